Context: an optimization exercise on an open-source flow, tuned for small area. The choices shown serve that exercise and are no tape-out recipe. Function was checked by simulation only, so behaviour that the tests miss may differ from the original. Runs are listed by start time; runs that overlapped did not see each other's results, and the first one shown may already differ from the original design. Some runs may be left out. An edit can pass the tests and still lose a function that they never use. No activity file was given, so power comes from the tool's default toggle rates.

[constraint.sdc]
create_clock -name core_clock -period 14.0 [get_ports {clk}]
set_input_delay 2.8000 -clock core_clock [delete_from_list [all_inputs] [get_ports {clk}]]
set_output_delay 2.8000 -clock core_clock [all_outputs]
set_load 0.01 [all_outputs]
[run.sh]
#!/bin/bash
# synth_recipe.tcl (not shown) runs the flow's synth.tcl, then flattens the netlist and writes it again
# the make line also repeats each setting of config.mk as NAME=value (left out here)
make -C /OpenROAD-flow-scripts/flow DESIGN_CONFIG=/design/flow/config.mk WORK_HOME=/design/flow/orfs CLKGATE_MAP_FILE= SYNTH_SCRIPT=/design/flow/synth_recipe.tcl finish
[design.v]
package rv32i_pkg;
    typedef enum logic [6:0] {
        LUI     = 7'b0110111,
        AUIPC   = 7'b0010111,
        JAL     = 7'b1101111,
        B       = 7'b1100011,
        LW      = 7'b0000011,
        JALR    = 7'b1100111,
        I       = 7'b0010011,
        SW      = 7'b0100011,
        R       = 7'b0110011,
        SYSTEM  = 7'b1110011
    } rv32i_opcode;
    typedef enum logic [5:0] {
        ADD,
        SUB,
        SLL,
        SLT,
        SLTU,
        XOR,
        SRL,
        SRA,
        OR,
        AND,
        ADDI,
        SLTI,
        SLTIU,
        XORI,
        ORI,
        ANDI,
        BYPASS,
        ALU_JALR,
        NOP,
        INVALID
    } alu_ops;
endpackage
module morv_top (
    input logic clk,
    input logic rst_n,
    output logic [31:0] address,
    output logic [31:0] wdata,
    output logic write,
    output logic [3:0] wstrb,
    input logic [31:0] rdata,
    input logic ready,
    output logic exception
);
    parameter [31:0] RESET_VECTOR = 32'b0;
    logic [31:0] pc;
    logic [31:0] ir;
    logic mem_access_en;
    logic [31:0] alu_result;
    assign address = mem_access_en ? alu_result : pc;
    logic [31:0] next_pc;
    always_ff @(posedge clk) begin
        if (!rst_n)
            pc <= RESET_VECTOR;
        else
            pc <= next_pc;
    end
    always_ff @(posedge clk) begin
        ir <= ready ? rdata : ir;
    end
    wire [6:0] opcode = ir[6:0];
    wire [4:0] rd = ir[11:7];
    wire [2:0] funct3 = ir[14:12];
    wire [4:0] rs1 = ir[19:15];
    wire [4:0] rs2 = ir[24:20];
    wire [6:0] funct7 = ir[31:25];
    logic [31:0] imm;
    always_comb begin
        imm = 0;
        case (opcode)
            rv32i_pkg::LUI,
            rv32i_pkg::AUIPC:
                imm = {ir[31:12], 12'b0};
            rv32i_pkg::JAL: begin
                imm[31:21] = {11{ir[31]}};
                imm[20] = ir[31];
                imm[19:12] = ir[19:12];
                imm[11] = ir[20];
                imm[10:1] = ir[30:21];
                imm[0] = 1'b0;
            end
            rv32i_pkg::JALR,
            rv32i_pkg::LW,
            rv32i_pkg::I:
                imm = {{20{ir[31]}}, ir[31:20]};
            rv32i_pkg::B: begin
                imm[31:13] = {20{ir[31]}};
                imm[12] = ir[31];
                imm[11] = ir[7];
                imm[10:5] = ir[30:25];
                imm[4:1] = ir[11:8];
                imm[0] = 1'b0;
            end
            rv32i_pkg::SW: begin
                imm[31:12] = {20{ir[31]}};
                imm[11:5] = ir[31:25];
                imm[4:0] = ir[11:7];
            end
            default: imm = 0;
        endcase
    end
    logic [31:0] xreg [0:31];
    wire [31:0] rs1_data;
    assign rs1_data = rs1 == 5'b0 ? 32'b0 : xreg[rs1];
    wire [31:0] rs2_data;
    assign rs2_data = rs2 == 5'b0 ? 32'b0 : xreg[rs2];
    logic [31:0] xreg_wdata;
    logic [4:0] xreg_rd;
    logic xreg_wren;
    always_ff @(posedge clk) begin
        if (!rst_n)
            for (int i = 0; i < 32; i++) begin
                xreg[i] <= 32'b0;
            end
        else if (rst_n && xreg_wren && (xreg_rd != 5'b0))
            xreg[xreg_rd] <= xreg_wdata;
    end
    wire [31:0] alu_a;
    logic alu_a_sel;
    assign alu_a = alu_a_sel ? rs1_data : pc;
    wire [31:0] alu_b;
    logic alu_b_sel;
    assign alu_b = alu_b_sel ? rs2_data : imm;
    rv32i_pkg::alu_ops alu_op;
    always_comb begin
        alu_a_sel = 0;
        alu_b_sel = 0;
        alu_op = rv32i_pkg::INVALID;
        case (opcode)
            rv32i_pkg::R: begin
                alu_a_sel = 1;
                alu_b_sel = 1;
                case (funct3)
                    3'b000: begin
                        case (funct7)
                            7'b0: alu_op = rv32i_pkg::ADD;
                            7'b0100000: alu_op = rv32i_pkg::SUB;
                            default: alu_op = rv32i_pkg::INVALID;
                        endcase
                    end
                    3'b001: alu_op = rv32i_pkg::SLL;
                    3'b010: alu_op = rv32i_pkg::SLT;
                    3'b011: alu_op = rv32i_pkg::SLTU;
                    3'b100: alu_op = rv32i_pkg::XOR;
                    3'b101: begin
                        case (funct7)
                            7'b0: alu_op = rv32i_pkg::SRL;
                            7'b0100000: alu_op = rv32i_pkg::SRA;
                            default: alu_op = rv32i_pkg::INVALID;
                        endcase
                    end
                    3'b110: alu_op = rv32i_pkg::OR;
                    3'b111: alu_op = rv32i_pkg::AND;
                    default: alu_op = rv32i_pkg::INVALID;
                endcase
            end
            rv32i_pkg::I: begin
                alu_a_sel = 1;
                alu_b_sel = 0;
                case (funct3)
                    3'b000: alu_op = rv32i_pkg::ADDI;
                    3'b001: alu_op = rv32i_pkg::SLL;
                    3'b010: alu_op = rv32i_pkg::SLTI;
                    3'b011: alu_op = rv32i_pkg::SLTIU;
                    3'b100: alu_op = rv32i_pkg::XORI;
                    3'b101: begin
                        case (funct7)
                            7'b0: alu_op = rv32i_pkg::SRL;
                            7'b0100000: alu_op = rv32i_pkg::SRA;
                            default: alu_op = rv32i_pkg::INVALID;
                        endcase
                    end
                    3'b110: alu_op = rv32i_pkg::ORI;
                    3'b111: alu_op = rv32i_pkg::ANDI;
                    default: alu_op = rv32i_pkg::INVALID;
                endcase
            end
            rv32i_pkg::LW, rv32i_pkg::SW: begin
                alu_a_sel = 1;
                alu_b_sel = 0;
                alu_op = rv32i_pkg::ADD;
            end
            rv32i_pkg::AUIPC: begin
                alu_a_sel = 0;
                alu_b_sel = 0;
                alu_op = rv32i_pkg::ADD;
            end
            rv32i_pkg::JAL, rv32i_pkg::B: begin
                alu_a_sel = 0;
                alu_b_sel = 0;
                alu_op = rv32i_pkg::ADD;
            end
            rv32i_pkg::JALR: begin
                alu_a_sel = 1;
                alu_b_sel = 0;
                alu_op = rv32i_pkg::ALU_JALR;
            end
            rv32i_pkg::LUI: begin
                alu_a_sel = 0;
                alu_b_sel = 0;
                alu_op = rv32i_pkg::BYPASS;
            end
            rv32i_pkg::SYSTEM: begin
                alu_a_sel = 0;
                alu_b_sel = 0;
                case (funct3)
                    3'b000:  
                        case (imm[11:0])
                            12'h000: alu_op = rv32i_pkg::INVALID;  
                            12'h001: alu_op = rv32i_pkg::INVALID;  
                            default: alu_op = rv32i_pkg::INVALID;
                        endcase
                    3'b001: alu_op = rv32i_pkg::NOP;  
                    default: alu_op = rv32i_pkg::INVALID;
                endcase
            end
            default: begin
                alu_a_sel = 0;
                alu_b_sel = 0;
                alu_op = rv32i_pkg::INVALID;
            end
        endcase
    end
    always_comb begin
        alu_result = 0;
        case (alu_op)
            rv32i_pkg::ADD, rv32i_pkg::ADDI: alu_result = alu_a + alu_b;
            rv32i_pkg::SUB: alu_result = alu_a - alu_b;
            rv32i_pkg::SLL: alu_result = alu_a << alu_b;
            rv32i_pkg::SLT, rv32i_pkg::SLTI: alu_result = $signed(alu_a) < $signed(alu_b);
            rv32i_pkg::SLTU, rv32i_pkg::SLTIU: alu_result = alu_a < alu_b;
            rv32i_pkg::XOR, rv32i_pkg::XORI: alu_result = alu_a ^ alu_b;
            rv32i_pkg::SRL: alu_result = alu_a >> alu_b;
            rv32i_pkg::SRA: alu_result = alu_a >>> alu_b;
            rv32i_pkg::OR, rv32i_pkg::ORI: alu_result = alu_a | alu_b;
            rv32i_pkg::AND, rv32i_pkg::ANDI: alu_result = alu_a & alu_b;
            rv32i_pkg::ALU_JALR: alu_result = (alu_a + alu_b) & ~(32'b1);
            rv32i_pkg::BYPASS: alu_result = alu_b;
            rv32i_pkg::NOP: alu_result = 0;
            default: alu_result = 0;  
        endcase
    end
    assign exception = alu_op == rv32i_pkg::INVALID;
    always_comb begin
        xreg_wren = 0;
        xreg_rd = rd;
        xreg_wdata = 0;
        case (opcode)
            rv32i_pkg::R, rv32i_pkg::I: begin
                xreg_wren = 1;
                xreg_wdata = alu_result;
            end
            rv32i_pkg::LW: begin
                xreg_wren = 1;
                case (funct3)
                    3'b000: begin  
                        case (alu_result[1:0])
                            2'b00: xreg_wdata = {{24{rdata[7]}}, rdata[7:0]};
                            2'b01: xreg_wdata = {{24{rdata[15]}}, rdata[15:8]};
                            2'b10: xreg_wdata = {{24{rdata[23]}}, rdata[23:16]};
                            2'b11: xreg_wdata = {{24{rdata[31]}}, rdata[31:24]};
                        endcase
                    end
                    3'b001: begin  
                        case (alu_result[1:0])
                            2'b00: xreg_wdata = {{16{rdata[15]}}, rdata[15:0]};
                            2'b10: xreg_wdata = {{16{rdata[31]}}, rdata[31:16]};
                            default: xreg_wdata = 0;  
                        endcase
                    end
                    3'b010: xreg_wdata = rdata;  
                    3'b100: begin  
                        case (alu_result[1:0])
                            2'b00: xreg_wdata = {24'b0, rdata[7:0]};
                            2'b01: xreg_wdata = {24'b0, rdata[15:8]};
                            2'b10: xreg_wdata = {24'b0, rdata[23:16]};
                            2'b11: xreg_wdata = {24'b0, rdata[31:24]};
                        endcase
                    end
                    3'b101: begin  
                        case (alu_result[1:0])
                            2'b00: xreg_wdata = {16'b0, rdata[15:0]};
                            2'b10: xreg_wdata = {16'b0, rdata[31:16]};
                            default: xreg_wdata = 0;  
                        endcase
                    end
                    default: xreg_wdata = 0;
                endcase
            end
            rv32i_pkg::LUI: begin
                xreg_wren = 1;
                xreg_wdata = alu_result;
            end
            rv32i_pkg::AUIPC: begin
                xreg_wren = 1;
                xreg_wdata = alu_result;
            end
            rv32i_pkg::JAL, rv32i_pkg::JALR: begin
                xreg_wren = 1;
                xreg_wdata = pc + 4;
            end
            rv32i_pkg::B, rv32i_pkg::SW, rv32i_pkg::SYSTEM: xreg_wren = 0;
            default: xreg_wren = 0;
        endcase
    end
    always_comb begin
        mem_access_en = 0;
        write = 0;
        wdata = 0;
        wstrb = 0;
        case (opcode)
            rv32i_pkg::LW: begin
                mem_access_en = 1;
                write = 0;
                wdata = 0;  
                wstrb = 0;  
            end
            rv32i_pkg::SW: begin
                mem_access_en = 1;
                write = 1;
                wdata = rs2_data;
                case (funct3)
                    3'b000: wstrb = 4'b0001 << alu_result[1:0];  
                    3'b001: wstrb = 4'b0011 << alu_result[1:0];  
                    3'b010: wstrb = 4'b1111 << alu_result[1:0];  
                    default: wstrb = 4'b0000;
                endcase
            end
            default: begin
                mem_access_en = 0;
                write = 0;
                wdata = 0;  
                wstrb = 0;  
            end
        endcase
    end
    always_comb begin
        next_pc = pc + 4;
        case (opcode)
            rv32i_pkg::JAL, rv32i_pkg::JALR: next_pc = alu_result;
            rv32i_pkg::B: begin
                case (funct3)
                    3'b000: begin  
                        if (rs1_data == rs2_data)
                            next_pc = alu_result;
                        else
                            next_pc = pc + 4;
                    end
                    3'b001: begin  
                        if (rs1_data != rs2_data)
                            next_pc = alu_result;
                        else
                            next_pc = pc + 4;
                    end
                    3'b100: begin  
                        if ($signed(rs1_data) < $signed(rs2_data))
                            next_pc = alu_result;
                        else
                            next_pc = pc + 4;
                    end
                    3'b101: begin  
                        if ($signed(rs1_data) >= $signed(rs2_data))
                            next_pc = alu_result;
                        else
                            next_pc = pc + 4;
                    end
                    3'b110: begin  
                        if (rs1_data < rs2_data)
                            next_pc = alu_result;
                        else
                            next_pc = pc + 4;
                    end
                    3'b111: begin  
                        if (rs1_data >= rs2_data)
                            next_pc = alu_result;
                        else
                            next_pc = pc + 4;
                    end
                endcase
            end
            default: next_pc = pc + 4;
        endcase
    end
endmodule
[config.mk]
export PLATFORM = sky130hd
export DESIGN_NAME = morv_top
export DESIGN_NICKNAME = morv_top
export VERILOG_FILES = /design/flow/design.v
export SDC_FILE = /design/flow/constraint.sdc
export NUM_CORES = 4
export LEC_CHECK = 0
export CAP_MARGIN = 20
export CORE_MARGIN = 2
export CORE_UTILIZATION = 40
export SLEW_MARGIN = 20
==> flow_summary.ini, run 1 <==
[floorplan]
core_um2 = 174000
num_io_pins = 105
die-area_um2 = 178000
die-width_um = 422
die_y_um = 422
initial_core_util_pct = 40.2
rows = 153

[job]
cap_violations = 0

[pwr]
p_leak_nw = 27.3
power_frac_seq_pct = 42.9
combPwrFrac_pct = 20.9
p_per_area_nw_per_um2 = 116
vdd_drop_max_uv = 118
switching_share_pct = 31.3
p_int_mw = 6.15
switching_power_mw = 2.81
power.share.clock_pct = 36.2

[synthesis]
synthSimpleGateAreaFrac_pct = 10.6
synthArstFlopShare_pct = 0
syn_inst = 6450
synth_area_um2 = 70000
synth_fa_ha_area_share_pct = 2.36
synth_edf_count = 1056
synth_top_cell_area_share_pct = 45.3
ys_types = 104
synth.avg_cell_area_um2 = 10.9
synth_xor_area_share_pct = 0.475
ys_seq_area_share_pct = 46.5
synth_largest_area_cell = edfxtp_1
synth_top_family_by_area = multiplexers
synth_compound_area_share_pct = 15.9
ys_warn_count = 1
synth.area.top_cells = edfxtp_1, mux2i_1, mux4_2
ys_ff_latch = 1098
synthMuxAreaShare_pct = 19.4
ys.flop_type = edfxtp_1

[final_layout]
final_common_cell = edfxtp_1
layout_common_cells = edfxtp_1, mux2i_1, nor2_1
fin_cells = 8739
final_nets = 6472
nFillCells = 16235
drive_gt1_share_pct = 14.4
areaGrowthSynthToFinish_pct = 10.5
fin_area_um2 = 77400

[clocking]
clock-sinks = 1098
insertion_delay_ns = 0.80
cts_hold_buf = 0
clock_tree.buffer_depth = 3
cts_made_buffers = 119
post_cts_buffers = 0
cts_resized = 0
cts_max_level = 3
clock-root-buffer = clkbuf_16
cts_tree = done
cts.clk_slew.worst_paths_ns = 0.06

[worst_setup_path]
worstSetupPathType = register to output port
cpPeakStageDelay_ns = 0.98
path_cells = buf_4 -> mux4_2 -> mux2_2 -> a221o_1 -> nand3_1 -> o21ai_4 -> ha_1 -> nor2b_1 -> o21ai_0 -> a21boi_0 -> o221ai_1 -> a21oi_1 -> o211ai_1 -> a21oi_1 -> o41ai_2 -> a221oi_1 -> and3_1 -> o21ai_0 -> clkdlybuf4s50_1
worstPathRequired_ns = 11.20
worstPathArrival_ns = 9.29
cp-end-kind = output port
start_kind = register
crit_slowest_cell = dfxtp_4
critPathMaxFanout = 47

[drt]
avgViaCountPerCell = 6.95
drt_iter0_drc = 9584
wire_per_inst_um = 38.4
routed_wirelength_um = 336000
dr.pass1.iters = 6
ant_nets = 0
drc_errors = 0
vias = 60772

[global_route]
antenna_found_initial = 20
grt_pass1_vias = 57803
grt_max_degree = 126
grt.total_usage_pct = 36.3
grt_pass1_wl_um = 459000
grt_overflow_total = 0

[timing]
hold_viol_final = 0
setup_viol = 0
slew_viol_final = 0
final.period_utilization_pct = 86.4
worst_pin_slew_ns = 1.35
finalSetupTns_ns = 0
postLayoutSetupSlackWorst_ns = 1.91
finClkSkew_ns = 0.0614
fin_crit_ns = 12.09
hold_ws_ns = 0.569
max_freq_mhz = 82.7
relSlewSlack_pct = 9.78
rsz0062_at_grt = false

[run_status]
status = finished clean

[placed_design]
place_hpwl_um = 215000
placed_area_um2 = 73400
portBuffers = 104
pre_cts_ws_ns = 2.95
dp_cells = 8509
place.gp.congestion = 1.02

[min_path]
min_path_type = register to register
critical path: cells and delay by family (launching register included):
| family | cells | cell delay [ns] |
|---|---|---|
| simple gates | 3 | 1.09 |
| fa+ha+maj | 1 | 0.50 |
| compound gates | 11 | 3.84 |
| mux | 2 | 0.87 |
| buf+inv | 2 | 1.17 |
| flops | 1 | 0.98 |
flip-flops by register name, indices dropped and copies added (netlist names), named ones only:
| signal | count |
|---|---|
| xreg | 1024 |
| ir | 32 |
| pc | 32 |
metrics by stage:
step / utilization, % / total power, mW
3_5_place_dp: 42.2 / 5.69
3_3_place_gp: 42.2 / 5.68
4_1_cts: 44.4 / 8.86
5_1_grt: 44.5 / 9.12
2_1_floorplan: - / 4.94
6_report: 44.5 / 8.96
cell type report:
type / instances / area (um^2) / share of cell area, %
Inverter: 116 / 438 / 0.566
Timing Repair Buffer: 315 / 2710 / 3.50
Clock inverter: 81 / 806 / 1.04
Clock buffer: 140 / 3080 / 3.98
Tap cell: 2325 / 2910 / 3.76
Antenna cell: 8 / 20.0 / 0.0259
Multi-Input combinational cell: 4656 / 34900 / 45.0
Sequential cell: 1098 / 32600 / 42.1
power groups by stage:
stage / Combinational, mW / Sequential (mW) / Clock [mW]
2_1_floorplan: 1.11 / 3.83 / 0
3_3_place_gp: 1.78 / 3.90 / 0
3_5_place_dp: 1.78 / 3.90 / 0
4_1_cts: 1.79 / 3.84 / 3.24
5_1_grt: 1.91 / 3.85 / 3.35
6_report: 1.87 / 3.84 / 3.24
cell families after synthesis:
group	after synthesis
XOR/XNOR	38
other	1
multiplexers	1127
AO/OA/AOI/OAI	1686
adder cells (fa/ha/maj)	131
flip-flops	1098
AND/OR/NAND/NOR	1642
buffers and inverters	727
cells in the mapped netlist (all sizes together) (51+ instances only):
library cell and n:
nand2 367, buf 296, o21ai 150, mux4 178
nand3 94, inv 116, o22ai 51, ha 129
mux2 63, nor2 825, nor2b 62, a21oi 672
clkbuf 315, mux2i 886, nor3 53, a211oi 72
a22oi 318, edfxtp 1056
layer usage:
layer / part of all wire (%) / wire length, um / track usage (%) / vias to the layer above
met4: 8.5 / 28400 / 25.8 / 12
met2: 43 / 145000 / 54.6 / 4999
met1: 35 / 119000 / 45.2 / 30270
li1: - / - / - / 24255
met3: 13 / 43200 / 9.78 / 1236
met5: 0.024 / 79 / 0.108 / -
path summary, 6_finish.rpt:
check	startpoint	end	slack, ns	depth (start not counted)
hold reg to reg	pc[0]	pc[0]	0.57	2
setup reg to reg	register	xreg[7][13]	3.96	21
setup / recovery	register	address[0]	1.91	19
hold / removal	pc[0]	pc[0]	0.57	2
==> inputs of run 2 (changes only) <==
==> design.v (replaced) <==
package rv32i_pkg;
    typedef enum logic [6:0] {
        LUI     = 7'b0110111,
        AUIPC   = 7'b0010111,
        JAL     = 7'b1101111,
        B       = 7'b1100011,
        LW      = 7'b0000011,
        JALR    = 7'b1100111,
        I       = 7'b0010011,
        SW      = 7'b0100011,
        R       = 7'b0110011,
        SYSTEM  = 7'b1110011
    } rv32i_opcode;
    typedef enum logic [5:0] {
        ADD,
        SUB,
        SLL,
        SLT,
        SLTU,
        XOR,
        SRL,
        SRA,
        OR,
        AND,
        ADDI,
        SLTI,
        SLTIU,
        XORI,
        ORI,
        ANDI,
        BYPASS,
        ALU_JALR,
        NOP,
        INVALID
    } alu_ops;
endpackage
module morv_aoi222 (
    input  logic a1, a2, b1, b2, c1, c2,
    output logic y
);
    assign y = ~((a1 & a2) | (b1 & b2) | (c1 & c2));
endmodule
module morv_mux2i (
    input  logic a, b, s,
    output logic y
);
    assign y = ~(s ? b : a);
endmodule
module morv_rdbit (
    input  logic [31:1] s,
    input  logic [31:1] d,
    output logic        y
);
    logic [10:0] t;
    genvar k;
    generate
        for (k = 0; k < 10; k++) begin : g_aoi
            morv_aoi222 u_aoi (
                .a1(s[3*k+1]), .a2(d[3*k+1]),
                .b1(s[3*k+2]), .b2(d[3*k+2]),
                .c1(s[3*k+3]), .c2(d[3*k+3]),
                .y(t[k])
            );
        end
    endgenerate
    assign t[10] = ~(s[31] & d[31]);
    assign y = ~&t;
endmodule
module morv_add #(parameter int N = 32) (
    input  logic [N-1:0] a,
    input  logic [N-1:0] b,
    input  logic         ci,
    output logic [N-1:0] s,
    output logic         co,
    output logic [N-1:0] p,
    output logic [N-1:0] g
);
    localparam int L0 = (N > 16) ? 16 : (N > 8) ? 8 : (N > 4) ? 4 : (N > 2) ? 2 : 1;
    logic [N-1:0] pp, gg;
    always_comb begin
        p = a ^ b;
        g = a & b;
        gg = g;
        pp = p;
        gg[0] = g[0] | (p[0] & ci);
        for (int l = 1; l < N; l = l * 2)
            for (int i = 0; i < N; i++)
                if (((i + 1) % (2 * l)) == 0) begin
                    gg[i] = gg[i] | (pp[i] & gg[i - l]);
                    pp[i] = pp[i] & pp[i - l];
                end
        for (int l = L0; l >= 1; l = l / 2)
            for (int i = 0; i < N; i++)
                if ((((i + 1) % (2 * l)) == l) && (i >= 2 * l)) begin
                    gg[i] = gg[i] | (pp[i] & gg[i - l]);
                    pp[i] = pp[i] & pp[i - l];
                end
        s[0] = p[0] ^ ci;
        for (int i = 1; i < N; i++) s[i] = p[i] ^ gg[i - 1];
        co = gg[N - 1];
    end
endmodule
module morv_rca #(parameter int N = 31, parameter int H = 8) (
    input  logic [N-1:0] a,
    input  logic [N-1:0] b,
    output logic [N-1:0] s
);
    logic [H-1:0] s0;
    logic         cl;
    always_comb begin
        logic c;
        c = 1'b0;
        for (int i = 0; i < N - H; i++) begin
            s[i] = a[i] ^ b[i] ^ c;
            c = (a[i] & b[i]) | (a[i] & c) | (b[i] & c);
        end
        cl = c;
        c = 1'b0;
        for (int i = 0; i < H; i++) begin
            s0[i] = a[N-H+i] ^ b[N-H+i] ^ c;
            c = (a[N-H+i] & b[N-H+i]) | (a[N-H+i] & c) | (b[N-H+i] & c);
        end
        s[N-1:N-H] = cl ? s0 + 1'b1 : s0;
    end
endmodule
module morv_shr (
    input  logic [31:0] a,
    input  logic        rev,
    input  logic [4:0]  n,
    output logic [31:0] y
);
    logic [31:0] x [0:5];
    genvar i, k;
    generate
        for (i = 0; i < 32; i++) begin : g_rev
            morv_mux2i u_m (.a(a[i]), .b(a[31-i]), .s(rev), .y(x[0][i]));
        end
        for (k = 0; k < 5; k++) begin : g_st
            for (i = 0; i < 32; i++) begin : g_b
                if (i + (1 << k) < 32) begin : g_m
                    morv_mux2i u_m (.a(x[k][i]), .b(x[k][i + (1 << k)]), .s(n[k]), .y(x[k+1][i]));
                end else if (k % 2 == 0) begin : g_z0
                    assign x[k+1][i] = ~(n[k] | x[k][i]);
                end else begin : g_z1
                    assign x[k+1][i] = ~(~n[k] & x[k][i]);
                end
            end
        end
    endgenerate
    assign y = x[5];
endmodule
module morv_top (
    input logic clk,
    input logic rst_n,
    output logic [31:0] address,
    output logic [31:0] wdata,
    output logic write,
    output logic [3:0] wstrb,
    input logic [31:0] rdata,
    input logic ready,
    output logic exception
);
    logic [31:1] pc_q;
    logic [31:0] ir;
    wire  [31:0] pc = {pc_q, 1'b0};
    always_ff @(posedge clk)
        if (ready) ir <= rdata;
    wire [6:0] opcode = ir[6:0];
    wire [4:0] rd     = ir[11:7];
    wire [2:0] funct3 = ir[14:12];
    wire [4:0] rs1    = ir[19:15];
    wire [4:0] rs2    = ir[24:20];
    wire [6:0] funct7 = ir[31:25];
    wire op_lui    = opcode == rv32i_pkg::LUI;
    wire op_auipc  = opcode == rv32i_pkg::AUIPC;
    wire op_jal    = opcode == rv32i_pkg::JAL;
    wire op_jalr   = opcode == rv32i_pkg::JALR;
    wire op_branch = opcode == rv32i_pkg::B;
    wire op_load   = opcode == rv32i_pkg::LW;
    wire op_store  = opcode == rv32i_pkg::SW;
    wire op_imm    = opcode == rv32i_pkg::I;
    wire op_reg    = opcode == rv32i_pkg::R;
    wire op_system = opcode == rv32i_pkg::SYSTEM;
    wire op_alu    = op_reg | op_imm;
    wire f7_zero = funct7 == 7'b0000000;
    wire f7_alt  = funct7 == 7'b0100000;
    wire f7_ok   = f7_zero | f7_alt;
    wire r_bad = op_reg & (funct3 == 3'b000 || funct3 == 3'b101) & ~f7_ok;
    wire i_bad = op_imm & (funct3 == 3'b101) & ~f7_ok;
    wire known = op_lui | op_auipc | op_jal | op_jalr | op_branch | op_load |
                 op_store | op_imm | op_reg | op_system;
    assign exception = ~known | r_bad | i_bad | (op_system & (funct3 != 3'b001));
    logic [31:0] xreg [1:31];
    logic [31:0] rf_wdata;
    wire rf_wen = op_alu | op_load | op_lui | op_auipc | op_jal | op_jalr;
    genvar g, b;
    generate
        for (g = 1; g < 32; g++) begin : g_rf
            wire en = ~rst_n | (rf_wen & (rd == g));
            always_ff @(posedge clk)
                if (en) xreg[g] <= rf_wdata;
        end
    endgenerate
    logic [31:1] sel1, sel2;
    always_comb
        for (int i = 1; i < 32; i++) begin
            sel1[i] = (rs1 == i) & ~op_lui;
            sel2[i] = (rs2 == i);
        end
    logic [31:0] rs1_data, rs2_data;
    generate
        for (b = 0; b < 32; b++) begin : g_rd
            logic [31:1] col;
            for (g = 1; g < 32; g++) begin : g_col
                assign col[g] = xreg[g][b];
            end
            morv_rdbit u_rd1 (.s(sel1), .d(col), .y(rs1_data[b]));
            morv_rdbit u_rd2 (.s(sel2), .d(col), .y(rs2_data[b]));
        end
    endgenerate
    wire [31:0] imm_i = {{20{ir[31]}}, ir[31:20]};
    wire [31:0] imm_s = {{20{ir[31]}}, ir[31:25], ir[11:7]};
    wire [31:0] imm_u = {ir[31:12], 12'b0};
    logic [31:0] op_b;
    always_comb begin
        if (op_reg | op_branch) op_b = rs2_data;
        else if (op_store)      op_b = imm_s;
        else if (op_lui)        op_b = imm_u;
        else                    op_b = imm_i;
    end
    wire f3_slt = funct3 == 3'b010 || funct3 == 3'b011;
    wire is_sub = (op_reg & (funct3 == 3'b000) & f7_alt) | (op_alu & f3_slt) | op_branch;
    wire [31:0] add_r, add_p, add_g;
    wire        add_co;
    morv_add #(.N(32)) u_add (
        .a(rs1_data), .b(op_b ^ {32{is_sub}}), .ci(is_sub), .s(add_r), .co(add_co),
        .p(add_p), .g(add_g)
    );
    wire ltu = ~add_co;
    wire lt  = (rs1_data[31] ^ op_b[31]) ? rs1_data[31] : ltu;
    wire eq  = ~|add_r;
    logic [31:1] imm_pc;
    always_comb begin
        if (op_auipc)     imm_pc = {ir[31:12], 11'b0};
        else if (op_jal)  imm_pc = {{12{ir[31]}}, ir[19:12], ir[20], ir[30:21]};
        else              imm_pc = {{20{ir[31]}}, ir[7], ir[30:25], ir[11:8]};
    end
    wire [31:1] pc_t;
    morv_rca #(.N(31)) u_pcadd (.a(pc_q), .b(imm_pc), .s(pc_t));
    wire [31:1] pc4 = {pc_q[31:2] + 30'd1, pc_q[1]};
    wire shl = funct3 == 3'b001;
    wire [31:0] sh_out;
    morv_shr u_shr (.a(rs1_data), .rev(shl), .n(op_b[4:0]), .y(sh_out));
    wire sh_ok = ~|op_b[31:5];
    wire [1:0] la = add_r[1:0];
    logic [31:0] ld_r;
    always_comb begin
        logic [7:0]  lb;
        logic [15:0] lh;
        case (la)
            2'b00: lb = rdata[7:0];
            2'b01: lb = rdata[15:8];
            2'b10: lb = rdata[23:16];
            default: lb = rdata[31:24];
        endcase
        lh = la[1] ? rdata[31:16] : rdata[15:0];
        case (funct3)
            3'b000: ld_r = {{24{lb[7]}}, lb};
            3'b100: ld_r = {24'b0, lb};
            3'b001: ld_r = la[0] ? 32'b0 : {{16{lh[15]}}, lh};
            3'b101: ld_r = la[0] ? 32'b0 : {16'b0, lh};
            3'b010: ld_r = rdata;
            default: ld_r = 32'b0;
        endcase
    end
    wire alu_ok = op_alu & ~r_bad & ~i_bad & rst_n;
    wire w_add  = (alu_ok & (funct3 == 3'b000)) | (op_lui & rst_n);
    wire w_sh   = alu_ok & (funct3 == 3'b001 || funct3 == 3'b101) & sh_ok;
    wire w_srl  = w_sh & ~shl;
    wire w_sll  = w_sh & shl;
    wire w_slt  = alu_ok & (funct3 == 3'b010);
    wire w_sltu = alu_ok & (funct3 == 3'b011);
    wire w_p    = alu_ok & (funct3 == 3'b100 || funct3 == 3'b110);
    wire w_g    = alu_ok & (funct3 == 3'b110 || funct3 == 3'b111);
    wire w_ld   = op_load & rst_n;
    wire w_pct  = op_auipc & rst_n;
    wire w_pc4  = (op_jal | op_jalr) & rst_n;
    always_comb
        for (int i = 0; i < 32; i++)
            rf_wdata[i] = (w_add & add_r[i]) | (w_srl & sh_out[i]) | (w_sll & sh_out[31 - i]) |
                          (w_p & add_p[i]) | (w_g & add_g[i]) | (w_ld & ld_r[i]) |
                          (w_pct & ((i == 0) ? 1'b0 : pc_t[i])) |
                          (w_pc4 & ((i == 0) ? 1'b0 : pc4[i])) |
                          ((i == 0) & ((w_slt & lt) | (w_sltu & ltu)));
    wire mem = op_load | op_store;
    assign address = mem ? add_r : pc;
    assign write   = op_store;
    assign wdata   = op_store ? rs2_data : 32'b0;
    always_comb begin
        wstrb = 4'b0000;
        if (op_store)
            case (funct3)
                3'b000: wstrb = 4'b0001 << add_r[1:0];
                3'b001: wstrb = 4'b0011 << add_r[1:0];
                3'b010: wstrb = 4'b1111 << add_r[1:0];
                default: wstrb = 4'b0000;
            endcase
    end
    logic taken;
    always_comb begin
        case (funct3)
            3'b000: taken = eq;
            3'b001: taken = ~eq;
            3'b100: taken = lt;
            3'b101: taken = ~lt;
            3'b110: taken = ltu;
            3'b111: taken = ~ltu;
            default: taken = 1'b0;
        endcase
    end
    wire n_jalr = op_jalr & rst_n;
    wire n_tgt  = (op_jal | (op_branch & taken)) & rst_n;
    wire n_seq  = ~(op_jalr | op_jal | (op_branch & taken)) & rst_n;
    always_ff @(posedge clk)
        pc_q <= ({31{n_jalr}} & add_r[31:1]) | ({31{n_tgt}} & pc_t) | ({31{n_seq}} & pc4);
endmodule
==> config.mk (replaced) <==
export PLATFORM = sky130hd
export DESIGN_NAME = morv_top
export DESIGN_NICKNAME = morv_top
export VERILOG_FILES = /design/flow/design.v
export SDC_FILE = /design/flow/constraint.sdc
export NUM_CORES = 4
export LEC_CHECK = 0
export CAP_MARGIN = 25
export CORE_MARGIN = 2
export CORE_UTILIZATION = 55
export CTS_BUF_LIST = sky130_fd_sc_hd__clkbuf_16
export CTS_CLUSTER_DIAMETER = 80
export CTS_CLUSTER_SIZE = 25
export SLEW_MARGIN = 25
export SYNTH_HIERARCHICAL = 1
==> run 2 against run 1 <==
Worst setup slack worse by 0.37 ns. Via count decreased by 33%. Clock-buffer cell count fell by 87. Area after synthesis down 29%. Clock skew up 0.033 ns. Flip-flop and latch count shrank 43. Largest power group unchanged. First-iteration DRC count rose by 13%. Largest cell class is now registers. Synthesized cell count fell by 48%. Worst hold slack gained 0.080 ns. Non-clock buffer count shrank 58. Die area fell by 48%.
==> flow_summary.ini, run 2 <==
[worst_setup_path]
r2r-start = ir[6]
crit_slowest_cell = edfxtp_1
reg2reg_slack_ns = 1.54
critPathMaxFanout = 31
worstPathArrival_ns = 12.75
path_common_cell = fa_1
worstPathRequired_ns = 14.29
r2r-end = xreg[31][31]
start_kind = register
r2r_cells = 33
cp-end-kind = register
worstSetupPathType = register to register
cpPeakStageDelay_ns = 0.52

[pwr]
p_per_area_nw_per_um2 = 124
combPwrFrac_pct = 20.8
power.share.clock_pct = 24.9
vdd_drop_max_uv = 116
power_frac_seq_pct = 54.2
p_leak_nw = 19.4
switching_power_mw = 2.12
p_int_mw = 4.74
finalPower_mw = 6.87
switching_share_pct = 31.0

[drt]
wire_per_inst_um = 45.3
vias = 40951
ant_nets = 0
dr.pass1.iters = 13
drt_iter0_drc = 10800
drc_errors = 0
avgViaCountPerCell = 8.61
routed_wirelength_um = 216000

[min_path]
hold_depth = 1
min-delay-start = pc_q[1]
whs_endpoint = pc_q[1]
min_path_type = register to register

[synthesis]
ys_warn_count = 13
ys.flop_type = edfxtp_1
synthTopCellsByCount = edfxtp_1, a222oi_1, mux2i_1
ys_ff_latch = 1055
yosysMostFrequentCell = edfxtp_1
synth_edf_count = 1024
synth_largest_area_cell = edfxtp_1
ys_types = 85
synth_top_cell_area_share_pct = 61.6
syn_inst = 3353
ys_seq_area_share_pct = 62.9
synth_area_um2 = 49900
synth.area.top_cells = edfxtp_1, a222oi_1, mux2i_1
synthArstFlopShare_pct = 0
synth.avg_cell_area_um2 = 14.9

[clocking]
cts_tree = done
clock_tree.buffer_depth = 3
post_cts_buffers = 0
insertion_delay_ns = 0.71
cts_hold_buf = 0
cts.clk_slew.worst_paths_ns = 0.10
cts_max_level = 2
cts_made_buffers = 53
cts_resized = 0
clock-root-buffer = clkbuf_16
clock-sinks = 1055

[final_layout]
layout_common_cells = edfxtp_1, a222oi_1, mux2i_1
drive_gt1_share_pct = 11.3
final_common_cell = edfxtp_1
largest_reg_flops = 992
top_register = xreg
final_util_pct = 61.7
areaGrowthSynthToFinish_pct = 11.4
final_nets = 3677
top_regs = xreg (992), ir (32), pc_q (31)

[timing]
rsz0062_at_grt = false
finClkSkew_ns = 0.0941
slew_viol_final = 0
max_freq_mhz = 80.2
setup_viol = 0
relSlewSlack_pct = 26.9
final.period_utilization_pct = 89.0
worst_pin_slew_ns = 1.09
finalSetupTns_ns = 0
hold_viol_final = 0
fin_crit_ns = 12.46

[placed_design]
place_hpwl_um = 138000
portBuffers = 104
place.gp.congestion = 1.03

[floorplan]
die-width_um = 305
initial_core_util_pct = 55.4
num_io_pins = 105
die_y_um = 305
rows = 110
core_um2 = 90000
die-area_um2 = 93200

[global_route]
grt_overflow_total = 0
antenna_found_initial = 12
grt_max_degree = 69
grt_pass1_vias = 38958
grt.total_usage_pct = 44.9
grt_pass1_wl_um = 295000

[job]
cap_violations = 0

[run_status]
status = finished clean
[run 2: cell count changes after synthesis, moves of 65 or more]
cell,previous run,this run
a211oi_1,67,2
a21oi_1,671,62
a222oi_1,10,668
a22oi_1,318,48
buf_2,171,11
clkbuf_1,315,79
ha_1,129,36
mux2i_1,886,213
mux4_2,178,2
nand2_1,367,185
nand3_1,93,20
nand4_1,28,143
nor2_1,733,117
nor2_2,90,1
[run 2: layout make-up]
type	instances	area, um^2
fillers	6837	34400
diodes	5	12.5
clock buffers	53	1330
repair buffers	257	2190
well taps	1176	1470
inverters	46	173
multi-input cells	2148	18900
clock inverters	17	156
flip-flops and latches	1055	31400
[run 2: how the worst max path moves through the flow]
stage | from | to | depth (start not counted) | slack, ns
after global routing | ir[6] | xreg[31][31] | 33 | 1.20
after CTS | ir[6] | xreg[31][31] | 33 | 1.56
after floorplan | ir[6] | xreg[10][29] | 36 | 1.91
after global placement | ir[6] | xreg[13][31] | 33 | 1.67
after detailed placement | ir[6] | xreg[18][31] | 33 | 1.53
final | ir[6] | xreg[31][31] | 33 | 1.54
[run 2: metal layers]
metal | up-vias | GRT usage, % | share of wire [%]
li1 | 15697 | - | -
met2 | 4301 | 64.5 | 41
met1 | 19963 | 58.1 | 33
met4 | 20 | 23.8 | 7.0
met3 | 970 | 18.8 | 18
met5 | - | 0 | 0.086
[run 2: cell families (layout without fill, tap and decap cells)]
kind of cell | after synthesis | in the layout | share of synthesized area, %
AO/OA/AOI/OAI | 1101 | 1101 | 20.0
XOR/XNOR | 86 | 86 | 1.51
adder cells (fa/ha/maj) | 81 | 81 | 2.71
buffers and inverters | 150 | 373 | 1.20
flip-flops | 1055 | 1055 | 62.9
multiplexers | 245 | 245 | 5.05
other | 0 | 5 | 0
AND/OR/NAND/NOR | 635 | 635 | 6.63
[run 2: critical path: cells and delay by family (launching register included)]
family / cells / cell delay [ns]
and+or+nand+nor: 5 / 0.92
DFF: 1 / 0.52
xor gates and xnor gates: 1 / 0.17
buffers and inverters: 1 / 0.35
AOI/OAI and AO/OA: 3 / 1.00
adders and majority gates: 23 / 9.15
[run 2: metrics by stage]
stage	area, um^2	instances	hold slack (ns)	setup WS, ns
floorplan	49900	3353	0.528	1.91
global placement	54000	4681	0.580	1.67
detailed placement	54000	4681	0.605	1.53
CTS	55500	4751	0.624	1.56
global route	55600	4752	0.668	1.20
finish	55600	4757	0.649	1.54
[run 2: Yosys stat by module (local to each module, per instance), excerpt]
module	cells inside	flops+latches	copies in the design
morv_top	2056	1055	1
morv_shr	33	0	1
morv_rdbit	4	0	64
morv_aoi222	1	0	640
morv_mux2i	1	0	161
[run 2: power groups by stage]
stage	Sequential (mW)	Combinational, mW	Clock, mW
after global routing	3.73	1.45	1.80
after CTS	3.71	1.35	1.70
after detailed placement	3.79	1.35	0
final	3.72	1.43	1.71
after global placement	3.77	1.34	0
after floorplan	3.75	0.770	0
==> inputs of run 3 (changes only) <==
--- a/design.v
+++ b/design.v
@@ -40,6 +40,38 @@
 );
     assign y = ~((a1 & a2) | (b1 & b2) | (c1 & c2));
 endmodule
+module morv_aoi22 (
+    input  logic a1, a2, b1, b2,
+    output logic y
+);
+    assign y = ~((a1 & a2) | (b1 & b2));
+endmodule
+module morv_ao #(parameter int N = 3, parameter bit O = 1'b0) (
+    input  logic [N-1:0] s,
+    input  logic [N-1:0] d,
+    input  logic         o,
+    output logic         y
+);
+    localparam int G = N / 3;
+    localparam int R = N % 3;
+    localparam int T = G + ((R > 0) ? 1 : 0);
+    logic [T-1:0] t;
+    genvar k;
+    generate
+        for (k = 0; k < G; k++) begin : g_aoi
+            morv_aoi222 u_aoi (
+                .a1(s[3*k]), .a2(d[3*k]), .b1(s[3*k+1]), .b2(d[3*k+1]),
+                .c1(s[3*k+2]), .c2(d[3*k+2]), .y(t[k])
+            );
+        end
+        if (R == 2) begin : g_r2
+            morv_aoi22 u_aoi (.a1(s[N-2]), .a2(d[N-2]), .b1(s[N-1]), .b2(d[N-1]), .y(t[G]));
+        end else if (R == 1) begin : g_r1
+            assign t[G] = ~(s[N-1] & d[N-1]);
+        end
+    endgenerate
+    assign y = O ? (o | ~&t) : ~&t;
+endmodule
 module morv_mux2i (
     input  logic a, b, s,
     output logic y
@@ -252,27 +284,6 @@
     wire [31:0] sh_out;
     morv_shr u_shr (.a(rs1_data), .rev(shl), .n(op_b[4:0]), .y(sh_out));
     wire sh_ok = ~|op_b[31:5];
-    wire [1:0] la = add_r[1:0];
-    logic [31:0] ld_r;
-    always_comb begin
-        logic [7:0]  lb;
-        logic [15:0] lh;
-        case (la)
-            2'b00: lb = rdata[7:0];
-            2'b01: lb = rdata[15:8];
-            2'b10: lb = rdata[23:16];
-            default: lb = rdata[31:24];
-        endcase
-        lh = la[1] ? rdata[31:16] : rdata[15:0];
-        case (funct3)
-            3'b000: ld_r = {{24{lb[7]}}, lb};
-            3'b100: ld_r = {24'b0, lb};
-            3'b001: ld_r = la[0] ? 32'b0 : {{16{lh[15]}}, lh};
-            3'b101: ld_r = la[0] ? 32'b0 : {16'b0, lh};
-            3'b010: ld_r = rdata;
-            default: ld_r = 32'b0;
-        endcase
-    end
     wire alu_ok = op_alu & ~r_bad & ~i_bad & rst_n;
     wire w_add  = (alu_ok & (funct3 == 3'b000)) | (op_lui & rst_n);
     wire w_sh   = alu_ok & (funct3 == 3'b001 || funct3 == 3'b101) & sh_ok;
@@ -285,13 +296,58 @@
     wire w_ld   = op_load & rst_n;
     wire w_pct  = op_auipc & rst_n;
     wire w_pc4  = (op_jal | op_jalr) & rst_n;
+    wire [1:0] la = add_r[1:0];
+    wire ld_b = funct3[1:0] == 2'b00;            
+    wire ld_h = funct3[1:0] == 2'b01;            
+    wire ld_w = funct3 == 3'b010;                
+    wire ld_s = ~funct3[2];                      
+    logic bsign;
     always_comb
-        for (int i = 0; i < 32; i++)
-            rf_wdata[i] = (w_add & add_r[i]) | (w_srl & sh_out[i]) | (w_sll & sh_out[31 - i]) |
-                          (w_p & add_p[i]) | (w_g & add_g[i]) | (w_ld & ld_r[i]) |
-                          (w_pct & ((i == 0) ? 1'b0 : pc_t[i])) |
-                          (w_pc4 & ((i == 0) ? 1'b0 : pc4[i])) |
-                          ((i == 0) & ((w_slt & lt) | (w_sltu & ltu)));
+        case (la)
+            2'b00: bsign = rdata[7];
+            2'b01: bsign = rdata[15];
+            2'b10: bsign = rdata[23];
+            default: bsign = rdata[31];
+        endcase
+    wire hsign = la[1] ? rdata[31] : rdata[15];
+    wire l0 = w_ld & (ld_w | ((ld_b | ld_h) & (la == 2'd0)));
+    wire l1 = w_ld & ld_b & (la == 2'd1);
+    wire l2 = w_ld & (ld_b | ld_h) & (la == 2'd2);
+    wire l3 = w_ld & ld_b & (la == 2'd3);
+    wire h0 = w_ld & (ld_w | (ld_h & (la == 2'd0)));
+    wire h1 = w_ld & ld_h & (la == 2'd2);
+    wire u0 = w_ld & ld_w;
+    wire sgn8  = w_ld & ld_s & ld_b & bsign;
+    wire sgn16 = w_ld & ld_s & ((ld_b & bsign) | (ld_h & ~la[0] & hsign));
+    generate
+        for (b = 0; b < 32; b++) begin : g_wb
+            if (b == 0) begin : g_b0
+                morv_ao #(.N(11)) u_ao (
+                    .s({w_add, w_srl, w_sll, w_p, w_g, l0, l1, l2, l3, w_slt, w_sltu}),
+                    .d({add_r[b], sh_out[b], sh_out[31-b], add_p[b], add_g[b],
+                        rdata[b], rdata[b+8], rdata[b+16], rdata[b+24], lt, ltu}),
+                    .o(1'b0), .y(rf_wdata[b]));
+            end else if (b < 8) begin : g_lo
+                morv_ao #(.N(11)) u_ao (
+                    .s({w_add, w_srl, w_sll, w_p, w_g, l0, l1, l2, l3, w_pct, w_pc4}),
+                    .d({add_r[b], sh_out[b], sh_out[31-b], add_p[b], add_g[b],
+                        rdata[b], rdata[b+8], rdata[b+16], rdata[b+24], pc_t[b], pc4[b]}),
+                    .o(1'b0), .y(rf_wdata[b]));
+            end else if (b < 16) begin : g_mid
+                morv_ao #(.N(9), .O(1'b1)) u_ao (
+                    .s({w_add, w_srl, w_sll, w_p, w_g, h0, h1, w_pct, w_pc4}),
+                    .d({add_r[b], sh_out[b], sh_out[31-b], add_p[b], add_g[b],
+                        rdata[b], rdata[b+16], pc_t[b], pc4[b]}),
+                    .o(sgn8), .y(rf_wdata[b]));
+            end else begin : g_hi
+                morv_ao #(.N(8), .O(1'b1)) u_ao (
+                    .s({w_add, w_srl, w_sll, w_p, w_g, u0, w_pct, w_pc4}),
+                    .d({add_r[b], sh_out[b], sh_out[31-b], add_p[b], add_g[b],
+                        rdata[b], pc_t[b], pc4[b]}),
+                    .o(sgn16), .y(rf_wdata[b]));
+            end
+        end
+    endgenerate
     wire mem = op_load | op_store;
     assign address = mem ? add_r : pc;
     assign write   = op_store;
==> flow/run.sh (new file) <==
#!/bin/bash
# The standard layout (standard.sh), with three changes made through ORFS's
# own environment variables:
#  - port buffers use the smallest buffer cell instead of clkdlybuf4s50_1;
#  - clock tree synthesis inserts no dummy loads;
#  - timing repair after global routing recovers power (downsizes cells
#    off the critical paths).
set -euo pipefail
export BUFFER_PORTS_ARGS="-buffer_cell sky130_fd_sc_hd__buf_1"
export CTS_ARGS="-sink_clustering_enable -repair_clock_nets -buf_list sky130_fd_sc_hd__clkbuf_16 -sink_clustering_size 25 -sink_clustering_max_diameter 80 -dont_use_dummy_load"
export RECOVER_POWER=100
bash standard.sh > standard.log 2>&1
==> standard.sh (new file) <==
#!/bin/bash
# synth_recipe.tcl (not shown) runs the flow's synth.tcl, then flattens the netlist and writes it again
# the make line also repeats each setting of config.mk as NAME=value (left out here)
make -C /OpenROAD-flow-scripts/flow DESIGN_CONFIG=/design/flow/config.mk WORK_HOME=/design/flow/orfs CLKGATE_MAP_FILE= SYNTH_SCRIPT=/design/flow/synth_recipe.tcl "${@:-finish}"
removed: run.sh
==> run 3 against run 2 <==
Now fails the layout checks on max-capacitance violations, max-slew violations. Flip-flop and latch count did not move. First-iteration DRC count up 1.7%. Clock power decreased by 4%. Combinational power shrank 7%. Die area fell by 1.1%. Sequential power about the same. Largest power group unchanged.
==> flow_summary.ini, run 3 <==
[worst_setup_path]
r2r_cells = 29
critPathMaxFanout = 35
reg2reg_slack_ns = 0.83
worstPathRequired_ns = 11.20
cp-end-kind = output port
start_kind = register
worstPathArrival_ns = 10.68
r2r-end = pc_q[4]
worstSetupPathType = register to output port
r2r-start = ir[22]

[timing]
relSlewSlack_pct = -136
rsz0062_at_grt = false
final.period_utilization_pct = 96.3
slew_viol_final = 1848
setup_viol = 0
finClkSkew_ns = 0.0991
finalSetupTns_ns = 0
fin_crit_ns = 13.48
worst_pin_slew_ns = 3.54
max_freq_mhz = 74.2
hold_viol_final = 0

[global_route]
grt_max_degree = 42
grt_pass1_wl_um = 297000
grt.total_usage_pct = 46.6
antenna_found_initial = 14
grt_pass1_vias = 37635
grt_overflow_total = 0

[floorplan]
die-area_um2 = 92100
num_io_pins = 105
die_y_um = 304
initial_core_util_pct = 55.7
die-width_um = 304
rows = 109
core_um2 = 88600

[final_layout]
top_register = xreg
largest_reg_flops = 992
final_common_cell = edfxtp_1
drive_gt1_share_pct = 9.22
top_regs = xreg (992), ir (32), pc_q (31)
areaGrowthSynthToFinish_pct = 9.61
final_nets = 3643
layout_common_cells = edfxtp_1, a222oi_1, nand2_1
fin_cells = 4701

[placed_design]
place.gp.congestion = 1.05
portBuffers = 104
place_hpwl_um = 138000
dp_cells = 4633

[drt]
dr.pass1.iters = 13
ant_nets = 0
drc_errors = 0
drt_iter0_drc = 10986
vias = 40458
avgViaCountPerCell = 8.61
wire_per_inst_um = 46.5
routed_wirelength_um = 219000

[clocking]
cts_hold_buf = 0
insertion_delay_ns = 0.69
cts_tree = done
clock_tree.buffer_depth = 3
clock-sinks = 1055
cts_resized = 0
clock-root-buffer = clkbuf_16
cts_max_level = 2
cts_made_buffers = 55
cts.clk_slew.worst_paths_ns = 0.06
post_cts_buffers = 0

[synthesis]
synth.avg_cell_area_um2 = 15.2
synth_area_um2 = 49300
syn_inst = 3255
ys_warn_count = 13

[pwr]
p_leak_nw = 18.6
p_per_area_nw_per_um2 = 124
vdd_drop_max_uv = 124

[min_path]
min_path_type = register to register
min-delay-start = pc_q[1]
whs_endpoint = pc_q[1]
hold_depth = 2

[job]
cap_violations = 57

[run_status]
status = failed layout checks
violatedChecks = max-capacitance violations, max-slew violations
## run 3: cell count changes in the layout (fill, tap and decap cells not counted), sizes merged, moves of 24 or more
cell	change
o21ai	-25
buf	+31
and3	-31
clkbuf	+99
inv	+45
mux2i	-50
a21oi	-31
clkdlybuf4s50	-103
and2	+34
a222oi	+52
o221ai	+24
## run 3: worst max-delay path, cell delays in order (launching register included)
cell       delay, ns
edfxtp_1        0.79
nand2b_1        0.54
nor2_4          0.20
clkbuf_1        1.79
a222oi_1        0.46
nand4_1         0.43
a2111o_1        0.32
nor2_1          0.13
nor2_4          0.12
buf_4           0.48
xnor2_1         0.22
inv_1           0.10
fa_1            0.40
inv_1           0.08
fa_1            0.27
a211oi_1        0.10
o21ai_0         0.46
o2111ai_1       0.32
o41ai_1         0.82
o21ai_0         0.25
o21ai_0         0.31
fa_1            0.25
xor2_1          0.50
nand2_1         0.10
o21ai_0         0.26
buf_1           0.23
## run 3: worst max-delay path by stage
stage / from / end
3_5_place_dp: ir[6] / xreg[4][29]
2_1_floorplan: ir[5] / xreg[10][29]
6_report: ir[22] / address[23]
3_3_place_gp: ir[6] / xreg[7][28]
4_1_cts: ir[6] / xreg[17][29]
5_1_grt: ir[22] / address[23]
## run 3: through the flow
stage | utilization, % | hold slack (ns) | instance area [um^2] | power, mW | worst slack (ns)
global placement | 59.9 | 0.581 | 53100 | 5.02 | 1.75
global route | 61.0 | 0.618 | 54100 | 6.80 | 0.562
CTS | 61.4 | 0.588 | 54500 | 6.62 | 1.54
detailed placement | 59.9 | 0.580 | 53100 | 5.04 | 1.57
finish | 61.0 | 0.589 | 54100 | 6.69 | 0.524
floorplan | - | 0.504 | 49300 | 4.38 | 1.99
## run 3: cell type report
type,instances,area (um^2)
repair buffers,282,1460
multi-input cells,2033,18000
fillers,6865,34600
flip-flops and latches,1055,31400
well taps,1165,1460
inverters,100,375
diodes,11,27.5
clock buffers,55,1380
## run 3: per-layer routing
layer  vias to the layer above  GRT usage, %  wire [um]
met5                         -          1.29        249
met4                         8          32.1      21500
li1                      15457             -          -
met2                      4192          70.8      94500
met1                     19789          56.7      67700
met3                      1012          14.8      34600
## run 3: report_power, final
part | internal, mW | switching [mW]
clock network | 0.696 | 0.956
registers | 3.61 | 0.0976
logic | 0.331 | 1.00
==> inputs of run 4 (changes only) <==
--- a/design.v
+++ b/design.v
@@ -65,13 +65,19 @@
             );
         end
         if (R == 2) begin : g_r2
-            morv_aoi22 u_aoi (.a1(s[N-2]), .a2(d[N-2]), .b1(s[N-1]), .b2(d[N-1]), .y(t[G]));
+            assign t[G] = ~((s[N-2] & d[N-2]) | (s[N-1] & d[N-1]));
         end else if (R == 1) begin : g_r1
             assign t[G] = ~(s[N-1] & d[N-1]);
         end
     endgenerate
     assign y = O ? (o | ~&t) : ~&t;
 endmodule
+module morv_hold (
+    input  logic e, h, d, q,
+    output logic y
+);
+    assign y = (e & d) | (h & q);
+endmodule
 module morv_mux2i (
     input  logic a, b, s,
     output logic y
@@ -195,8 +201,16 @@
     logic [31:1] pc_q;
     logic [31:0] ir;
     wire  [31:0] pc = {pc_q, 1'b0};
+    wire ready_n = ~ready;
+    logic [31:0] ir_d;
+    genvar gi;
+    generate
+        for (gi = 0; gi < 32; gi++) begin : g_ir
+            morv_hold u_h (.e(ready), .h(ready_n), .d(rdata[gi]), .q(ir[gi]), .y(ir_d[gi]));
+        end
+    endgenerate
     always_ff @(posedge clk)
-        if (ready) ir <= rdata;
+        ir <= ir_d;
     wire [6:0] opcode = ir[6:0];
     wire [4:0] rd     = ir[11:7];
     wire [2:0] funct3 = ir[14:12];
@@ -229,8 +243,13 @@
     generate
         for (g = 1; g < 32; g++) begin : g_rf
             wire en = ~rst_n | (rf_wen & (rd == g));
+            wire hold = ~en;
+            logic [31:0] xd;
+            for (b = 0; b < 32; b++) begin : g_b
+                morv_hold u_h (.e(en), .h(hold), .d(rf_wdata[b]), .q(xreg[g][b]), .y(xd[b]));
+            end
             always_ff @(posedge clk)
-                if (en) xreg[g] <= rf_wdata;
+                xreg[g] <= xd;
         end
     endgenerate
     logic [31:1] sel1, sel2;
==> flow/run.sh (replaced) <==
#!/bin/bash
# The standard layout (standard.sh), with three changes made through ORFS's
# own environment variables:
#  - port buffers use the smallest buffer cell instead of clkdlybuf4s50_1;
#  - clock tree synthesis inserts no dummy loads.
set -euo pipefail
export BUFFER_PORTS_ARGS="-buffer_cell sky130_fd_sc_hd__buf_1"
export CTS_ARGS="-sink_clustering_enable -repair_clock_nets -buf_list sky130_fd_sc_hd__clkbuf_16 -sink_clustering_size 25 -sink_clustering_max_diameter 80 -dont_use_dummy_load"
bash standard.sh > standard.log 2>&1
==> run 4 against run 3 <==
The run now finishes clean. Fmax is 3.4% higher. Combinational power is 49% lower. Worst hold slack lost 0.089 ns. Final cell count increased by 22%. Sequential share of layout area fell by 18 points. Utilization grew 0.35 points. Non-clock buffer count decreased by 1. First-iteration DRC count rose by 27%. Clock power hardly changed. Flip-flop and latch count stayed put. Synthesized cell count increased by 33%. Critical endpoint is now xreg[28][27]. Largest cell class is now multi-input gates.
==> flow_summary.ini, run 4 <==
[pwr]
switching_share_pct = 29.2
p_leak_nw = 19.8
vdd_drop_max_uv = 111
p_int_mw = 3.87
combPwrFrac_pct = 12.5
switching_power_mw = 1.60
power.share.clock_pct = 30.6
finalPower_mw = 5.46
p_per_area_nw_per_um2 = 102
power_frac_seq_pct = 56.9

[worst_setup_path]
crit_slowest_cell = nand4b_1
worst_path_dominant_cell_family = adder cells
r2r-end = xreg[28][27]
path_common_cell = fa_1
crit_path_start = ir[4]
r2r-start = ir[4]
cp-end-kind = register
critPathMaxFanout = 33
path_buf_inv = 2
cpPeakStageDelay_ns = 0.84
start_kind = register
worstPathArrival_ns = 13.63
worstSetupPathType = register to register
worstPathRequired_ns = 14.60
r2r_cells = 35
reg2reg_slack_ns = 0.97

[final_layout]
fin_area_um2 = 53300
final_common_cell = dfxtp_1
drive_gt1_share_pct = 9.59
final_nets = 4695
top_regs = xreg (992), ir (32), pc_q (31)
layout_common_cells = dfxtp_1, a22o_1, a222oi_1
largest_reg_flops = 992
fin_cells = 5753
top_register = xreg
areaGrowthSynthToFinish_pct = 10.6

[clocking]
cts_hold_buf = 0
post_cts_buffers = 0
insertion_delay_ns = 0.73
clock-root-buffer = clkbuf_16
clock_tree.buffer_depth = 3
cts_tree = done
clock-sinks = 1055
cts.clk_slew.worst_paths_ns = 0.09
cts_resized = 0
cts_made_buffers = 52
cts_max_level = 2

[floorplan]
die-width_um = 300
core_um2 = 86900
rows = 108
num_io_pins = 105
die_y_um = 300
initial_core_util_pct = 55.5
die-area_um2 = 90100

[drt]
wire_per_inst_um = 43.2
avgViaCountPerCell = 8.73
vias = 50227
ant_nets = 0
drc_errors = 0
routed_wirelength_um = 248000
dr.pass1.iters = 19
drt_iter0_drc = 13910

[global_route]
grt_max_degree = 53
grt.total_usage_pct = 52.8
met2_usage_pct = 70.5
grtUsageMet1_pct = 66.6
grt_pass1_wl_um = 345000
grt_busiest_layer = met2
antenna_found_initial = 40
grtUsageMet3_pct = 26.2
grt_overflow_total = 0
grt_pass1_vias = 45115

[min_path]
hold_depth = 1
min-delay-start = xreg[11][14]
min_path_type = register to register
whs_endpoint = xreg[11][14]

[placed_design]
place.gp.congestion = 1.12
portBuffers = 104
dp_cells = 5678
place_hpwl_um = 150000
placed_area_um2 = 51900

[timing]
rsz0062_at_grt = false
final.period_utilization_pct = 93.1
hold_ws_ns = 0.501
finalSetupTns_ns = 0
max_freq_mhz = 76.8
relSlewSlack_pct = 19.1
setup_viol = 0
slew_viol_final = 0
fin_crit_ns = 13.03
worst_pin_slew_ns = 1.21
hold_viol_final = 0
finClkSkew_ns = 0.0885

[synthesis]
syn_inst = 4315
synth_area_um2 = 48200
synth.avg_cell_area_um2 = 11.2
ys_warn_count = 14

[job]
cap_violations = 0

[run_status]
status = finished clean
==> run 4: worst max path at each step <==
stage | endpoint | slack, ns | cells after the start
floorplan | xreg[10][29] | 1.90 | 35
global placement | xreg[19][27] | 1.41 | 35
detailed placement | xreg[10][27] | 1.16 | 35
CTS | xreg[25][27] | 1.25 | 35
global route | xreg[25][27] | 0.67 | 35
finish | xreg[28][27] | 0.97 | 35
==> run 4: area by class of cell <==
cell class / count / area, um^2
Fill cell: 7250 / 33600
Antenna cell: 21 / 52.6
Tap cell: 1155 / 1450
Clock buffer: 52 / 1300
Inverter: 95 / 357
Timing Repair Buffer: 281 / 1750
Sequential cell: 1055 / 21100
Multi-Input combinational cell: 3094 / 27300
==> run 4: power groups by stage <==
stage          Clock, mW  Sequential, mW  Combinational, mW
2_1_floorplan          0            3.14              0.349
3_3_place_gp           0            3.17              0.626
3_5_place_dp           0            3.17              0.629
4_1_cts             1.66            3.10              0.631
5_1_grt             1.76            3.11              0.676
6_report            1.67            3.11              0.684
==> run 4: per-layer routing <==
| metal | part of all wire, % | wire length (um) | up-vias |
|---|---|---|---|
| met4 | 8.7 | 21500 | 54 |
| met2 | 38 | 94100 | 5161 |
| met3 | 19 | 46900 | 1244 |
| met5 | 0.27 | 677 | - |
| met1 | 34 | 85200 | 24006 |
| li1 | - | - | 19762 |
==> run 4: stage by stage <==
step / utilization [%] / setup slack [ns]
after global routing: 61.3 / 0.668
after global placement: 59.7 / 1.41
after detailed placement: 59.8 / 1.16
after floorplan: - / 1.90
after CTS: 61.3 / 1.25
final: 61.4 / 0.973
==> inputs of run 5 (changes only) <==
==> run.sh (new file) <==
#!/bin/bash
# synth_recipe.tcl (not shown) runs the flow's synth.tcl, then flattens the netlist and writes it again
# the make line also repeats each setting of config.mk as NAME=value (left out here)
make -C /OpenROAD-flow-scripts/flow DESIGN_CONFIG=/design/flow/config.mk WORK_HOME=/design/flow/orfs CLKGATE_MAP_FILE= SYNTH_SCRIPT=/design/flow/synth_recipe.tcl finish
removed: flow/run.sh
removed: standard.sh
==> run 5 against run 4 <==
Critical endpoint is now xreg[15][31]. Die area is the same. Final cell count up 0.50%. Routed wire length up 0.69%. Sequential power is essentially flat. Largest cell class unchanged.
==> flow_summary.ini, run 5 <==
[clocking]
clock-sinks = 1055
clock_tree.buffer_depth = 3
cts_max_level = 2
clock-root-buffer = clkbuf_16
cts_made_buffers = 52
post_cts_buffers = 0
cts_tree = done
cts_resized = 0
insertion_delay_ns = 0.71
cts.clk_slew.worst_paths_ns = 0.10
cts_hold_buf = 0

[pwr]
p_leak_nw = 20.2
p_per_area_nw_per_um2 = 103
vdd_drop_max_uv = 115
finalPower_mw = 5.60

[worst_setup_path]
start_kind = register
cp-end-kind = register
critPathMaxFanout = 33
path_common_cell = fa_1
crit_path_start = ir[4]
worstPathArrival_ns = 13.09
worstSetupPathType = register to register
crit_slowest_cell = dfxtp_1
cpPeakStageDelay_ns = 0.58
worstPathRequired_ns = 14.59
r2r-start = ir[4]

[final_layout]
layout_common_cells = dfxtp_1, a22o_1, a222oi_1
top_regs = xreg (992), ir (32), pc_q (31)
final_common_cell = dfxtp_1
multi_input_area_um2 = 27300
areaGrowthSynthToFinish_pct = 12.5
nFillCells = 7284
largest_reg_flops = 992
top_register = xreg
register_area_um2 = 21100
drive_gt1_share_pct = 9.82
final_nets = 4714

[synthesis]
synth_area_um2 = 48200
synth.avg_cell_area_um2 = 11.2
syn_inst = 4315
ys_warn_count = 14

[floorplan]
num_io_pins = 105
rows = 108
die-width_um = 300
core_um2 = 86900
initial_core_util_pct = 55.5
die_y_um = 300
die-area_um2 = 90100

[drt]
routed_wirelength_um = 250000
vias = 50415
avgViaCountPerCell = 8.72
ant_nets = 0
drc_errors = 0
drt_iter0_drc = 12683
dr.pass1.iters = 15
wire_per_inst_um = 43.2

[min_path]
min_path_type = register to register
min-delay-start = xreg[28][4]

[placed_design]
portBuffers = 104
place.gp.congestion = 1.09
place_hpwl_um = 153000

[timing]
setup_viol = 0
rsz0062_at_grt = false
fin_crit_ns = 12.49
finClkSkew_ns = 0.0375
max_freq_mhz = 80.0
final.period_utilization_pct = 89.2
worst_pin_slew_ns = 1.16
slew_viol_final = 0
hold_viol_final = 0
finalSetupTns_ns = 0
relSlewSlack_pct = 22.8

[global_route]
grt_overflow_total = 0
grt_pass1_wl_um = 350000
grt.total_usage_pct = 53.3
grt_max_degree = 51
antenna_found_initial = 32
grt_pass1_vias = 46535

[run_status]
status = finished clean

[job]
cap_violations = 0
run 5: power by group:
part           switching (mW)  total [mW]  internal [mW]
logic                   0.523       0.702          0.180
registers              0.0686        3.11           3.04
clock network            1.08        1.79          0.715
total                    1.67        5.60           3.94
run 5: path summary, 6_finish.rpt:
check	to	slack, ns	cells past startpoint
setup reg to reg	xreg[15][31]	1.51	35
hold / removal	xreg[28][4]	0.50	1
setup / recovery	xreg[15][31]	1.51	35
hold reg to reg	xreg[28][4]	0.50	1
run 5: critical path, delay by kind of cell (launching register included):
kind                       cells  cell delay (ns)
AOI/OAI and AO/OA              3             0.92
DFF                            1             0.58
and+or+nand+nor                6             1.21
adders and majority gates     23             8.88
buffers and inverters          2             0.62
xor gates and xnor gates       1             0.14
run 5: layer usage:
layer	global-route usage [%]	up-vias	wire [um]
met3	26.6	1282	45700
met5	0.370	-	278
met1	65.9	24286	85800
li1	-	19773	-
met4	36.3	38	22700
met2	72.1	5036	95600
run 5: layout make-up:
type	count	share of cell area, %
clock inverters	13	0.323
multi-input cells	3094	50.2
diodes	16	0.0738
flip-flops and latches	1055	38.9
repair buffers	300	4.66
inverters	95	0.657
clock buffers	54	2.49
well taps	1155	2.66
run 5: stage by stage:
step                      cell area [um^2]  instances  worst slack [ns]  util, %  hold WS [ns]
after floorplan                      48200       4315              1.90        -         0.437
after global placement               52700       5698              1.92     60.6         0.473
after detailed placement             52700       5698              1.75     60.6         0.477
after CTS                            54200       5765              1.75     62.4         0.502
after global routing                 54200       5769              1.16     62.4         0.515
final                                54300       5782              1.51     62.5         0.503
==> inputs of run 6 (changes only) <==
==> flow/run.sh (new file) <==
#!/bin/bash
# The standard layout (standard.sh), with two changes made through ORFS's
# own environment variables:
#  - port buffers use the smallest buffer cell instead of clkdlybuf4s50_1;
#  - clock tree synthesis inserts no dummy loads.
set -euo pipefail
export BUFFER_PORTS_ARGS="-buffer_cell sky130_fd_sc_hd__buf_1"
export CTS_ARGS="-sink_clustering_enable -repair_clock_nets -buf_list sky130_fd_sc_hd__clkbuf_16 -sink_clustering_size 30 -sink_clustering_max_diameter 80 -dont_use_dummy_load"
bash standard.sh > standard.log 2>&1
==> standard.sh (new file) <==
#!/bin/bash
# synth_recipe.tcl (not shown) runs the flow's synth.tcl, then flattens the netlist and writes it again
# the make line also repeats each setting of config.mk as NAME=value (left out here)
make -C /OpenROAD-flow-scripts/flow DESIGN_CONFIG=/design/flow/config.mk WORK_HOME=/design/flow/orfs CLKGATE_MAP_FILE= SYNTH_SCRIPT=/design/flow/synth_recipe.tcl "${@:-finish}"
--- a/config.mk
+++ b/config.mk
@@ -10,6 +10,6 @@
 export CORE_UTILIZATION = 55
 export CTS_BUF_LIST = sky130_fd_sc_hd__clkbuf_16
 export CTS_CLUSTER_DIAMETER = 80
-export CTS_CLUSTER_SIZE = 25
+export CTS_CLUSTER_SIZE = 30
 export SLEW_MARGIN = 25
 export SYNTH_HIERARCHICAL = 1
removed: run.sh
==> run 6 against run 5 <==
Clock skew increased by 0.061 ns. Non-clock buffer count decreased by 20. Final cell count decreased by 0.71%. Largest power group unchanged.
==> flow_summary.ini, run 6 <==
[final_layout]
largest_reg_flops = 992
final_util_pct = 61.2
final_common_cell = dfxtp_1
fin_area_um2 = 53200
top_register = xreg
final_nets = 4689
top_regs = xreg (992), ir (32), pc_q (31)
layout_common_cells = dfxtp_1, a22o_1, a222oi_1
drive_gt1_share_pct = 9.49
nFillCells = 7260
multi_input_area_um2 = 27300
areaGrowthSynthToFinish_pct = 10.3
register_area_um2 = 21100

[worst_setup_path]
critPathMaxFanout = 33
worst_path_dominant_cell_family = adder cells
worstPathRequired_ns = 14.59
cp-end-kind = register
start_kind = register
path_common_cell = fa_1
worstPathArrival_ns = 13.59
worstSetupPathType = register to register
cpPeakStageDelay_ns = 0.82
path_buf_inv = 2
crit_slowest_cell = nand4b_1

[timing]
hold_ws_ns = 0.505
postLayoutSetupSlackWorst_ns = 1.01
finalSetupTns_ns = 0
max_freq_mhz = 77.0
finClkSkew_ns = 0.0984
worst_pin_slew_ns = 1.19
hold_viol_final = 0
final.period_utilization_pct = 92.8
slew_viol_final = 0
fin_crit_ns = 12.99
rsz0062_at_grt = false
setup_viol = 0
relSlewSlack_pct = 20.4

[clocking]
cts_tree = done
post_cts_buffers = 0
clock-root-buffer = clkbuf_16
clock-sinks = 1055
cts.clk_slew.worst_paths_ns = 0.07
cts_max_level = 2
clock_tree.buffer_depth = 3
cts_made_buffers = 47
insertion_delay_ns = 0.74
cts_hold_buf = 0
cts_resized = 0

[floorplan]
initial_core_util_pct = 55.5
rows = 108
die_y_um = 300
core_um2 = 86900
num_io_pins = 105
die-area_um2 = 90100
die-width_um = 300

[pwr]
switching_share_pct = 29.4
p_int_mw = 3.81
p_per_area_nw_per_um2 = 101
power_frac_seq_pct = 57.6
power.share.clock_pct = 29.7
p_leak_nw = 19.7
vdd_drop_max_uv = 124
combPwrFrac_pct = 12.7
switching_power_mw = 1.59

[placed_design]
place.gp.congestion = 1.12
place_hpwl_um = 150000
pre_cts_ws_ns = 1.16
placed_area_um2 = 51900
portBuffers = 104

[drt]
ant_nets = 0
drc_errors = 0
wire_per_inst_um = 43.4
avgViaCountPerCell = 8.68
drt_iter0_drc = 13516
vias = 49831
routed_wirelength_um = 249000
dr.pass1.iters = 14

[synthesis]
synth.avg_cell_area_um2 = 11.2
syn_inst = 4315
synth_area_um2 = 48200
ys_warn_count = 14

[global_route]
grt_overflow_total = 0
grt.total_usage_pct = 52.8
grt_max_degree = 53
grt_pass1_vias = 44937
antenna_found_initial = 32
grt_pass1_wl_um = 346000

[min_path]
min_path_type = register to register

[run_status]
status = finished clean

[job]
cap_violations = 0
-- run 6: worst register-to-register path, delay by kind of cell (launching register included) --
kind | cells | cell delay [ns]
AND/OR/NAND/NOR | 6 | 1.88
buffers and inverters | 2 | 0.85
AO/OA/AOI/OAI | 3 | 0.56
adder cells (fa/ha/maj) | 23 | 8.96
flip-flops | 1 | 0.55
XOR/XNOR | 1 | 0.14
-- run 6: worst paths after layout --
path | startpoint | slack (ns) | depth (start not counted) | end
worst max-delay path | ir[4] | 1.01 | 35 | xreg[11][27]
worst min register to register | xreg[15][26] | 0.50 | 1 | xreg[15][26]
worst max register to register | ir[4] | 1.01 | 35 | xreg[11][27]
worst min-delay path | xreg[15][26] | 0.50 | 1 | xreg[15][26]
-- run 6: area by class of cell --
cell class	instances	share of cell area (%)
inverters	95	0.671
repair buffers	280	3.27
clock buffers	47	2.21
well taps	1155	2.72
flip-flops and latches	1055	39.7
diodes	15	0.0706
multi-input cells	3094	51.3
-- run 6: per-stage QoR --
| step | cells | power [mW] |
|---|---|---|
| after detailed placement | 5678 | 3.80 |
| after CTS | 5725 | 5.32 |
| final | 5741 | 5.39 |
| after global routing | 5728 | 5.47 |
| after global placement | 5675 | 3.80 |
| after floorplan | 4315 | 3.49 |
-- run 6: metal layers --
metal  vias up  GRT usage, %  routed length [um]
li1      19725             -                   -
met2      5099          70.5               94300
met4        52          33.3               21200
met5         -         0.794                 556
met3      1172          27.4               47700
met1     23783          66.3               85100
-- run 6: power by group through the flow --
stage / clock [mW] / sequential (mW) / combinational, mW
after global routing: 1.68 / 3.11 / 0.677
final: 1.60 / 3.11 / 0.684
after detailed placement: 0 / 3.17 / 0.629
after floorplan: 0 / 3.14 / 0.349
after CTS: 1.59 / 3.10 / 0.631
after global placement: 0 / 3.17 / 0.626

==> separate check: timing with driven ports <==
The flow's constraints put no driver on any port. The routed layouts listed below were extracted and timed again, unchanged, in two steps.
Step 1: set_driving_cell puts a clkbuf_16 on clk and a buf_2 on each other input, an assumption about the parent block.
Step 2 also shifts input and output timing later by t, the mid clock arrival at the registers, as if the neighbouring blocks saw the same clock.
Three values: ideal ports, drivers, drivers and shift; two values: the first two.
run	t, ns	setup slack, ns	latest minus earliest clock arrival (ns)	worst slew at a driven data input, ns	cell pins on the clock port's net
run 1	0.849	1.906 / 1.826 / 2.675	0.061 / 0.061	0.05	1
run 2	0.728	1.536 / 1.536 / 1.536	0.095 / 0.094	0.05	1
run 3	0.702	0.524 / 0.459 / 0.830	0.099 / 0.099	0.05	1
run 4	0.768	0.973 / 0.973 / 0.973	0.088 / 0.088	0.04	1
run 5	0.764	1.505 / 1.505 / 1.505	0.038 / 0.038	0.04	1
run 6	0.765	1.007 / 1.007 / 1.007	0.099 / 0.099	0.04	1
